From an optimization exercise on the open Yosys and OpenROAD flow, aimed at small area; shortcuts taken in it are not production practice.
Where RTL was checked, it was by simulation tests only, not by an equivalence proof against the original.
Runs are listed by start time; runs that overlapped did not see each other's results, and the first one shown may already differ from the original design.
Not every run is shown, and edits may drop behaviour that the tests do not exercise.
For runs 3 to 6, only the layout was checked, not whether the RTL still works.
The clock cells of runs 6 and 7 come from the design's own scripts or RTL, not from TritonCTS.
The clock input has no modelled driver; a real chip could not lean on it and would need a root buffer or a full tree.
Power is estimated from default activity; no workload was simulated.

[flow/config.mk]
export PLATFORM = sky130hd
export DESIGN_NAME = top_level
export DESIGN_NICKNAME = top_level
export VERILOG_FILES = /design/flow/design.v
export SDC_FILE = /design/flow/constraint.sdc
export NUM_CORES = 4
export LEC_CHECK = 0
export CAP_MARGIN = 20
export CORE_MARGIN = 2
export CORE_UTILIZATION = 40
export SLEW_MARGIN = 20
[flow/constraint.sdc]
create_clock -name core_clock -period 20.0 [get_ports {clk}]
set_input_delay 4.0000 -clock core_clock [delete_from_list [all_inputs] [get_ports {clk}]]
set_output_delay 4.0000 -clock core_clock [all_outputs]
set_load 0.01 [all_outputs]
[flow/design.v]
module timer(clk, rst, timedClk);
  input clk, rst;
  output reg timedClk;
  reg [31:0] counter;
  always_ff @(posedge clk) begin
    if (rst) begin
      counter <= 32'd0;
      timedClk <= 1'd0;
    end else begin
      counter++;
      if (counter == 32'd24999999) begin
        timedClk <= 1'd1;
        counter <= 32'd0;
      end else begin
        timedClk <= 1'd0;
      end
    end
  end
endmodule
module traffic_light(clk, rst, attention, preset, preset_add, force_red, preferential, leds, lgreen);
  input clk, rst;
  input attention, preferential;
  input preset, preset_add, force_red;
  output reg lgreen;
  reg lgreen_ff;
  output reg [0:2] leds;
  reg [0:2] leds_ff;
  reg [7:0] timer;
  reg [7:0] timer_ff;
  reg [3:0] last_state;
  reg [3:0] last_state_ff;
  reg [7:0] extra_time;
  reg [7:0] extra_time_ff;
  enum {STATE_INITIAL, STATE_GREEN, STATE_YELLOW, STATE_RED, ADD_TIMER, ATTENTION, PRESET, ADD_PRESET} CurrentState, NextState;
  always_ff @(posedge clk, posedge rst) begin
    if (rst == 1'b1) begin
		CurrentState <= STATE_INITIAL;
		timer_ff <= 8'd0;
		last_state_ff <= 4'd0;
		extra_time_ff <= 8'd0;
		leds_ff <= 3'd0;
		lgreen_ff <= 1'd0;
	 end else begin
		CurrentState <= NextState;
		timer_ff <= timer;
		extra_time_ff <= extra_time;
		last_state_ff <= last_state;
		leds_ff <= leds;
		lgreen_ff <= lgreen;
	 end
  end
  always_comb begin
    timer = timer_ff;
    last_state = last_state_ff;
    extra_time = extra_time_ff;
    leds = leds_ff;
	 lgreen = lgreen_ff;
    case (CurrentState)
      STATE_INITIAL: begin
        leds = 3'b000;
        last_state = 4'd0;
        if (preferential) begin
          extra_time = 7'd10;
        end else begin
          extra_time = 7'd0;
        end
      end
      PRESET: begin
			lgreen = 1'd0;
      end
      ADD_PRESET: begin
        extra_time = extra_time + 7'd10;
		  lgreen = 1'd1;
      end
      STATE_GREEN: begin
        leds = 3'b100;
        if (last_state != 4'd1) timer = 7'd0;
        last_state = 4'd1;
      end
      STATE_YELLOW: begin
        leds = 3'b010;
        if (last_state != 4'd2) timer = 7'd0;
        last_state = 4'd2;
      end
      STATE_RED: begin
        leds = 3'b001;
        if (last_state != 4'd3) timer = 7'd0;
        last_state = 4'd3;
      end
      ADD_TIMER: begin
        timer = timer + 7'd1;
      end
      ATTENTION: begin
        leds = 3'b000;
        if (last_state != 4'd4) timer = 7'd0;
        last_state = 4'd4;
      end
    endcase
  end
  always_comb begin
    NextState = CurrentState;
    case (CurrentState)
      STATE_INITIAL: begin
        if (!preset) NextState = STATE_GREEN;
        else NextState = PRESET;
      end
      PRESET: begin
        if (!preset) NextState = STATE_GREEN;
        else if (preset_add) NextState = ADD_PRESET;
      end
      ADD_PRESET: begin
        if (!preset_add) NextState = PRESET;
      end
      STATE_GREEN: begin
        if (force_red) NextState = STATE_RED;
        else if (attention) NextState = ATTENTION;
        else if (timer == (7'd30 + extra_time) && last_state == 4'd1) NextState = STATE_YELLOW;
        else NextState = ADD_TIMER;
      end
      STATE_YELLOW: begin
        if (force_red) NextState = STATE_RED;
        else if (attention && timer == 1) NextState = ATTENTION;
        else if (timer == 7'd3 && last_state == 4'd2) NextState = STATE_RED;
        else NextState = ADD_TIMER;
      end
      STATE_RED: begin
        if (attention && !force_red) NextState = ATTENTION;
        else if (timer == 7'd2 && last_state == 4'd3 && !force_red) NextState = STATE_GREEN;
        else if (!force_red) NextState = ADD_TIMER;
      end
      ADD_TIMER: begin
        if (last_state == 4'd1) NextState = STATE_GREEN;
        else if (last_state == 4'd2) NextState = STATE_YELLOW;
        else if (last_state == 4'd3) NextState = STATE_RED;
        else if (last_state == 4'd4) NextState = ATTENTION;
      end
      ATTENTION: begin
        if (timer == 7'd1) NextState = STATE_YELLOW;
        else NextState = ADD_TIMER;
      end
    endcase
  end
endmodule
module top_level(clk, rst, attention, preset, preset_adds, force_reds, preferentials, ltfs, lgreen);
  input clk, rst;
  input attention;
  input preset;
  input [3:0] preset_adds, force_reds, preferentials;
  output [11:0] ltfs;
  output [3:0] lgreen;
  reg [7:0] timer;
  reg [7:0] timer_ff;
  reg [3:0] last_state;
  reg [3:0] last_state_ff;
  reg [0:3] resets;
  reg [0:3] resets_ff;
  reg timedClk;
  timer t(.*);
  traffic_light tl1(.clk(clk), .rst(resets[0]), .attention(attention), .preset(preset), .preset_add(preset_adds[0]), .force_red(force_reds[0]), .preferential(preferentials[0]), .leds(ltfs[2:0]), .lgreen(lgreen[0]));
  traffic_light tl2(.clk(clk), .rst(resets[1]), .attention(attention), .preset(preset), .preset_add(preset_adds[1]), .force_red(force_reds[1]), .preferential(preferentials[1]), .leds(ltfs[5:3]), .lgreen(lgreen[1]));
  traffic_light tl3(.clk(clk), .rst(resets[2]), .attention(attention), .preset(preset), .preset_add(preset_adds[2]), .force_red(force_reds[2]), .preferential(preferentials[2]), .leds(ltfs[8:6]), .lgreen(lgreen[2]));
  traffic_light tl4(.clk(clk), .rst(resets[3]), .attention(attention), .preset(preset), .preset_add(preset_adds[3]), .force_red(force_reds[3]), .preferential(preferentials[3]), .leds(ltfs[11:9]), .lgreen(lgreen[3]));
  enum {INITIAL, TRAFFIC_LIGHT_1, TRAFFIC_LIGHT_2, TRAFFIC_LIGHT_3, TRAFFIC_LIGHT_4, ADD_TIMER} CurrentState, NextState;
  always_ff @(posedge clk, posedge rst) begin
    if (rst == 1'b1) begin
		CurrentState <= INITIAL;
		timer_ff <= 8'd0;
		resets_ff <= 4'd0;
		last_state_ff <= 4'd0;
	 end else begin
		CurrentState <= NextState;
		timer_ff <= timer;
		resets_ff <= resets;
		last_state_ff <= last_state;
	end
  end
  always_comb begin
    timer = timer_ff;
    resets = resets_ff;
    last_state = last_state_ff;
    case (CurrentState)
      INITIAL: begin
        timer = 8'd0;
        resets[0] = 1'b1;
        resets[1] = 1'b1;
        resets[2] = 1'b1;
        resets[3] = 1'b1;
      end
      TRAFFIC_LIGHT_1: begin
        if (last_state !== 4'd1) timer = 8'd0;
        last_state = 4'd1;
        resets[0] = 1'b0;
        resets[1] = 1'b1;
        resets[2] = 1'b1;
        resets[3] = 1'b1;
      end
      TRAFFIC_LIGHT_2: begin
        if (last_state !== 4'd2) timer = 8'd0;
        resets[0] = 1'b0;
        resets[1] = 1'b0;
        resets[2] = 1'b1;
        resets[3] = 1'b1;
        last_state = 4'd2;
      end
      TRAFFIC_LIGHT_3: begin
        if (last_state !== 4'd3) timer = 8'd0;
        resets[0] = 1'b0;
        resets[1] = 1'b0;
        resets[2] = 1'b0;
        resets[3] = 1'b1;
        last_state = 4'd3;
      end
      TRAFFIC_LIGHT_4: begin
        if (last_state !== 4'd4) timer = 8'd0;
        resets[0] = 1'b0;
        resets[1] = 1'b0;
        resets[2] = 1'b0;
        resets[3] = 1'b0;
        last_state = 4'd4;
      end
      ADD_TIMER: begin
        timer = timer + 8'd1;
      end
    endcase
  end
  always_comb begin
    NextState = CurrentState;
    case (CurrentState)
      INITIAL: NextState = TRAFFIC_LIGHT_1;
      TRAFFIC_LIGHT_1: begin
        if (timer == 8'd3) NextState = TRAFFIC_LIGHT_2;
        else NextState = ADD_TIMER;
      end
      TRAFFIC_LIGHT_2: begin
        if (timer == 8'd3) NextState = TRAFFIC_LIGHT_3;
        else NextState = ADD_TIMER;
      end
      TRAFFIC_LIGHT_3: begin
        if (timer == 8'd3) NextState = TRAFFIC_LIGHT_4;
        else NextState = ADD_TIMER;
      end
      TRAFFIC_LIGHT_4: begin
      end
      ADD_TIMER: begin
        if (last_state == 4'd1) NextState = TRAFFIC_LIGHT_1;
        else if (last_state == 4'd2) NextState = TRAFFIC_LIGHT_2;
        else if (last_state == 4'd3) NextState = TRAFFIC_LIGHT_3;
        else if (last_state == 4'd4) NextState = TRAFFIC_LIGHT_4;
      end
    endcase
  end
endmodule
[flow/run.sh]
#!/bin/bash
# synth_recipe.tcl (not shown) runs the flow's synth.tcl, then flattens the netlist and writes it again
# the make line also repeats each setting of config.mk as NAME=value (left out here)
make -C /OpenROAD-flow-scripts/flow DESIGN_CONFIG=/design/flow/config.mk WORK_HOME=/design/flow/orfs CLKGATE_MAP_FILE= SYNTH_SCRIPT=/design/flow/synth_recipe.tcl finish
==> results_tabular.tex, run 1 <==
\begin{tabular}{lr}
\hline
Metric & Value \\
\hline
\multicolumn{2}{l}{\textbf{Logic synthesis}} \\
\quad Number of distinct library cell variants in the gate-level netlist after synthesis & 94 \\
\quad Post-synthesis instance area & 0.00900 mm\^{}2 \\
\quad Dominant register cell in the synthesized netlist & sky130\_fd\_sc\_hd\_\_dfrtp\_1 \\
\quad Register bit count reported by yosys & 127 \\
\quad Gate Count Post-Synth & 1081 \\
\quad Net count after synthesis & 1110 \\
\quad Number of synthesized flops with an enable pin & 0 \\
\quad Share of the yosys chip area belonging to registers & 0.353 \\
\quad Number of warnings printed during yosys synthesis & 3 \\
\quad FFs w/ async S/R, synth & 1.00 \\
\quad Synth Area per Inst & 8.32 um\^{}2 \\
\multicolumn{2}{l}{\textbf{CTS}} \\
\quad Num CTS Buffers & 17 \\
\quad Clock-pin slew on the worst setup and hold paths & 0.06 ns \\
\quad Number of H-tree branching levels & 4 \\
\quad Post-CTS Repair Setup Buffers & 0 \\
\quad Deepest clock path buffer count & 2 \\
\quad Root Buffer & sky130\_fd\_sc\_hd\_\_clkbuf\_16 \\
\quad Number of buffers added to fix hold violations after cts & 0 \\
\quad TritonCTS clock tree & yes \\
\quad Resized Gates After CTS & 0 \\
\quad Clock tree sinks & 127 \\
\quad Skew-Pair Late Insertion Delay & 0.42 ns \\
\multicolumn{2}{l}{\textbf{Pwr}} \\
\quad Relative contribution of the clock network to total power & 0.200 \\
\quad Net switching power of the design & 709 uW \\
\quad Maximum vdd drop & 0.0865 mV \\
\quad Static power due to leakage & 4.42 nW \\
\quad Internal power & 887 uW \\
\quad Part of the total power dissipated in combinational logic & 0.530 \\
\quad Part of the power in registers & 0.270 \\
\quad Total power divided by cell area & 157 mW/mm\^{}2 \\
\quad Switch share & 0.444 \\
\multicolumn{2}{l}{\textbf{Global route}} \\
\quad Met1 Use GR & 0.270 \\
\quad Met2 GRT Util & 0.300 \\
\quad Tot GR Track Use & 0.189 \\
\quad Number of global-route vias before repair & 7396 \\
\quad Largest net degree at the start of global routing & 36 \\
\quad Antenna violations before repair & 0 \\
\quad GR Overflow Total & 0 \\
\quad Most Used Layer, Global Route & met2 \\
\quad Global-route wire length before repair & 37.1 mm \\
\quad Met3 Track Usage GR & 0.0287 \\
\multicolumn{2}{l}{\textbf{Drt}} \\
\quad Drt via density & 5.90 \\
\quad Total routed wirelength & 22.1 mm \\
\quad Number of nets with antenna violations after routing & 0 \\
\quad First-pass DRT Iterations & 6 \\
\quad Drt wl/cell & 16.1 um \\
\quad Vias after detailed routing & 8130 \\
\quad Number of DRC violations after detailed-routing iteration 0 & 547 \\
\quad Count of unresolved DRC violations after routing & 0 \\
\multicolumn{2}{l}{\textbf{STA}} \\
\quad Accumulated negative setup slack & 0 ns \\
\quad Worst max-slew margin expressed relative to the limit & 0.293 \\
\quad Finish-stage setup viols & 0 \\
\quad Count of final hold-check violations & 0 \\
\quad Max Fclk & 0.147 GHz \\
\quad Max-slew violations & 0 \\
\quad Worst-case clock skew & 0.0108 ns \\
\quad Fin crit period & 6.79 ns \\
\quad Slew @ Worst Pin & 1.05 ns \\
\quad Post-route clock period utilization & 0.339 \\
\quad Setup repair after global routing missed its margin & no \\
\multicolumn{2}{l}{\textbf{Floorplan}} \\
\quad Total die area & 0.0237 mm\^{}2 \\
\quad Horiz. Die Dim & 154 um \\
\quad Core ar. & 0.0220 mm\^{}2 \\
\quad Effective utilization at floorplan & 0.410 \\
\quad FP Rows & 54 \\
\quad Top-level I/O count & 32 \\
\quad Vertical extent of the die & 154 um \\
\multicolumn{2}{l}{\textbf{Worst setup path}} \\
\quad CP Data Required Time & 20.31 ns \\
\quad Data arrival at the endpoint of the critical path & 7.09 ns \\
\quad Reg2reg start & tl3.CurrentState[2] \\
\quad Worst reg2reg path depth & 9 \\
\quad Endpoint of the worst register-to-register path & tl3.CurrentState[2] \\
\quad Largest fanout on the critical path & 3 \\
\quad Type of origin of the critical path & input port \\
\quad Worst reg2reg setup slack & 15.96 ns \\
\quad Worst setup path category & input port to flip-flop \\
\quad Endpoint type of the worst setup path & flip-flop \\
\multicolumn{2}{l}{\textbf{Placement}} \\
\quad Cell Area, Placed & 0.00949 mm\^{}2 \\
\quad Input/output buffers & 31 \\
\quad Final HPWL DP & 15.6 mm \\
\quad RePlAce Congestion & 0.867 \\
\multicolumn{2}{l}{\textbf{Worst hold path}} \\
\quad Worst min path class & flip-flop to async pin \\
\multicolumn{2}{l}{\textbf{Cells and area}} \\
\quad Ratio of cells with drive above 1 in the final layout & 0.0738 \\
\quad Final Instance Area & 0.0102 mm\^{}2 \\
\quad Final-layout fill cell count & 2084 \\
\quad Post-layout nets & 1113 \\
\quad Diodes inserted & 0 \\
\quad Area growth from synthesis to layout & 13.2\% \\
\multicolumn{2}{l}{\textbf{Flow run}} \\
\quad Number of maximum-capacitance constraint violations & 0 \\
\multicolumn{2}{l}{\textbf{Run status}} \\
\quad Result of the run & complete, no violations \\
\hline
\end{tabular}
[flip-flops by register name (all words and copies together), names as in the netlist, 8 cells and up]
register and cells:
tl4.extra_time_ff 8, tl1.timer_ff 8, tl1.extra_time_ff 8, tl4.timer_ff 8
tl3.timer_ff 8, tl3.extra_time_ff 8, tl2.timer_ff 8, tl2.extra_time_ff 8
timer_ff 8
[power groups by stage]
stage          Sequential (mW)  Clock, mW  Combinational [mW]
2_1_floorplan            0.381          0               0.694
3_3_place_gp             0.433          0               0.836
3_5_place_dp             0.433          0               0.839
4_1_cts                  0.429      0.327               0.845
5_1_grt                  0.447      0.338               0.947
6_report                 0.432      0.318               0.846
[synthesized netlist by cell type (9+ instances only)]
master | n | area [um^2]
sky130_fd_sc_hd__nor2b_1 | 20 | 125
sky130_fd_sc_hd__clkbuf_1 | 37 | 139
sky130_fd_sc_hd__nand2_1 | 98 | 368
sky130_fd_sc_hd__xor2_1 | 17 | 149
sky130_fd_sc_hd__o21a_1 | 10 | 75.1
sky130_fd_sc_hd__nand3_1 | 56 | 280
sky130_fd_sc_hd__or4_1 | 11 | 82.6
sky130_fd_sc_hd__dfrtp_1 | 127 | 3180
sky130_fd_sc_hd__and2_1 | 18 | 113
sky130_fd_sc_hd__nor2_1 | 90 | 338
sky130_fd_sc_hd__a21oi_1 | 65 | 325
sky130_fd_sc_hd__nor3_1 | 32 | 160
sky130_fd_sc_hd__inv_1 | 53 | 199
sky130_fd_sc_hd__a31oi_1 | 19 | 119
sky130_fd_sc_hd__mux2i_1 | 14 | 140
sky130_fd_sc_hd__o31ai_1 | 11 | 82.6
sky130_fd_sc_hd__ha_1 | 13 | 163
sky130_fd_sc_hd__o22ai_1 | 10 | 62.6
sky130_fd_sc_hd__nand4_1 | 17 | 106
sky130_fd_sc_hd__o21ai_0 | 62 | 310
sky130_fd_sc_hd__or3_1 | 15 | 93.8
sky130_fd_sc_hd__a21o_1 | 15 | 113
sky130_fd_sc_hd__and3_1 | 14 | 87.6
sky130_fd_sc_hd__xnor2_1 | 30 | 263
sky130_fd_sc_hd__nor4_1 | 10 | 62.6
sky130_fd_sc_hd__nor4b_1 | 10 | 87.6
sky130_fd_sc_hd__o211ai_1 | 20 | 150
sky130_fd_sc_hd__nand2b_1 | 9 | 56.3
[worst max-delay path: stages]
cell and delay [ns]:
sky130_fd_sc_hd__clkdlybuf4s50_1 0.40, sky130_fd_sc_hd__or4_1 0.39, sky130_fd_sc_hd__o211ai_1 0.13, sky130_fd_sc_hd__ha_1 0.24
sky130_fd_sc_hd__nand3_1 0.13, sky130_fd_sc_hd__or2_1 0.25, sky130_fd_sc_hd__or4_1 0.49, sky130_fd_sc_hd__a31o_1 0.23
sky130_fd_sc_hd__a2111o_1 0.38, sky130_fd_sc_hd__a31oi_1 0.22, sky130_fd_sc_hd__a2bb2o_4 0.23
[logic make-up (layout without fill, tap and decap cells)]
group,Yosys count,count (layout),synth area share
adder cells (fa/ha/maj),14,14,0.0192
AND/OR/NAND/NOR,451,451,0.266
XOR/XNOR,48,48,0.0483
buffers and inverters,112,128,0.0524
flip-flops,127,127,0.353
multiplexers,20,20,0.0231
AO/OA/AOI/OAI,309,309,0.238
[layout make-up]
| type | instances | area [um^2] | area share |
|---|---|---|---|
| multi-input combinational | 842 | 5400 | 0.530 |
| timing repair buffer | 42 | 453 | 0.0445 |
| tap | 280 | 350 | 0.0344 |
| clock buffer | 19 | 443 | 0.0435 |
| inverter | 54 | 203 | 0.0199 |
| sequential | 127 | 3180 | 0.312 |
| clock inverter | 13 | 164 | 0.0161 |
[cell usage in the layout, fill, tap and decap left out, drive strengths merged, types with 7 or more instances in the layout]
| cell | count |
|---|---|
| o31ai | 11 |
| o21a | 10 |
| xnor2 | 30 |
| o22ai | 10 |
| a31oi | 19 |
| or3b | 8 |
| nand2b | 9 |
| nand3b | 7 |
| or2 | 8 |
| and2 | 19 |
| nand4 | 17 |
| nor2 | 92 |
| nand2 | 98 |
| nor3 | 33 |
| xor2 | 17 |
| buf | 11 |
| inv | 54 |
| clkbuf | 19 |
| nand3 | 56 |
| a221oi | 7 |
| nor4b | 10 |
| a21o | 15 |
| mux2i | 14 |
| clkdlybuf4s50 | 31 |
| or4 | 11 |
| o41ai | 8 |
| dfrtp | 127 |
| nor3b | 7 |
| a22oi | 7 |
| nor4bb | 7 |
| a211oi | 7 |
| a21oi | 66 |
| and3 | 14 |
| nor2b | 20 |
| ha | 13 |
| or3 | 15 |
| o21ai | 64 |
| o211ai | 21 |
| nor4 | 10 |
[worst max path at each step]
stage | from | end | slack (ns) | depth (start not counted)
floorplan | preferentials[2] | tl3.CurrentState[2] | 13.39 | 10
global placement | preferentials[2] | tl3.CurrentState[2] | 12.86 | 11
detailed placement | preferentials[2] | tl3.CurrentState[2] | 12.78 | 11
CTS | preferentials[2] | tl3.CurrentState[2] | 13.23 | 11
global route | preferentials[2] | tl3.CurrentState[2] | 13.08 | 11
finish | preferentials[2] | tl3.CurrentState[2] | 13.21 | 11
[metrics by stage]
| stage | util | cells | power, mW | setup WS, ns | hold WS, ns |
|---|---|---|---|---|---|
| 6_report | 0.464 | 1377 | 1.60 | 13.21 | 0.342 |
| 5_1_grt | 0.464 | 1377 | 1.73 | 13.08 | 0.385 |
| 4_1_cts | 0.460 | 1374 | 1.60 | 13.23 | 0.437 |
| 3_5_place_dp | 0.432 | 1342 | 1.27 | 12.78 | 0.436 |
| 3_3_place_gp | 0.432 | 1342 | 1.27 | 12.86 | 0.436 |
| 2_1_floorplan | - | 1081 | 1.07 | 13.39 | 0.443 |
[layer usage]
layer	routed length [um]	up-vias	part of all wire
met5	0	-	0
met4	218	0	0.0099
met3	796	23	0.036
met2	10300	189	0.47
met1	10800	3889	0.49
li1	-	4029	-
==> run 2: changes to the inputs <==
==> flow/design.v (replaced) <==
module timer(clk, rst, timedClk);
  input clk, rst;
  output reg timedClk;
  reg [31:0] counter;
  always_ff @(posedge clk) begin
    if (rst) begin
      counter <= 32'd0;
      timedClk <= 1'd0;
    end else begin
      counter++;
      if (counter == 32'd24999999) begin
        timedClk <= 1'd1;
        counter <= 32'd0;
      end else begin
        timedClk <= 1'd0;
      end
    end
  end
endmodule
module traffic_light #(parameter ID = 0) (clk, rst, attention, preset, preset_add, force_red, preferential, leds, lgreen);
  input clk, rst;
  input attention, preferential;
  input preset, preset_add, force_red;
  output lgreen;
  output [0:2] leds;
  localparam [2:0] S_INIT   = 3'd0,
                   S_PRESET = 3'd1,
                   S_ADD    = 3'd2,
                   S_ATT    = 3'd3,
                   S_GREEN  = 3'd4,
                   S_YELLOW = 3'd5,
                   S_RED    = 3'd6;
  reg [2:0] st, st_n;
  reg [8:0] c;
  reg [6:0] tgt;
  reg clr, hold;
  wire go = (ID == 0) ? c[0] :
            (ID == 1) ? c[3] :
            (ID == 2) ? (c[3] & c[2] & c[1] & c[0]) :
                        (c[4] & c[2] & c[1]);
  wire dec = ~c[0];
  always @* begin
    st_n = st;
    clr = 1'b0;
    hold = 1'b0;
    case (st)
      S_INIT:
        if (go) begin
          st_n = preset ? S_PRESET : S_GREEN;
          clr = 1'b1;
        end
      S_PRESET:
        if (!preset) begin
          st_n = S_GREEN;
          clr = 1'b1;
        end else if (preset_add) begin
          st_n = S_ADD;
        end
      S_ADD:
        if (!preset_add) st_n = S_PRESET;
      S_GREEN:
        if (dec) begin
          if (force_red) begin
            st_n = S_RED; clr = 1'b1;
          end else if (attention) begin
            st_n = S_ATT; clr = 1'b1;
          end else if (c[8:1] == {tgt, 1'b0}) begin
            st_n = S_YELLOW; clr = 1'b1;
          end
        end
      S_YELLOW:
        if (dec) begin
          if (force_red) begin
            st_n = S_RED; clr = 1'b1;
          end else if (attention && c[1] && !c[2]) begin
            st_n = S_ATT; clr = 1'b1;
          end else if (c[1] && c[2]) begin
            st_n = S_RED; clr = 1'b1;
          end
        end
      S_RED:
        if (dec) begin
          if (force_red) begin
            hold = 1'b1;
          end else if (attention) begin
            st_n = S_ATT; clr = 1'b1;
          end else if (c[2]) begin
            st_n = S_GREEN; clr = 1'b1;
          end
        end
      default:
        if (dec && c[1]) begin
          st_n = S_YELLOW; clr = 1'b1;
        end
    endcase
  end
  always @(posedge clk, posedge rst) begin
    if (rst) begin
      st <= S_INIT;
      c <= 9'd0;
    end else begin
      st <= st_n;
      if (clr) c <= 9'd0;
      else if (!hold) c <= c + 9'd1;
    end
  end
  always @(posedge clk) begin
    if (st == S_INIT) tgt <= preferential ? 7'd20 : 7'd15;
    else if (st == S_ADD) tgt <= tgt + 7'd5;
  end
  assign leds = {st == S_GREEN, st == S_YELLOW, st == S_RED};
  assign lgreen = (st == S_ADD);
endmodule
module top_level(clk, rst, attention, preset, preset_adds, force_reds, preferentials, ltfs, lgreen);
  input clk, rst;
  input attention;
  input preset;
  input [3:0] preset_adds, force_reds, preferentials;
  output [11:0] ltfs;
  output [3:0] lgreen;
  traffic_light #(.ID(0)) tl1(.clk(clk), .rst(rst), .attention(attention), .preset(preset), .preset_add(preset_adds[0]), .force_red(force_reds[0]), .preferential(preferentials[0]), .leds(ltfs[2:0]), .lgreen(lgreen[0]));
  traffic_light #(.ID(1)) tl2(.clk(clk), .rst(rst), .attention(attention), .preset(preset), .preset_add(preset_adds[1]), .force_red(force_reds[1]), .preferential(preferentials[1]), .leds(ltfs[5:3]), .lgreen(lgreen[1]));
  traffic_light #(.ID(2)) tl3(.clk(clk), .rst(rst), .attention(attention), .preset(preset), .preset_add(preset_adds[2]), .force_red(force_reds[2]), .preferential(preferentials[2]), .leds(ltfs[8:6]), .lgreen(lgreen[2]));
  traffic_light #(.ID(3)) tl4(.clk(clk), .rst(rst), .attention(attention), .preset(preset), .preset_add(preset_adds[3]), .force_red(force_reds[3]), .preferential(preferentials[3]), .leds(ltfs[11:9]), .lgreen(lgreen[3]));
endmodule
==> run 2 against run 1 <==
First-iteration DRC count shrank 14%. Clock power shrank 46%. Via count shrank 47%. Die area shrank 40%. Critical path depth shrank 8. Worst setup slack gained 0.68 ns. Routed wire length shrank 48%. Critical path type is now flip-flop to output pin.
==> results_tabular.tex, run 2 <==
\begin{tabular}{lr}
\hline
Metric & Value \\
\hline
\multicolumn{2}{l}{\textbf{Pwr}} \\
\quad Net switching power of the design & 402 uW (-43\%) \\
\quad Relative contribution of the clock network to total power & 0.181 (-0.019) \\
\quad Part of the total power dissipated in combinational logic & 0.443 (-0.087) \\
\quad Total Power Consumption & 953 uW (-40\%) \\
\quad Part of the power in registers & 0.376 (+0.106) \\
\quad Internal power & 552 uW (-38\%) \\
\quad Static power due to leakage & 2.48 nW (-44\%) \\
\quad Maximum vdd drop & 0.0882 mV (+2.0\%) \\
\quad Total power divided by cell area & 160 mW/mm\^{}2 (+2.2\%) \\
\quad Switch share & 0.421 (-0.0228) \\
\multicolumn{2}{l}{\textbf{CTS}} \\
\quad Number of H-tree branching levels & 3 (-1) \\
\quad Root Buffer & sky130\_fd\_sc\_hd\_\_clkbuf\_16 \\
\quad Deepest clock path buffer count & 2 (unchanged) \\
\quad Number of buffers added to fix hold violations after cts & 0 (unchanged) \\
\quad Clock tree sinks & 76 (-40\%) \\
\quad Post-CTS Repair Setup Buffers & 0 (unchanged) \\
\quad TritonCTS clock tree & yes \\
\quad Skew-Pair Late Insertion Delay & 0.34 ns (-0.08 ns) \\
\quad Num CTS Buffers & 9 (-8) \\
\quad Resized Gates After CTS & 0 (unchanged) \\
\quad Clock-pin slew on the worst setup and hold paths & 0.06 ns (about the same) \\
\multicolumn{2}{l}{\textbf{Logic synthesis}} \\
\quad Main area contributors after synthesis & sky130\_fd\_sc\_hd\_\_dfrtp\_1 23\%, sky130\_fd\_sc\_hd\_\_edfxtp\_1 16\%, sky130\_fd\_sc\_hd\_\_xor2\_1 10\% \\
\quad FFs w/ async S/R, synth & 0.632 (-0.368) \\
\quad Number of synthesized flops with an enable pin & 28 (+28) \\
\quad Register bit count reported by yosys & 76 (-40\%) \\
\quad Portion of synthesized cell area occupied by the leading cell type & 0.227 (-0.126) \\
\quad Net count after synthesis & 616 (-45\%) \\
\quad Share of the yosys chip area belonging to registers & 0.387 (+0.0335) \\
\quad Largest family of logic cells by synthesized area & simple AND/OR/NAND/NOR gates \\
\quad Parity-gate share of the synthesized area counting xor and xnor cells & 0.119 (+0.0712) \\
\quad Top cell type by total area after synthesis & sky130\_fd\_sc\_hd\_\_dfrtp\_1 \\
\quad Simple-gate share of the synthesized area & 0.209 (-0.0567) \\
\quad Post-synthesis instance area & 0.00528 mm\^{}2 (-41\%) \\
\quad Synth Area per Inst & 8.98 um\^{}2 (+7.9\%) \\
\quad Gate Count Post-Synth & 588 (-46\%) \\
\quad Number of distinct library cell variants in the gate-level netlist after synthesis & 70 (-26\%) \\
\quad Mux cell area share after synthesis & 0.0232 (+0.000135) \\
\quad Synth Area in Compound Gates & 0.184 (-0.0539) \\
\quad Number of warnings printed during yosys synthesis & 4 (+1) \\
\quad Library cell with the highest instance count after synthesis & sky130\_fd\_sc\_hd\_\_xor2\_1 \\
\quad Dominant register cell in the synthesized netlist & sky130\_fd\_sc\_hd\_\_dfrtp\_1 \\
\quad Post-Synth Adder-Cell Area & 0.0284 (+0.00924) \\
\quad Post-synth top cells & 62 x sky130\_fd\_sc\_hd\_\_xor2\_1, 59 x sky130\_fd\_sc\_hd\_\_nor2\_1, 48 x sky130\_fd\_sc\_hd\_\_dfrtp\_1 \\
\multicolumn{2}{l}{\textbf{Cells and area}} \\
\quad Diodes inserted & 0 (unchanged) \\
\quad Ratio of cells with drive above 1 in the final layout & 0.0433 (-0.0305) \\
\quad Post-layout nets & 623 (-44\%) \\
\quad Area used by sequential logic in the layout & 0.00204 mm\^{}2 (-36\%) \\
\quad Area growth from synthesis to layout & 12.7\% \\
\quad Most frequent cells in the layout & 62 x sky130\_fd\_sc\_hd\_\_xor2\_1, 59 x sky130\_fd\_sc\_hd\_\_nor2\_1, 48 x sky130\_fd\_sc\_hd\_\_dfrtp\_1 \\
\quad Final-layout fill cell count & 1227 (-41\%) \\
\quad Most common library cell in the layout ignoring fill and taps & sky130\_fd\_sc\_hd\_\_xor2\_1 \\
\quad Multi-input gate area in the final layout & 0.00298 mm\^{}2 (-45\%) \\
\multicolumn{2}{l}{\textbf{Global route}} \\
\quad Tot GR Track Use & 0.171 (-0.0178) \\
\quad Global-route wire length before repair & 19.8 mm (-47\%) \\
\quad GR Overflow Total & 0 (unchanged) \\
\quad Antenna violations before repair & 0 (unchanged) \\
\quad Number of global-route vias before repair & 4059 (-45\%) \\
\quad Largest net degree at the start of global routing & 49 (+36\%) \\
\multicolumn{2}{l}{\textbf{STA}} \\
\quad Finish-stage setup viols & 0 (unchanged) \\
\quad Accumulated negative setup slack & 0 ns (unchanged) \\
\quad Fin crit period & 6.11 ns (-0.681 ns) \\
\quad Max Fclk & 0.164 GHz (+11\%) \\
\quad Worst-case clock skew & 0.00572 ns (-0.00510 ns) \\
\quad Slew @ Worst Pin & 0.849 ns (-0.197 ns) \\
\quad Max-slew violations & 0 (unchanged) \\
\quad Worst max-slew margin expressed relative to the limit & 0.434 (+0.141) \\
\quad Post-route clock period utilization & 0.305 (-0.0341) \\
\quad Count of final hold-check violations & 0 (unchanged) \\
\quad Setup repair after global routing missed its margin & no \\
\multicolumn{2}{l}{\textbf{Worst hold path}} \\
\quad Worst min path class & flip-flop to flip-flop \\
\multicolumn{2}{l}{\textbf{Floorplan}} \\
\quad Vertical extent of the die & 119 um (-23\%) \\
\quad Horiz. Die Dim & 119 um (-23\%) \\
\quad Effective utilization at floorplan & 0.413 (+0.00367) \\
\quad FP Rows & 41 (-24\%) \\
\quad Total die area & 0.0141 mm\^{}2 (-40\%) \\
\quad Top-level I/O count & 32 (unchanged) \\
\quad Core ar. & 0.0128 mm\^{}2 (-42\%) \\
\multicolumn{2}{l}{\textbf{Drt}} \\
\quad First-pass DRT Iterations & 5 (-1) \\
\quad Total routed wirelength & 11.5 mm (-48\%) \\
\quad Vias after detailed routing & 4299 (-47\%) \\
\quad Drt wl/cell & 14.9 um (-7.4\%) \\
\quad Drt via density & 5.57 (-5.7\%) \\
\quad Count of unresolved DRC violations after routing & 0 (unchanged) \\
\quad Number of nets with antenna violations after routing & 0 (unchanged) \\
\quad Number of DRC violations after detailed-routing iteration 0 & 471 (-14\%) \\
\multicolumn{2}{l}{\textbf{Worst setup path}} \\
\quad Endpoint type of the worst setup path & output pin \\
\quad Worst path cell trace & inv\_1 -> nor3\_1 -> clkdlybuf4s50\_1 \\
\quad Type of origin of the critical path & flip-flop \\
\quad CP Data Required Time & 16.00 ns (-4.31 ns) \\
\quad Dominant delay contributor by cell family on the critical path & buffers and inverters \\
\quad Biggest cell delay along the critical path & 0.63 ns (+0.14 ns) \\
\quad Worst setup path category & flip-flop to output pin \\
\quad Data arrival at the endpoint of the critical path & 2.11 ns (-4.98 ns) \\
\quad Largest fanout on the critical path & 14 (+11) \\
\quad Critical-path top delay cell & sky130\_fd\_sc\_hd\_\_clkdlybuf4s50\_1 \\
\quad Number of buffer and inverter stages on the critical path & 2 (+1) \\
\multicolumn{2}{l}{\textbf{Placement}} \\
\quad RePlAce Congestion & 0.860 (-0.85\%) \\
\quad Input/output buffers & 31 (unchanged) \\
\quad Final HPWL DP & 7.83 mm (-50\%) \\
\multicolumn{2}{l}{\textbf{Flow run}} \\
\quad Number of maximum-capacitance constraint violations & 0 (unchanged) \\
\multicolumn{2}{l}{\textbf{Run status}} \\
\quad Result of the run & complete, no violations \\
\hline
\end{tabular}
[run 2: cell count changes after synthesis, moves of 28 or more]
| cell | previous run | this run |
|---|---|---|
| sky130_fd_sc_hd__inv_1 | 53 | 19 |
| sky130_fd_sc_hd__nor2_1 | 90 | 59 |
| sky130_fd_sc_hd__a21oi_1 | 65 | 34 |
| sky130_fd_sc_hd__dfrtp_1 | 127 | 48 |
| sky130_fd_sc_hd__xor2_1 | 17 | 62 |
| sky130_fd_sc_hd__edfxtp_1 | 0 | 28 |
| sky130_fd_sc_hd__nand3_1 | 56 | 22 |
| sky130_fd_sc_hd__nand2_1 | 98 | 37 |
[run 2: through the flow]
stage | instance area [um^2] | hold slack [ns] | utilization | instances | setup slack [ns]
final | 5950 | 0.564 | 0.466 | 772 | 13.89
after global routing | 5950 | 0.586 | 0.466 | 772 | 13.80
after CTS | 5950 | 0.570 | 0.466 | 771 | 13.91
after detailed placement | 5640 | 0.557 | 0.441 | 755 | 13.54
after global placement | 5640 | 0.546 | 0.441 | 755 | 13.59
after floorplan | 5280 | 0.523 | - | 588 | 14.73
[run 2: power groups by stage]
stage / Clock [mW] / Combinational, mW / Sequential, mW
2_1_floorplan: 0 / 0.389 / 0.287
3_3_place_gp: 0 / 0.412 / 0.357
3_5_place_dp: 0 / 0.419 / 0.358
4_1_cts: 0.178 / 0.423 / 0.355
5_1_grt: 0.186 / 0.476 / 0.373
6_report: 0.173 / 0.423 / 0.358
[run 2: layer usage]
| layer | wire, um | share of wire | vias to the layer above | GRT usage |
|---|---|---|---|---|
| li1 | - | - | 2137 | - |
| met2 | 5150 | 0.45 | 99 | 0.261 |
| met4 | 120 | 0.010 | 0 | 0.0379 |
| met5 | 0 | 0 | - | 0 |
| met1 | 5700 | 0.50 | 2053 | 0.240 |
| met3 | 512 | 0.045 | 10 | 0.0498 |
[run 2: cells by family after synthesis]
family                   Yosys count
AND/OR/NAND/NOR                  213
multiplexers                      11
flip-flops                        76
buffers and inverters             58
AO/OA/AOI/OAI                    146
adder cells (fa/ha/maj)           12
XOR/XNOR                          72
[run 2: final cells by class]
type	instances	area share
multi-input cells	454	0.500
flip-flops and latches	76	0.343
repair buffers	34	0.0555
clock buffers	12	0.0397
well taps	172	0.0361
inverters	20	0.0128
clock inverters	4	0.0124
[run 2: path summary, 6_finish.rpt]
path | cells after the start | start | slack, ns | endpoint
max | 3 | tl2.st[2] | 13.89 | ltfs[5]
max in group asynchronous | 2 | rst | 15.36 | tl1.c[8]
min | 2 | tl1.c[8] | 0.56 | tl1.c[8]
min in group asynchronous | 2 | rst | 4.12 | tl2.st[1]
max reg2reg | 6 | tl3.st[1] | 17.66 | tl3.c[1]
min reg2reg | 2 | tl1.c[8] | 0.56 | tl1.c[8]
[run 2: worst min-delay path, cell delays in order, from the launching register on]
cell and delay (ns):
sky130_fd_sc_hd__dfrtp_1 0.37, sky130_fd_sc_hd__xor2_1 0.08, sky130_fd_sc_hd__nor2_1 0.08
==> run 3: changes to the inputs <==
--- a/flow/design.v
+++ b/flow/design.v
@@ -33,7 +33,7 @@
   reg [2:0] st, st_n;
   reg [8:0] c;
   reg [6:0] tgt;
-  reg clr, hold;
+  reg clr, inc;
   wire go = (ID == 0) ? c[0] :
             (ID == 1) ? c[3] :
             (ID == 2) ? (c[3] & c[2] & c[1] & c[0]) :
@@ -42,7 +42,7 @@
   always @* begin
     st_n = st;
     clr = 1'b0;
-    hold = 1'b0;
+    inc = 1'b1;
     case (st)
       S_INIT:
         if (go) begin
@@ -81,32 +81,36 @@
       S_RED:
         if (dec) begin
           if (force_red) begin
-            hold = 1'b1;
+            inc = 1'b0;
           end else if (attention) begin
             st_n = S_ATT; clr = 1'b1;
           end else if (c[2]) begin
             st_n = S_GREEN; clr = 1'b1;
           end
         end
-      default:
+      S_ATT:
         if (dec && c[1]) begin
           st_n = S_YELLOW; clr = 1'b1;
         end
+      default: ;
     endcase
   end
+  localparam NR = (ID == 0) ? 1 : (ID == 3) ? 5 : 4;
+  wire [8:0] c_n = clr ? 9'd0 : c + {8'd0, inc};
   always @(posedge clk, posedge rst) begin
     if (rst) begin
       st <= S_INIT;
-      c <= 9'd0;
+      c[NR-1:0] <= {NR{1'b0}};
     end else begin
       st <= st_n;
-      if (clr) c <= 9'd0;
-      else if (!hold) c <= c + 9'd1;
+      c[NR-1:0] <= c_n[NR-1:0];
     end
   end
-  always @(posedge clk) begin
-    if (st == S_INIT) tgt <= preferential ? 7'd20 : 7'd15;
-    else if (st == S_ADD) tgt <= tgt + 7'd5;
+  always @(posedge clk) c[8:NR] <= c_n[8:NR];
+  wire add5 = ((st == S_INIT) & go & preferential) | (st == S_ADD);
+  always @(posedge clk, posedge rst) begin
+    if (rst) tgt <= 7'd15;
+    else tgt <= tgt + (add5 ? 7'd5 : 7'd0);
   end
   assign leds = {st == S_GREEN, st == S_YELLOW, st == S_RED};
   assign lgreen = (st == S_ADD);
==> flow/flow/run.sh (new file) <==
#!/bin/bash
set -e
export BUFFER_PORTS_ARGS="-buffer_cell sky130_fd_sc_hd__buf_1"
export CTS_ARGS="-sink_clustering_enable -repair_clock_nets -sink_clustering_size 40 -sink_clustering_max_diameter 300 -buf_list sky130_fd_sc_hd__clkbuf_8 -root_buf sky130_fd_sc_hd__clkbuf_8 -dont_use_dummy_load"
bash standard.sh > standard.log 2>&1
==> flow/standard.sh (new file) <==
#!/bin/bash
# synth_recipe.tcl (not shown) runs the flow's synth.tcl, then flattens the netlist and writes it again
# the make line also repeats each setting of config.mk as NAME=value (left out here)
make -C /OpenROAD-flow-scripts/flow DESIGN_CONFIG=/design/flow/config.mk WORK_HOME=/design/flow/orfs CLKGATE_MAP_FILE= SYNTH_SCRIPT=/design/flow/synth_recipe.tcl "${@:-finish}"
removed: flow/run.sh
==> run 3 against run 2 <==
Still clean on timing, DRC and antenna. Sequential power is 8.9% lower. Critical path depth stayed put. Power is 20% lower. First-iteration DRC count is 14% lower. Routed wire length is 10% lower. Register-to-register slack worse by 0.17 ns.
==> results_tabular.tex, run 3 <==
\begin{tabular}{lr}
\hline
Metric & Value \\
\hline
\multicolumn{2}{l}{\textbf{CTS}} \\
\quad Num CTS Buffers & 9 (unchanged) \\
\quad Number of H-tree branching levels & 3 (unchanged) \\
\quad Resized Gates After CTS & 0 (unchanged) \\
\quad Number of buffers added to fix hold violations after cts & 0 (unchanged) \\
\quad Clock tree sinks & 76 (unchanged) \\
\quad Clock-pin slew on the worst setup and hold paths & 0.07 ns (about the same) \\
\quad Root Buffer & sky130\_fd\_sc\_hd\_\_clkbuf\_8 \\
\quad Deepest clock path buffer count & 2 (unchanged) \\
\quad Skew-Pair Late Insertion Delay & 0.37 ns (+0.03 ns) \\
\quad TritonCTS clock tree & yes \\
\quad Post-CTS Repair Setup Buffers & 0 (unchanged) \\
\multicolumn{2}{l}{\textbf{Drt}} \\
\quad Number of nets with antenna violations after routing & 0 (unchanged) \\
\quad First-pass DRT Iterations & 4 (-1) \\
\quad Count of unresolved DRC violations after routing & 0 (unchanged) \\
\quad Number of DRC violations after detailed-routing iteration 0 & 404 (-14\%) \\
\quad Drt via density & 5.53 (-0.76\%) \\
\quad Total routed wirelength & 10.3 mm (-10\%) \\
\quad Vias after detailed routing & 3896 (-9.4\%) \\
\quad Drt wl/cell & 14.6 um (-1.8\%) \\
\multicolumn{2}{l}{\textbf{Cells and area}} \\
\quad Most common library cell in the layout ignoring fill and taps & sky130\_fd\_sc\_hd\_\_nor2\_1 \\
\quad Area growth from synthesis to layout & 5.66\% \\
\quad Post-layout nets & 598 (-4.0\%) \\
\quad Final-layout fill cell count & 1174 (-4.3\%) \\
\quad Ratio of cells with drive above 1 in the final layout & 0.0663 (+0.0230) \\
\quad Util after Layout & 0.430 (-0.0362) \\
\quad Diodes inserted & 0 (unchanged) \\
\quad Final Instance Area & 0.00514 mm\^{}2 (-14\%) \\
\quad Most frequent cells in the layout & 53 x sky130\_fd\_sc\_hd\_\_nor2\_1, 52 x sky130\_fd\_sc\_hd\_\_xor2\_1, 39 x sky130\_fd\_sc\_hd\_\_a21oi\_1 \\
\multicolumn{2}{l}{\textbf{Worst hold path}} \\
\quad Worst min path class & flip-flop to flip-flop \\
\multicolumn{2}{l}{\textbf{Worst setup path}} \\
\quad CP Data Required Time & 16.00 ns (about the same) \\
\quad Type of origin of the critical path & flip-flop \\
\quad Worst setup path category & flip-flop to output pin \\
\quad Endpoint type of the worst setup path & output pin \\
\quad Largest fanout on the critical path & 21 (+7) \\
\quad Data arrival at the endpoint of the critical path & 1.76 ns (-0.35 ns) \\
\multicolumn{2}{l}{\textbf{Logic synthesis}} \\
\quad Gate Count Post-Synth & 551 (-6.3\%) \\
\quad Main area contributors after synthesis & sky130\_fd\_sc\_hd\_\_dfrtp\_1 20\%, sky130\_fd\_sc\_hd\_\_xor2\_1 9.4\%, sky130\_fd\_sc\_hd\_\_dfxtp\_1 9.1\% \\
\quad Number of synthesized flops with an enable pin & 0 (-100\%) \\
\quad Library cell with the highest instance count after synthesis & sky130\_fd\_sc\_hd\_\_nor2\_1 \\
\quad Number of distinct library cell variants in the gate-level netlist after synthesis & 63 (-10\%) \\
\quad FFs w/ async S/R, synth & 0.711 (+0.0789) \\
\quad Dominant register cell in the synthesized netlist & sky130\_fd\_sc\_hd\_\_dfrtp\_1 \\
\quad Share of the yosys chip area belonging to registers & 0.372 (-0.0144) \\
\quad Number of warnings printed during yosys synthesis & 4 (unchanged) \\
\quad Net count after synthesis & 589 (-4.4\%) \\
\quad Register bit count reported by yosys & 76 (unchanged) \\
\quad Top cell type by total area after synthesis & sky130\_fd\_sc\_hd\_\_dfrtp\_1 \\
\quad Post-synth top cells & 53 x sky130\_fd\_sc\_hd\_\_nor2\_1, 52 x sky130\_fd\_sc\_hd\_\_xor2\_1, 39 x sky130\_fd\_sc\_hd\_\_a21oi\_1 \\
\quad Synth Area per Inst & 8.83 um\^{}2 (-1.7\%) \\
\quad Post-synthesis instance area & 0.00487 mm\^{}2 (-7.8\%) \\
\quad Portion of synthesized cell area occupied by the leading cell type & 0.195 (-0.0321) \\
\multicolumn{2}{l}{\textbf{Floorplan}} \\
\quad Core ar. & 0.0120 mm\^{}2 (-6.4\%) \\
\quad Horiz. Die Dim & 114 um (-3.9\%) \\
\quad Total die area & 0.0131 mm\^{}2 (-7.6\%) \\
\quad FP Rows & 40 (-2.4\%) \\
\quad Effective utilization at floorplan & 0.407 (-0.00656) \\
\quad Vertical extent of the die & 114 um (-3.9\%) \\
\quad Top-level I/O count & 32 (unchanged) \\
\multicolumn{2}{l}{\textbf{STA}} \\
\quad Slew @ Worst Pin & 0.908 ns (+0.0593 ns) \\
\quad Accumulated negative setup slack & 0 ns (unchanged) \\
\quad Post-route clock period utilization & 0.288 (-0.0173) \\
\quad Worst-case clock skew & 0.0126 ns (+0.00693 ns) \\
\quad Worst max-slew margin expressed relative to the limit & 0.395 (-0.0389) \\
\quad Max-slew violations & 0 (unchanged) \\
\quad Fin crit period & 5.76 ns (-0.346 ns) \\
\quad Max Fclk & 0.174 GHz (+6.0\%) \\
\quad Count of final hold-check violations & 0 (unchanged) \\
\quad Setup repair after global routing missed its margin & no \\
\quad Finish-stage setup viols & 0 (unchanged) \\
\multicolumn{2}{l}{\textbf{Placement}} \\
\quad Input/output buffers & 31 (unchanged) \\
\quad Final HPWL DP & 7.19 mm (-8.2\%) \\
\quad RePlAce Congestion & 0.800 (-7.0\%) \\
\quad Cell Area, Placed & 0.00502 mm\^{}2 (-11\%) \\
\multicolumn{2}{l}{\textbf{Pwr}} \\
\quad Total power divided by cell area & 149 mW/mm\^{}2 (-7.3\%) \\
\quad Maximum vdd drop & 0.0465 mV (-47\%) \\
\quad Static power due to leakage & 2.20 nW (-11\%) \\
\multicolumn{2}{l}{\textbf{Run status}} \\
\quad Result of the run & complete, no violations \\
\multicolumn{2}{l}{\textbf{Global route}} \\
\quad Global-route wire length before repair & 17.8 mm (-10\%) \\
\quad GR Overflow Total & 0 (unchanged) \\
\quad Largest net degree at the start of global routing & 55 (+12\%) \\
\quad Tot GR Track Use & 0.168 (-0.00315) \\
\quad Number of global-route vias before repair & 3734 (-8.0\%) \\
\quad Antenna violations before repair & 0 (unchanged) \\
\multicolumn{2}{l}{\textbf{Flow run}} \\
\quad Number of maximum-capacitance constraint violations & 0 (unchanged) \\
\hline
\end{tabular}
run 3: cell types whose count changed in the layout (fill, tap and decap cells not counted), moves of 14 or more:
cell,before,now
sky130_fd_sc_hd__buf_1,0,31
sky130_fd_sc_hd__clkdlybuf4s50_1,31,0
sky130_fd_sc_hd__dfstp_2,0,16
sky130_fd_sc_hd__dfxtp_1,0,22
sky130_fd_sc_hd__edfxtp_1,28,0
sky130_fd_sc_hd__xnor2_1,10,24
run 3: worst max-delay path: stages (launching register included):
cell	delay, ns
sky130_fd_sc_hd__dfrtp_1	0.70
sky130_fd_sc_hd__nor2b_1	0.33
sky130_fd_sc_hd__and2_1	0.21
sky130_fd_sc_hd__buf_1	0.16
run 3: path summary, 6_finish.rpt:
path                             from          to  slack, ns  cells after the start
max                         tl3.st[2]     ltfs[6]      14.24                      3
min                        tl4.tgt[6]  tl4.tgt[6]       0.49                      1
max reg2reg                 tl4.st[1]    tl4.c[8]      17.49                     10
min in group asynchronous         rst    tl3.c[3]       3.79                      3
min reg2reg                tl4.tgt[6]  tl4.tgt[6]       0.49                      1
max in group asynchronous         rst  tl2.tgt[4]      15.73                      3
run 3: through the flow:
stage,worst slack [ns],cells,total power [mW],hold WS (ns)
after global routing,14.07,705,0.840,0.515
after floorplan,14.48,551,0.602,0.461
after detailed placement,13.98,696,0.675,0.476
after CTS,14.20,705,0.771,0.490
final,14.24,705,0.764,0.488
after global placement,14.03,696,0.666,0.477
run 3: cell families after synthesis:
family                   count (synthesis)  synth area share
adder cells (fa/ha/maj)                 22            0.0566
AO/OA/AOI/OAI                          130             0.179
flip-flops                              76             0.372
AND/OR/NAND/NOR                        185             0.195
XOR/XNOR                                76             0.137
buffers and inverters                   58            0.0514
multiplexers                             4           0.00849
run 3: cell type report:
class                   instances  area [um^2]  share of cell area
inverters                      23         86.3              0.0168
flip-flops and latches         76         1810               0.352
clock buffers                   9          124              0.0241
repair buffers                 33          131              0.0256
multi-input cells             417         2800               0.545
well taps                     147          184              0.0358
run 3: routing by layer:
layer  vias to the layer above  global-route usage  part of all wire
li1                       1960                   -                 -
met1                      1860               0.224              0.48
met2                        68               0.269              0.47
met3                         8              0.0296             0.037
met4                         0              0.0707            0.0098
met5                         -                   0                 0
run 3: report_power, final:
part / switching, mW / internal [mW] / total [mW]
clock: 0.0521 / 0.0402 / 0.0923
sequential: 0.106 / 0.220 / 0.326
combinational: 0.187 / 0.159 / 0.346
total: 0.345 / 0.419 / 0.764
==> run 4: changes to the inputs <==
==> flow/flow/run.sh (replaced) <==
#!/bin/bash
set -e
export BUFFER_PORTS_ARGS="-buffer_cell sky130_fd_sc_hd__buf_1"
export CTS_ARGS="-repair_clock_nets -buf_list sky130_fd_sc_hd__clkbuf_16 -root_buf sky130_fd_sc_hd__clkbuf_16 -dont_use_dummy_load"
bash standard.sh > standard.log 2>&1
==> run 4 against run 3 <==
Still clean. Non-clock buffer count stayed put. Register-to-register slack about the same. Hold slack got worse by 0.0020 ns. Routed wire length about the same. Global-route usage up 0.20 points. Sequential power about the same. Worst setup slack better by 0.019 ns. Design area up 2.0%. Cell count unchanged. First-iteration DRC count is 9.9% lower. Sequential share of layout area down 0.68 points. Critical path type unchanged. Largest cell class unchanged.
==> results_tabular.tex, run 4 <==
\begin{tabular}{lr}
\hline
Metric & Value \\
\hline
\multicolumn{2}{l}{\textbf{Run status}} \\
\quad Result of the run & complete, no violations \\
\multicolumn{2}{l}{\textbf{STA}} \\
\quad Max-slew violations & 0 (unchanged) \\
\quad Accumulated negative setup slack & 0 ns (unchanged) \\
\quad Slack of the critical path & 14.26 ns (+0.0186 ns) \\
\quad Worst-case clock skew & 0.0109 ns (-0.00170 ns) \\
\quad Max Fclk & 0.174 GHz (+0.32\%) \\
\quad Finish-stage setup viols & 0 (unchanged) \\
\quad Setup repair after global routing missed its margin & no \\
\quad Count of final hold-check violations & 0 (unchanged) \\
\quad Post-route clock period utilization & 0.287 (-0.000930) \\
\quad Slew @ Worst Pin & 0.917 ns (+0.00943 ns) \\
\quad Fin crit period & 5.74 ns (-0.0186 ns) \\
\quad Final hold slack & 0.486 ns (-0.00201 ns) \\
\quad Worst max-slew margin expressed relative to the limit & 0.389 (-0.00629) \\
\multicolumn{2}{l}{\textbf{Drt}} \\
\quad Total routed wirelength & 10.3 mm (about the same) \\
\quad First-pass DRT Iterations & 4 (unchanged) \\
\quad Drt wl/cell & 14.6 um (about the same) \\
\quad Count of unresolved DRC violations after routing & 0 (unchanged) \\
\quad Number of nets with antenna violations after routing & 0 (unchanged) \\
\quad Vias after detailed routing & 3913 (+0.44\%) \\
\quad Drt via density & 5.55 (+0.44\%) \\
\quad Number of DRC violations after detailed-routing iteration 0 & 364 (-9.9\%) \\
\multicolumn{2}{l}{\textbf{Cells and area}} \\
\quad Area growth from synthesis to layout & 7.74\% \\
\quad Most frequent cells in the layout & 53 x sky130\_fd\_sc\_hd\_\_nor2\_1, 52 x sky130\_fd\_sc\_hd\_\_xor2\_1, 39 x sky130\_fd\_sc\_hd\_\_a21oi\_1 \\
\quad Number of standard cells in the final layout excluding fillers & 705 (unchanged) \\
\quad Diodes inserted & 0 (unchanged) \\
\quad Ratio of cells with drive above 1 in the final layout & 0.0663 (unchanged) \\
\quad Post-layout nets & 598 (unchanged) \\
\quad Final Instance Area & 0.00524 mm\^{}2 (+2.0\%) \\
\quad Most common library cell in the layout ignoring fill and taps & sky130\_fd\_sc\_hd\_\_nor2\_1 \\
\quad Util after Layout & 0.438 (+0.00847) \\
\multicolumn{2}{l}{\textbf{Floorplan}} \\
\quad Effective utilization at floorplan & 0.407 (unchanged) \\
\quad Top-level I/O count & 32 (unchanged) \\
\quad Total die area & 0.0131 mm\^{}2 (unchanged) \\
\quad Horiz. Die Dim & 114 um (unchanged) \\
\quad Core ar. & 0.0120 mm\^{}2 (unchanged) \\
\quad Vertical extent of the die & 114 um (unchanged) \\
\quad FP Rows & 40 (unchanged) \\
\multicolumn{2}{l}{\textbf{CTS}} \\
\quad Skew-Pair Late Insertion Delay & 0.34 ns (-0.03 ns) \\
\quad Num CTS Buffers & 9 (unchanged) \\
\quad Number of H-tree branching levels & 3 (unchanged) \\
\quad Post-CTS Repair Setup Buffers & 0 (unchanged) \\
\quad Clock-pin slew on the worst setup and hold paths & 0.05 ns (-0.02 ns) \\
\quad Deepest clock path buffer count & 2 (unchanged) \\
\quad TritonCTS clock tree & yes \\
\quad Resized Gates After CTS & 0 (unchanged) \\
\quad Root Buffer & sky130\_fd\_sc\_hd\_\_clkbuf\_16 \\
\quad Clock tree sinks & 76 (unchanged) \\
\quad Number of buffers added to fix hold violations after cts & 0 (unchanged) \\
\multicolumn{2}{l}{\textbf{Worst setup path}} \\
\quad Endpoint of the most critical setup path & ltfs[6] \\
\quad Endpoint of the worst register-to-register path & tl4.c[8] \\
\quad Worst reg2reg path depth & 10 (unchanged) \\
\quad Type of origin of the critical path & flip-flop \\
\quad Worst reg2reg setup slack & 17.49 ns (about the same) \\
\quad First element of the critical path & tl3.st[2] \\
\quad Endpoint type of the worst setup path & output pin \\
\quad Largest fanout on the critical path & 21 (unchanged) \\
\quad Worst setup path category & flip-flop to output pin \\
\quad Reg2reg start & tl4.st[1] \\
\quad CP Data Required Time & 16.00 ns (about the same) \\
\quad Data arrival at the endpoint of the critical path & 1.74 ns (-0.02 ns) \\
\multicolumn{2}{l}{\textbf{Pwr}} \\
\quad Total power divided by cell area & 154 mW/mm\^{}2 (+3.7\%) \\
\quad Static power due to leakage & 2.25 nW (+2.1\%) \\
\quad Part of the power in registers & 0.404 (-0.022) \\
\quad Net switching power of the design & 350 uW (+1.4\%) \\
\quad Relative contribution of the clock network to total power & 0.167 (+0.046) \\
\quad Maximum vdd drop & 0.0505 mV (+8.6\%) \\
\quad Total Power Consumption & 807 uW (+5.7\%) \\
\quad Internal power & 458 uW (+9.3\%) \\
\quad Switch share & 0.433 (-0.0186) \\
\quad Part of the total power dissipated in combinational logic & 0.429 (-0.024) \\
\multicolumn{2}{l}{\textbf{Logic synthesis}} \\
\quad Post-synthesis instance area & 0.00487 mm\^{}2 (unchanged) \\
\quad Register bit count reported by yosys & 76 (unchanged) \\
\quad Dominant register cell in the synthesized netlist & sky130\_fd\_sc\_hd\_\_dfrtp\_1 \\
\quad Top cell type by total area after synthesis & sky130\_fd\_sc\_hd\_\_dfrtp\_1 \\
\quad Synth Area per Inst & 8.83 um\^{}2 (unchanged) \\
\quad Share of the yosys chip area belonging to registers & 0.372 (unchanged) \\
\quad Portion of synthesized cell area occupied by the leading cell type & 0.195 (unchanged) \\
\quad Net count after synthesis & 589 (unchanged) \\
\quad Number of distinct library cell variants in the gate-level netlist after synthesis & 63 (unchanged) \\
\quad Library cell with the highest instance count after synthesis & sky130\_fd\_sc\_hd\_\_nor2\_1 \\
\quad Main area contributors after synthesis & sky130\_fd\_sc\_hd\_\_dfrtp\_1 20\%, sky130\_fd\_sc\_hd\_\_xor2\_1 9.4\%, sky130\_fd\_sc\_hd\_\_dfxtp\_1 9.1\% \\
\quad Number of warnings printed during yosys synthesis & 4 (unchanged) \\
\quad FFs w/ async S/R, synth & 0.711 (unchanged) \\
\quad Number of synthesized flops with an enable pin & 0 (unchanged) \\
\quad Post-synth top cells & 53 x sky130\_fd\_sc\_hd\_\_nor2\_1, 52 x sky130\_fd\_sc\_hd\_\_xor2\_1, 39 x sky130\_fd\_sc\_hd\_\_a21oi\_1 \\
\quad Gate Count Post-Synth & 551 (unchanged) \\
\multicolumn{2}{l}{\textbf{Placement}} \\
\quad RePlAce Congestion & 0.800 (unchanged) \\
\quad Setup slack at placement & 13.98 ns (unchanged) \\
\quad Input/output buffers & 31 (unchanged) \\
\quad Cell Area, Placed & 0.00502 mm\^{}2 (unchanged) \\
\quad Placed cell count & 696 (unchanged) \\
\quad Final HPWL DP & 7.19 mm (unchanged) \\
\multicolumn{2}{l}{\textbf{Global route}} \\
\quad Global-route wire length before repair & 17.8 mm (+0.24\%) \\
\quad GR Overflow Total & 0 (unchanged) \\
\quad Tot GR Track Use & 0.170 (+0.00204) \\
\quad Number of global-route vias before repair & 3728 (-0.16\%) \\
\quad Largest net degree at the start of global routing & 55 (unchanged) \\
\quad Antenna violations before repair & 0 (unchanged) \\
\multicolumn{2}{l}{\textbf{Worst hold path}} \\
\quad Worst min path class & flip-flop to flip-flop \\
\multicolumn{2}{l}{\textbf{Flow run}} \\
\quad Number of maximum-capacitance constraint violations & 0 (unchanged) \\
\hline
\end{tabular}
run 4: changes by cell type in the layout (fill, tap and decap cells not counted):
cell                        before  now
sky130_fd_sc_hd__clkbuf_16       0    9
sky130_fd_sc_hd__clkbuf_8        9    0
run 4: power by group through the flow:
stage                     Sequential (mW)  Clock, mW  Combinational [mW]
after floorplan                     0.262          0               0.340
after global placement              0.326          0               0.340
after detailed placement            0.328          0               0.347
after CTS                           0.325      0.141               0.349
after global routing                0.341      0.149               0.396
final                               0.326      0.135               0.346
run 4: area by class of cell:
| type | count | area (um^2) |
|---|---|---|
| sequential | 76 | 1810 |
| clock buffer | 9 | 225 |
| inverter | 23 | 86.3 |
| timing repair buffer | 33 | 131 |
| multi-input combinational | 417 | 2800 |
| tap | 147 | 184 |
| fill | 1161 | 6720 |
run 4: worst max-delay path, cell delays in order, from the launching register on:
cell	delay [ns]
sky130_fd_sc_hd__dfrtp_1	0.69
sky130_fd_sc_hd__nor2b_1	0.34
sky130_fd_sc_hd__and2_1	0.21
sky130_fd_sc_hd__buf_1	0.16
run 4: layer usage:
layer  wire length [um]  GRT usage  up-vias
met5                  0          0        -
met4                102     0.0512        0
met3                387     0.0503        9
met2               4820      0.270       61
met1               4980      0.224     1880
li1                   -          -     1963
run 4: cells by family (layout without fill, tap and decap cells):
kind of cell | Yosys count | count (layout) | share of synthesized area
and+or+nand+nor | 185 | 185 | 0.195
AOI/OAI and AO/OA | 130 | 130 | 0.179
xor gates and xnor gates | 76 | 76 | 0.137
DFF | 76 | 76 | 0.372
buffers and inverters | 58 | 65 | 0.0514
adders and majority gates | 22 | 22 | 0.0566
muxes | 4 | 4 | 0.00849
run 4: worst min path at each step:
stage / cells after the start / slack (ns) / startpoint / endpoint
after floorplan: 1 / 0.46 / tl2.tgt[6] / tl2.tgt[6]
after global placement: 1 / 0.48 / tl2.tgt[6] / tl2.tgt[6]
after detailed placement: 1 / 0.48 / tl2.tgt[6] / tl2.tgt[6]
after CTS: 1 / 0.49 / tl2.tgt[6] / tl2.tgt[6]
after global routing: 1 / 0.51 / tl3.tgt[6] / tl3.tgt[6]
final: 1 / 0.49 / tl4.tgt[6] / tl4.tgt[6]
==> run 5: changes to the inputs <==
==> flow/flow/run.sh (replaced) <==
#!/bin/bash
set -e
export BUFFER_PORTS_ARGS="-buffer_cell sky130_fd_sc_hd__buf_1"
export CTS_ARGS="-sink_clustering_enable -repair_clock_nets -sink_clustering_size 100 -sink_clustering_max_diameter 500 -sink_clustering_levels 1 -buf_list sky130_fd_sc_hd__clkbuf_8 -root_buf sky130_fd_sc_hd__clkbuf_8 -dont_use_dummy_load"
bash standard.sh > standard.log 2>&1
==> run 5 against run 4 <==
Critical path depth is the same. Non-clock buffer count unchanged. Clock skew rose by 0.0017 ns. Register-to-register slack is essentially flat. Combinational power barely moved. Worst setup slack worse by 0.019 ns. Synthesized area unchanged. Core utilization down 0.85 points. Die area is the same. Flip-flop and latch count is the same. Cell count unchanged. Via count down 0.43%. Critical endpoint unchanged.
==> results_tabular.tex, run 5 <==
\begin{tabular}{lr}
\hline
Metric & Value \\
\hline
\multicolumn{2}{l}{\textbf{Floorplan}} \\
\quad Vertical extent of the die & 114 um (unchanged) \\
\quad Core ar. & 0.0120 mm\^{}2 (unchanged) \\
\quad Top-level I/O count & 32 (unchanged) \\
\quad Horiz. Die Dim & 114 um (unchanged) \\
\quad Total die area & 0.0131 mm\^{}2 (unchanged) \\
\quad Effective utilization at floorplan & 0.407 (unchanged) \\
\quad FP Rows & 40 (unchanged) \\
\multicolumn{2}{l}{\textbf{Cells and area}} \\
\quad Multi-input gate area in the final layout & 0.00280 mm\^{}2 (unchanged) \\
\quad Util after Layout & 0.430 (-0.00847) \\
\quad Final Instance Area & 0.00514 mm\^{}2 (-1.9\%) \\
\quad Area growth from synthesis to layout & 5.66\% \\
\quad Number of standard cells in the final layout excluding fillers & 705 (unchanged) \\
\quad Ratio of cells with drive above 1 in the final layout & 0.0663 (unchanged) \\
\quad Post-layout nets & 598 (unchanged) \\
\quad Area used by sequential logic in the layout & 0.00181 mm\^{}2 (unchanged) \\
\quad Diodes inserted & 0 (unchanged) \\
\quad Most frequent cells in the layout & 53 x sky130\_fd\_sc\_hd\_\_nor2\_1, 52 x sky130\_fd\_sc\_hd\_\_xor2\_1, 39 x sky130\_fd\_sc\_hd\_\_a21oi\_1 \\
\quad Final-layout fill cell count & 1174 (+1.1\%) \\
\quad Most common library cell in the layout ignoring fill and taps & sky130\_fd\_sc\_hd\_\_nor2\_1 \\
\multicolumn{2}{l}{\textbf{Placement}} \\
\quad RePlAce Congestion & 0.800 (unchanged) \\
\quad Input/output buffers & 31 (unchanged) \\
\quad Final HPWL DP & 7.19 mm (unchanged) \\
\quad Setup slack at placement & 13.98 ns (unchanged) \\
\quad Placed cell count & 696 (unchanged) \\
\quad Cell Area, Placed & 0.00502 mm\^{}2 (unchanged) \\
\multicolumn{2}{l}{\textbf{STA}} \\
\quad Max-slew violations & 0 (unchanged) \\
\quad Max Fclk & 0.174 GHz (-0.32\%) \\
\quad Count of final hold-check violations & 0 (unchanged) \\
\quad Worst max-slew margin expressed relative to the limit & 0.395 (+0.00629) \\
\quad Final hold slack & 0.488 ns (+0.00201 ns) \\
\quad Worst-case clock skew & 0.0126 ns (+0.00170 ns) \\
\quad Fin crit period & 5.76 ns (+0.0186 ns) \\
\quad Setup repair after global routing missed its margin & no \\
\quad Finish-stage setup viols & 0 (unchanged) \\
\quad Slew @ Worst Pin & 0.908 ns (-0.00943 ns) \\
\quad Post-route clock period utilization & 0.288 (+0.000930) \\
\quad Accumulated negative setup slack & 0 ns (unchanged) \\
\quad Slack of the critical path & 14.24 ns (-0.0186 ns) \\
\multicolumn{2}{l}{\textbf{Pwr}} \\
\quad Maximum vdd drop & 0.0465 mV (-7.9\%) \\
\quad Total power divided by cell area & 149 mW/mm\^{}2 (-3.6\%) \\
\quad Static power due to leakage & 2.20 nW (-2.1\%) \\
\quad Total Power Consumption & 764 uW (-5.4\%) \\
\multicolumn{2}{l}{\textbf{Logic synthesis}} \\
\quad Post-synthesis instance area & 0.00487 mm\^{}2 (unchanged) \\
\quad Gate Count Post-Synth & 551 (unchanged) \\
\quad Register bit count reported by yosys & 76 (unchanged) \\
\quad Top cell type by total area after synthesis & sky130\_fd\_sc\_hd\_\_dfrtp\_1 \\
\quad Portion of synthesized cell area occupied by the leading cell type & 0.195 (unchanged) \\
\quad Dominant register cell in the synthesized netlist & sky130\_fd\_sc\_hd\_\_dfrtp\_1 \\
\quad Net count after synthesis & 589 (unchanged) \\
\quad Number of warnings printed during yosys synthesis & 4 (unchanged) \\
\quad Synth Area per Inst & 8.83 um\^{}2 (unchanged) \\
\quad Main area contributors after synthesis & sky130\_fd\_sc\_hd\_\_dfrtp\_1 20\%, sky130\_fd\_sc\_hd\_\_xor2\_1 9.4\%, sky130\_fd\_sc\_hd\_\_dfxtp\_1 9.1\% \\
\quad FFs w/ async S/R, synth & 0.711 (unchanged) \\
\quad Post-synth top cells & 53 x sky130\_fd\_sc\_hd\_\_nor2\_1, 52 x sky130\_fd\_sc\_hd\_\_xor2\_1, 39 x sky130\_fd\_sc\_hd\_\_a21oi\_1 \\
\quad Number of synthesized flops with an enable pin & 0 (unchanged) \\
\quad Library cell with the highest instance count after synthesis & sky130\_fd\_sc\_hd\_\_nor2\_1 \\
\quad Share of the yosys chip area belonging to registers & 0.372 (unchanged) \\
\quad Number of distinct library cell variants in the gate-level netlist after synthesis & 63 (unchanged) \\
\multicolumn{2}{l}{\textbf{Worst setup path}} \\
\quad Worst path cell trace & nor2b\_1 -> and2\_1 -> buf\_1 \\
\quad Endpoint type of the worst setup path & output pin \\
\quad Largest fanout on the critical path & 21 (unchanged) \\
\quad Worst reg2reg setup slack & 17.49 ns (about the same) \\
\quad Data arrival at the endpoint of the critical path & 1.76 ns (+0.02 ns) \\
\quad Number of buffer and inverter stages on the critical path & 1 (unchanged) \\
\quad Dominant delay contributor by cell family on the critical path & flip-flops \\
\quad Worst setup path category & flip-flop to output pin \\
\quad Critical-path top delay cell & sky130\_fd\_sc\_hd\_\_dfrtp\_1 \\
\quad CP Data Required Time & 16.00 ns (about the same) \\
\quad Type of origin of the critical path & flip-flop \\
\quad Biggest cell delay along the critical path & 0.70 ns (about the same) \\
\multicolumn{2}{l}{\textbf{CTS}} \\
\quad Number of H-tree branching levels & 3 (unchanged) \\
\quad Skew-Pair Late Insertion Delay & 0.37 ns (+0.03 ns) \\
\quad Num CTS Buffers & 9 (unchanged) \\
\quad Number of buffers added to fix hold violations after cts & 0 (unchanged) \\
\quad Root Buffer & sky130\_fd\_sc\_hd\_\_clkbuf\_8 \\
\quad Clock tree sinks & 76 (unchanged) \\
\quad Deepest clock path buffer count & 2 (unchanged) \\
\quad TritonCTS clock tree & yes \\
\quad Post-CTS Repair Setup Buffers & 0 (unchanged) \\
\quad Clock-pin slew on the worst setup and hold paths & 0.07 ns (+0.02 ns) \\
\quad Resized Gates After CTS & 0 (unchanged) \\
\multicolumn{2}{l}{\textbf{Drt}} \\
\quad Vias after detailed routing & 3896 (-0.43\%) \\
\quad Drt via density & 5.53 (-0.43\%) \\
\quad Total routed wirelength & 10.3 mm (about the same) \\
\quad Drt wl/cell & 14.6 um (about the same) \\
\quad Count of unresolved DRC violations after routing & 0 (unchanged) \\
\quad Number of nets with antenna violations after routing & 0 (unchanged) \\
\quad First-pass DRT Iterations & 4 (unchanged) \\
\quad Number of DRC violations after detailed-routing iteration 0 & 404 (+11\%) \\
\multicolumn{2}{l}{\textbf{Run status}} \\
\quad Result of the run & complete, no violations \\
\multicolumn{2}{l}{\textbf{Global route}} \\
\quad Largest net degree at the start of global routing & 55 (unchanged) \\
\quad Global-route wire length before repair & 17.8 mm (-0.24\%) \\
\quad Tot GR Track Use & 0.168 (-0.00204) \\
\quad Number of global-route vias before repair & 3734 (+0.16\%) \\
\quad GR Overflow Total & 0 (unchanged) \\
\quad Antenna violations before repair & 0 (unchanged) \\
\multicolumn{2}{l}{\textbf{Worst hold path}} \\
\quad Worst min path class & flip-flop to flip-flop \\
\multicolumn{2}{l}{\textbf{Flow run}} \\
\quad Number of maximum-capacitance constraint violations & 0 (unchanged) \\
\hline
\end{tabular}
## run 5: path summary, 6_finish.rpt
path | startpoint | to | depth (start not counted)
max reg2reg | tl4.st[1] | tl4.c[8] | 10
min reg2reg | tl4.tgt[6] | tl4.tgt[6] | 1
min | tl4.tgt[6] | tl4.tgt[6] | 1
min in group asynchronous | rst | tl3.c[3] | 3
max in group asynchronous | rst | tl2.tgt[4] | 3
max | tl3.st[2] | ltfs[6] | 3
## run 5: cells by family after synthesis
kind of cell / Yosys count / synth area share
multiplexers: 4 / 0.00849
flip-flops: 76 / 0.372
buffers and inverters: 58 / 0.0514
AO/OA/AOI/OAI: 130 / 0.179
XOR/XNOR: 76 / 0.137
adder cells (fa/ha/maj): 22 / 0.0566
AND/OR/NAND/NOR: 185 / 0.195
## run 5: layout make-up
cell class                 count  share of cell area
inverter                      23              0.0168
sequential                    76               0.352
clock buffer                   9              0.0241
timing repair buffer          33              0.0256
tap                          147              0.0358
multi-input combinational    417               0.545
## run 5: layer usage
layer	track usage	up-vias	wire, um
met2	0.269	68	4870
met1	0.224	1860	4950
met3	0.0296	8	383
met4	0.0707	0	101
li1	-	1960	-
met5	0	-	0
## run 5: power breakdown
group	total [mW]	switching, mW	internal [mW]
registers	0.326	0.106	0.220
logic	0.346	0.187	0.159
clock network	0.0923	0.0521	0.0402
total	0.764	0.345	0.419
==> run 6: changes to the inputs <==
--- a/flow/design.v
+++ b/flow/design.v
@@ -96,7 +96,9 @@
     endcase
   end
   localparam NR = (ID == 0) ? 1 : (ID == 3) ? 5 : 4;
-  wire [8:0] c_n = clr ? 9'd0 : c + {8'd0, inc};
+  wire [NR:0] lo_inc = {1'b0, c[NR-1:0]} + {{NR{1'b0}}, inc};
+  wire [8-NR:0] hi_inc = c[8:NR] + {{(8-NR){1'b0}}, lo_inc[NR]};
+  wire [8:0] c_n = clr ? 9'd0 : {hi_inc, lo_inc[NR-1:0]};
   always @(posedge clk, posedge rst) begin
     if (rst) begin
       st <= S_INIT;
==> flow/flow/run.sh (replaced) <==
#!/bin/bash
set -e
HERE=$(cd "$(dirname "$0")" && pwd)
export BUFFER_PORTS_ARGS="-buffer_cell sky130_fd_sc_hd__buf_1"
export FLOW_CLK_BUF=sky130_fd_sc_hd__clkbuf_8
export FLOW_CLK_LEAVES=4
export PRE_CTS_TCL="$HERE/clock_root.tcl"
bash standard.sh > standard.log 2>&1
==> flow/flow/clock_root.tcl (new file) <==
# Run before ORFS's CTS step (as its PRE_CTS_TCL hook), in place of ORFS's
# clock_tree_synthesis, which builds a 9-buffer H-tree with dummy loads for
# these few registers. The registers are split into FLOW_CLK_LEAVES groups by
# position (halves by x, then halves by y); each group gets one clock buffer
# at its centre, and the clock port drives those buffers. Every register gets
# the clock through one buffer of the same kind, so no register's clock is
# delayed on purpose relative to another's.
set block [ord::get_db_block]
set db [ord::get_db]
set clk_net [[$block findBTerm clk] getNet]
set master [$db findMaster $::env(FLOW_CLK_BUF)]
set nleaves $::env(FLOW_CLK_LEAVES)

set sinks {}
foreach it [$clk_net getITerms] {
  set loc [[$it getInst] getLocation]
  lappend sinks [list [lindex $loc 0] [lindex $loc 1] $it]
}

# split a list of sinks into n groups: halve along x, then y, alternately
proc split_sinks {sinks n axis} {
  if {$n <= 1} { return [list $sinks] }
  set sorted [lsort -integer -index $axis $sinks]
  set n1 [expr {$n / 2}]
  set cut [expr {([llength $sorted] * $n1) / $n}]
  set a [lrange $sorted 0 [expr {$cut - 1}]]
  set b [lrange $sorted $cut end]
  set next [expr {1 - $axis}]
  return [concat [split_sinks $a $n1 $next] [split_sinks $b [expr {$n - $n1}] $next]]
}

set i 0
foreach group [split_sinks $sinks $nleaves 0] {
  set buf [odb::dbInst_create $block $master clkbuf_leaf_$i]
  set net [odb::dbNet_create $block clknet_leaf_$i]
  $net setSigType CLOCK
  set sx 0
  set sy 0
  foreach s $group {
    set sx [expr {$sx + [lindex $s 0]}]
    set sy [expr {$sy + [lindex $s 1]}]
    set it [lindex $s 2]
    $it disconnect
    $it connect $net
  }
  set n [llength $group]
  [$buf findITerm A] connect $clk_net
  [$buf findITerm X] connect $net
  $buf setLocation [expr {$sx / $n}] [expr {$sy / $n}]
  $buf setPlacementStatus PLACED
  puts "clock_root: clkbuf_leaf_$i drives $n clock pins"
  incr i
}
detailed_placement
set_propagated_clock [all_clocks]
proc clock_tree_synthesis {args} { puts "clock_tree_synthesis skipped: clock buffers inserted by clock_root.tcl" }
==> run 6 against run 5 <==
Power about the same. Combinational power grew 7.5%. Via count is 1.8% lower. Synthesized cell count shrank 3.3%. Synthesized area is 0.87% higher. Register-to-register slack worse by 0.36 ns. Core utilization decreased by 0.18 points. Global-route usage fell by 1.5 points. Largest power group unchanged. Sequential share of layout area unchanged. Die area is 0.84% higher. Worst setup slack gained 0.055 ns. Critical path depth increased by 7. Still clean.
==> results_tabular.tex, run 6 <==
\begin{tabular}{lr}
\hline
Metric & Value \\
\hline
\multicolumn{2}{l}{\textbf{Worst setup path}} \\
\quad Largest fanout on the critical path & 7 (-67\%) \\
\quad Endpoint of the worst register-to-register path & tl3.c[8] \\
\quad Worst reg2reg path depth & 11 (+1) \\
\quad Worst reg2reg setup slack & 17.13 ns (-0.36 ns) \\
\quad Endpoint type of the worst setup path & flip-flop \\
\quad CP Data Required Time & 20.04 ns (+4.04 ns) \\
\quad Type of origin of the critical path & input port \\
\quad Data arrival at the endpoint of the critical path & 5.75 ns (+3.99 ns) \\
\quad Reg2reg start & tl3.st[1] \\
\quad Worst setup path category & input port to flip-flop \\
\quad Critical-path top delay cell & sky130\_fd\_sc\_hd\_\_buf\_1 \\
\quad Top cell by count, worst path & sky130\_fd\_sc\_hd\_\_ha\_1 \\
\quad Biggest cell delay along the critical path & 0.25 ns (-0.45 ns) \\
\quad Worst path cell trace & buf\_1 -> nand3b\_1 -> ha\_1 -> ha\_1 -> and3\_1 -> ha\_1 -> ha\_1 -> nand3\_1 -> xor2\_1 -> nor3\_1 \\
\multicolumn{2}{l}{\textbf{Floorplan}} \\
\quad Horiz. Die Dim & 115 um (+0.42\%) \\
\quad Top-level I/O count & 32 (unchanged) \\
\quad Effective utilization at floorplan & 0.409 (+0.00185) \\
\quad Core ar. & 0.0120 mm\^{}2 (+0.42\%) \\
\quad FP Rows & 40 (unchanged) \\
\quad Total die area & 0.0132 mm\^{}2 (+0.84\%) \\
\quad Vertical extent of the die & 115 um (+0.42\%) \\
\multicolumn{2}{l}{\textbf{STA}} \\
\quad Slack of the critical path & 14.29 ns (+0.0546 ns) \\
\quad Fin crit period & 5.71 ns (-0.0546 ns) \\
\quad Count of final hold-check violations & 0 (unchanged) \\
\quad Max-slew violations & 0 (unchanged) \\
\quad Finish-stage setup viols & 0 (unchanged) \\
\quad Worst-case clock skew & 0.00656 ns (-0.00609 ns) \\
\quad Accumulated negative setup slack & 0 ns (unchanged) \\
\quad Worst max-slew margin expressed relative to the limit & 0.450 (+0.0553) \\
\quad Setup repair after global routing missed its margin & no \\
\quad Max Fclk & 0.175 GHz (+0.96\%) \\
\quad Slew @ Worst Pin & 0.816 ns (-0.0918 ns) \\
\quad Post-route clock period utilization & 0.285 (-0.00273) \\
\multicolumn{2}{l}{\textbf{Cells and area}} \\
\quad Ratio of cells with drive above 1 in the final layout & 0.0758 (+0.00948) \\
\quad Final Instance Area & 0.00514 mm\^{}2 (unchanged) \\
\quad Most common library cell in the layout ignoring fill and taps & sky130\_fd\_sc\_hd\_\_xor2\_1 \\
\quad Post-layout nets & 587 (-1.8\%) \\
\quad Most frequent cells in the layout & 55 x sky130\_fd\_sc\_hd\_\_xor2\_1, 42 x sky130\_fd\_sc\_hd\_\_nor2\_1, 38 x sky130\_fd\_sc\_hd\_\_dfrtp\_1 \\
\quad Diodes inserted & 0 (unchanged) \\
\quad Area used by sequential logic in the layout & 0.00181 mm\^{}2 (unchanged) \\
\quad Multi-input gate area in the final layout & 0.00286 mm\^{}2 (+2.1\%) \\
\quad Final-layout fill cell count & 1185 (+0.94\%) \\
\quad Area growth from synthesis to layout & 4.74\% \\
\multicolumn{2}{l}{\textbf{Pwr}} \\
\quad Maximum vdd drop & 0.0588 mV (+26\%) \\
\quad Part of the total power dissipated in combinational logic & 0.487 (+0.034) \\
\quad Static power due to leakage & 2.26 nW (+2.8\%) \\
\quad Switch share & 0.443 (-0.00807) \\
\quad Net switching power of the design & 339 uW (-1.7\%) \\
\quad Part of the power in registers & 0.436 (+0.010) \\
\quad Total power divided by cell area & 149 mW/mm\^{}2 (about the same) \\
\quad Relative contribution of the clock network to total power & 0.076 (-0.045) \\
\quad Internal power & 425 uW (+1.5\%) \\
\multicolumn{2}{l}{\textbf{CTS}} \\
\quad Resized Gates After CTS & 0 (unchanged) \\
\quad Skew-Pair Late Insertion Delay & 0.17 ns (-0.20 ns) \\
\quad Number of buffers added to fix hold violations after cts & 0 (unchanged) \\
\quad Clock-pin slew on the worst setup and hold paths & 0.12 ns (+0.05 ns) \\
\quad Post-CTS Repair Setup Buffers & 0 (unchanged) \\
\multicolumn{2}{l}{\textbf{Logic synthesis}} \\
\quad Number of warnings printed during yosys synthesis & 4 (unchanged) \\
\quad Register bit count reported by yosys & 76 (unchanged) \\
\quad Post-synthesis instance area & 0.00491 mm\^{}2 (+0.87\%) \\
\quad Number of synthesized flops with an enable pin & 0 (unchanged) \\
\quad Portion of synthesized cell area occupied by the leading cell type & 0.194 (-0.00169) \\
\quad Top cell type by total area after synthesis & sky130\_fd\_sc\_hd\_\_dfrtp\_1 \\
\quad Main area contributors after synthesis & sky130\_fd\_sc\_hd\_\_dfrtp\_1 19\%, sky130\_fd\_sc\_hd\_\_xor2\_1 9.8\%, sky130\_fd\_sc\_hd\_\_dfxtp\_1 9.0\% \\
\quad FFs w/ async S/R, synth & 0.711 (unchanged) \\
\quad Dominant register cell in the synthesized netlist & sky130\_fd\_sc\_hd\_\_dfrtp\_1 \\
\quad Gate Count Post-Synth & 533 (-3.3\%) \\
\quad Number of distinct library cell variants in the gate-level netlist after synthesis & 62 (-1.6\%) \\
\quad Post-synth top cells & 55 x sky130\_fd\_sc\_hd\_\_xor2\_1, 42 x sky130\_fd\_sc\_hd\_\_nor2\_1, 38 x sky130\_fd\_sc\_hd\_\_dfrtp\_1 \\
\quad Synth Area per Inst & 9.21 um\^{}2 (+4.3\%) \\
\quad Library cell with the highest instance count after synthesis & sky130\_fd\_sc\_hd\_\_xor2\_1 \\
\quad Net count after synthesis & 577 (-2.0\%) \\
\quad Share of the yosys chip area belonging to registers & 0.369 (-0.00323) \\
\multicolumn{2}{l}{\textbf{Worst hold path}} \\
\quad Worst min path class & flip-flop to flip-flop \\
\quad Hold Path Stages & 1 (unchanged) \\
\quad Hold path startpoint & tl4.tgt[6] \\
\quad Hold Crit Endpoint & tl4.tgt[6] \\
\multicolumn{2}{l}{\textbf{Placement}} \\
\quad RePlAce Congestion & 0.805 (+0.68\%) \\
\quad Setup slack at placement & 14.13 ns (+0.144 ns) \\
\quad Final HPWL DP & 7.11 mm (-1.1\%) \\
\quad Input/output buffers & 31 (unchanged) \\
\quad Cell Area, Placed & 0.00509 mm\^{}2 (+1.4\%) \\
\multicolumn{2}{l}{\textbf{Global route}} \\
\quad Antenna violations before repair & 0 (unchanged) \\
\quad Tot GR Track Use & 0.153 (-0.0151) \\
\quad Largest net degree at the start of global routing & 55 (unchanged) \\
\quad Number of global-route vias before repair & 3637 (-2.6\%) \\
\quad Global-route wire length before repair & 17.3 mm (-2.8\%) \\
\quad GR Overflow Total & 0 (unchanged) \\
\multicolumn{2}{l}{\textbf{Drt}} \\
\quad Number of DRC violations after detailed-routing iteration 0 & 305 (-25\%) \\
\quad Total routed wirelength & 9.87 mm (-4.2\%) \\
\quad Count of unresolved DRC violations after routing & 0 (unchanged) \\
\quad Vias after detailed routing & 3824 (-1.8\%) \\
\quad First-pass DRT Iterations & 4 (unchanged) \\
\quad Number of nets with antenna violations after routing & 0 (unchanged) \\
\quad Drt via density & 5.56 (+0.58\%) \\
\quad Drt wl/cell & 14.3 um (-1.8\%) \\
\multicolumn{2}{l}{\textbf{Run status}} \\
\quad Result of the run & complete, no violations \\
\multicolumn{2}{l}{\textbf{Flow run}} \\
\quad Number of maximum-capacitance constraint violations & 0 (unchanged) \\
\hline
\end{tabular}
-- run 6: per-stage QoR --
step                      hold slack [ns]   util  total power [mW]  cells
after floorplan                     0.461      -             0.631    533
after global placement              0.476  0.423             0.700    684
after detailed placement            0.479  0.423             0.710    684
after CTS                           0.499  0.428             0.770    688
after global routing                0.505  0.428             0.839    688
final                               0.497  0.428             0.764    688
-- run 6: worst max-delay path, delay by kind of cell --
kind,cells,cell delay (ns)
adders and majority gates,4,0.88
buffers and inverters,1,0.25
xor gates and xnor gates,1,0.15
and+or+nand+nor,4,0.47
-- run 6: logic make-up (layout without fill, tap and decap cells) --
group | count (synthesis) | in the layout | synth area share
DFF | 76 | 76 | 0.369
and+or+nand+nor | 185 | 185 | 0.206
buffers and inverters | 54 | 62 | 0.0479
xor gates and xnor gates | 69 | 69 | 0.123
muxes | 13 | 13 | 0.0303
AOI/OAI and AO/OA | 108 | 108 | 0.152
adders and majority gates | 28 | 28 | 0.0714
-- run 6: cell type report --
| type | count | area share |
|---|---|---|
| flip-flops and latches | 76 | 0.352 |
| inverters | 24 | 0.0175 |
| plain buffers | 4 | 0.0107 |
| multi-input cells | 403 | 0.557 |
| repair buffers | 34 | 0.0270 |
| well taps | 147 | 0.0358 |
-- run 6: worst max path at each step --
stage,endpoint,cells past startpoint,startpoint,slack (ns)
after global placement,tl3.c[8],10,force_reds[2],14.15
after CTS,tl3.c[8],10,force_reds[2],14.31
after detailed placement,tl3.c[8],10,force_reds[2],14.13
final,tl3.c[8],10,force_reds[2],14.29
after global routing,tl3.c[8],10,force_reds[2],14.11
after floorplan,tl1.st[0],6,preset,14.48
-- run 6: routing by layer --
layer / track usage / share of wire / up-vias
met2: 0.263 / 0.48 / 54
met4: 0.0145 / 0.0092 / 0
li1: - / - / 1917
met5: 0 / 0 / -
met3: 0.0169 / 0.040 / 9
met1: 0.217 / 0.48 / 1844
-- run 6: power groups by stage --
stage	logic (mW)	clock network (mW)	registers (mW)
after floorplan	0.358	0	0.273
after global placement	0.366	0	0.333
after detailed placement	0.374	0	0.336
after CTS	0.376	0.0616	0.333
after global routing	0.423	0.0659	0.349
final	0.372	0.0584	0.333
==> run 7: changes to the inputs <==
--- a/flow/design.v
+++ b/flow/design.v
@@ -33,38 +33,39 @@
   reg [2:0] st, st_n;
   reg [8:0] c;
   reg [6:0] tgt;
-  reg clr, inc;
+  reg clr, hold;
   wire go = (ID == 0) ? c[0] :
             (ID == 1) ? c[3] :
             (ID == 2) ? (c[3] & c[2] & c[1] & c[0]) :
                         (c[4] & c[2] & c[1]);
   wire dec = ~c[0];
+  wire green_done = (&c[8:2]) & ~c[1];
   always @* begin
     st_n = st;
     clr = 1'b0;
-    inc = 1'b1;
+    hold = 1'b0;
     case (st)
       S_INIT:
         if (go) begin
           st_n = preset ? S_PRESET : S_GREEN;
           clr = 1'b1;
         end
-      S_PRESET:
-        if (!preset) begin
-          st_n = S_GREEN;
-          clr = 1'b1;
-        end else if (preset_add) begin
-          st_n = S_ADD;
-        end
-      S_ADD:
+      S_PRESET: begin
+        clr = 1'b1;
+        if (!preset) st_n = S_GREEN;
+        else if (preset_add) st_n = S_ADD;
+      end
+      S_ADD: begin
+        clr = 1'b1;
         if (!preset_add) st_n = S_PRESET;
+      end
       S_GREEN:
         if (dec) begin
           if (force_red) begin
             st_n = S_RED; clr = 1'b1;
           end else if (attention) begin
             st_n = S_ATT; clr = 1'b1;
-          end else if (c[8:1] == {tgt, 1'b0}) begin
+          end else if (green_done) begin
             st_n = S_YELLOW; clr = 1'b1;
           end
         end
@@ -81,7 +82,7 @@
       S_RED:
         if (dec) begin
           if (force_red) begin
-            inc = 1'b0;
+            hold = 1'b1;
           end else if (attention) begin
             st_n = S_ATT; clr = 1'b1;
           end else if (c[2]) begin
@@ -95,10 +96,18 @@
       default: ;
     endcase
   end
+  wire add5 = ((st == S_INIT) & go & preferential) | (st == S_ADD);
+  wire [6:0] tgt_n = tgt + (add5 ? 7'd5 : 7'd0);
+  always @(posedge clk, posedge rst) begin
+    if (rst) tgt <= 7'd15;
+    else tgt <= tgt_n;
+  end
   localparam NR = (ID == 0) ? 1 : (ID == 3) ? 5 : 4;
-  wire [NR:0] lo_inc = {1'b0, c[NR-1:0]} + {{NR{1'b0}}, inc};
+  wire [NR:0] lo_inc = {1'b0, c[NR-1:0]} + {{NR{1'b0}}, ~hold};
   wire [8-NR:0] hi_inc = c[8:NR] + {{(8-NR){1'b0}}, lo_inc[NR]};
-  wire [8:0] c_n = clr ? 9'd0 : {hi_inc, lo_inc[NR-1:0]};
+  wire to_green = (st_n == S_GREEN) & (st != S_GREEN);
+  wire [8:0] c_ld = {~tgt_n[6:1], to_green & ~tgt_n[0], 2'b00};
+  wire [8:0] c_n = clr ? c_ld : {hi_inc, lo_inc[NR-1:0]};
   always @(posedge clk, posedge rst) begin
     if (rst) begin
       st <= S_INIT;
@@ -109,11 +118,6 @@
     end
   end
   always @(posedge clk) c[8:NR] <= c_n[8:NR];
-  wire add5 = ((st == S_INIT) & go & preferential) | (st == S_ADD);
-  always @(posedge clk, posedge rst) begin
-    if (rst) tgt <= 7'd15;
-    else tgt <= tgt + (add5 ? 7'd5 : 7'd0);
-  end
   assign leds = {st == S_GREEN, st == S_YELLOW, st == S_RED};
   assign lgreen = (st == S_ADD);
 endmodule
==> flow/flow/run.sh (replaced) <==
#!/bin/bash
set -e
HERE=$(cd "$(dirname "$0")" && pwd)
export BUFFER_PORTS_ARGS="-buffer_cell sky130_fd_sc_hd__buf_1"
export FLOW_CLK_BUF=sky130_fd_sc_hd__clkbuf_16
export FLOW_CLK_LEAVES=4
export PRE_CTS_TCL="$HERE/clock_root.tcl"
bash standard.sh > standard.log 2>&1
==> run 7 against run 6 <==
Critical path type unchanged. Synthesized area shrank 5.5%. Cell count shrank 7.0%. Global-route usage grew 0.23 points. Worst setup slack lost 0.14 ns. First-iteration DRC count shrank 0.33%. Critical path depth shrank 4.
==> results_tabular.tex, run 7 <==
\begin{tabular}{lr}
\hline
Metric & Value \\
\hline
\multicolumn{2}{l}{\textbf{Logic synthesis}} \\
\quad Portion of synthesized cell area occupied by the leading cell type & 0.205 (+0.0113) \\
\quad Post-synth top cells & 38 x sky130\_fd\_sc\_hd\_\_dfrtp\_1, 38 x sky130\_fd\_sc\_hd\_\_nor2\_1, 29 x sky130\_fd\_sc\_hd\_\_ha\_1, 29 x sky130\_fd\_sc\_hd\_\_inv\_1, 28 x sky130\_fd\_sc\_hd\_\_nand2\_1 \\
\quad Post-synthesis instance area & 0.00464 mm\^{}2 (-5.5\%) \\
\quad Dominant register cell in the synthesized netlist & sky130\_fd\_sc\_hd\_\_dfrtp\_1 \\
\quad Synth Area per Inst & 9.43 um\^{}2 (+2.4\%) \\
\quad Number of warnings printed during yosys synthesis & 4 (unchanged) \\
\quad Share of the yosys chip area belonging to registers & 0.391 (+0.0215) \\
\quad Number of distinct library cell variants in the gate-level netlist after synthesis & 66 (+6.5\%) \\
\quad Gate Count Post-Synth & 492 (-7.7\%) \\
\quad Top cell type by total area after synthesis & sky130\_fd\_sc\_hd\_\_dfrtp\_1 \\
\quad Main area contributors after synthesis & sky130\_fd\_sc\_hd\_\_dfrtp\_1 21\%, sky130\_fd\_sc\_hd\_\_dfxtp\_1 9.5\%, sky130\_fd\_sc\_hd\_\_dfstp\_2 9.1\% \\
\quad Net count after synthesis & 537 (-6.9\%) \\
\quad FFs w/ async S/R, synth & 0.711 (unchanged) \\
\quad Register bit count reported by yosys & 76 (unchanged) \\
\quad Number of synthesized flops with an enable pin & 0 (unchanged) \\
\multicolumn{2}{l}{\textbf{Drt}} \\
\quad Number of DRC violations after detailed-routing iteration 0 & 304 (-0.33\%) \\
\quad Total routed wirelength & 9.67 mm (-2.0\%) \\
\quad Drt via density & 5.58 (+0.30\%) \\
\quad Count of unresolved DRC violations after routing & 0 (unchanged) \\
\quad Number of nets with antenna violations after routing & 0 (unchanged) \\
\quad Drt wl/cell & 15.1 um (+5.4\%) \\
\quad Vias after detailed routing & 3568 (-6.7\%) \\
\quad First-pass DRT Iterations & 5 (+1) \\
\multicolumn{2}{l}{\textbf{Placement}} \\
\quad Setup slack at placement & 14.00 ns (-0.131 ns) \\
\quad RePlAce Congestion & 0.894 (+11\%) \\
\quad Input/output buffers & 31 (unchanged) \\
\quad Final HPWL DP & 6.98 mm (-1.8\%) \\
\multicolumn{2}{l}{\textbf{CTS}} \\
\quad Resized Gates After CTS & 0 (unchanged) \\
\quad Clock-pin slew on the worst setup and hold paths & 0.08 ns (-0.04 ns) \\
\quad Skew-Pair Late Insertion Delay & 0.14 ns (-0.03 ns) \\
\quad Number of buffers added to fix hold violations after cts & 0 (unchanged) \\
\quad Post-CTS Repair Setup Buffers & 0 (unchanged) \\
\multicolumn{2}{l}{\textbf{STA}} \\
\quad Worst-case clock skew & 0.00294 ns (-0.00361 ns) \\
\quad Slack of the critical path & 14.16 ns (-0.136 ns) \\
\quad Slew @ Worst Pin & 0.774 ns (-0.0417 ns) \\
\quad Max-slew violations & 0 (unchanged) \\
\quad Fin crit period & 5.84 ns (+0.136 ns) \\
\quad Finish-stage setup viols & 0 (unchanged) \\
\quad Setup repair after global routing missed its margin & no \\
\quad Accumulated negative setup slack & 0 ns (unchanged) \\
\quad Count of final hold-check violations & 0 (unchanged) \\
\quad Worst max-slew margin expressed relative to the limit & 0.484 (+0.0338) \\
\quad Post-route clock period utilization & 0.292 (+0.00681) \\
\quad Max Fclk & 0.171 GHz (-2.3\%) \\
\multicolumn{2}{l}{\textbf{Worst setup path}} \\
\quad Dominant delay contributor by cell family on the critical path & buffers and inverters \\
\quad Logic depth of the worst path, buffers included & 6 (-4) \\
\quad Endpoint of the most critical setup path & tl4.c[4] \\
\quad Worst reg2reg setup slack & 17.59 ns (+0.46 ns) \\
\quad Biggest cell delay along the critical path & 0.56 ns (+0.31 ns) \\
\quad Endpoint of the worst register-to-register path & tl4.c[8] \\
\quad Endpoint type of the worst setup path & flip-flop \\
\quad Type of origin of the critical path & input port \\
\quad First element of the critical path & attention \\
\quad CP Data Required Time & 20.06 ns (+0.02 ns) \\
\quad Critical-path top delay cell & sky130\_fd\_sc\_hd\_\_buf\_1 \\
\quad Worst path cell trace & buf\_1 -> inv\_1 -> o21ai\_0 -> nor2\_1 -> o2111ai\_2 -> mux2i\_1 \\
\quad Number of buffer and inverter stages on the critical path & 2 (+1) \\
\quad Largest fanout on the critical path & 19 (+12) \\
\quad Reg2reg start & tl4.c[2] \\
\quad Data arrival at the endpoint of the critical path & 5.90 ns (+0.15 ns) \\
\quad Worst reg2reg path depth & 10 (-1) \\
\quad Worst setup path category & input port to flip-flop \\
\multicolumn{2}{l}{\textbf{Cells and area}} \\
\quad Area growth from synthesis to layout & 4.56\% \\
\quad Ratio of cells with drive above 1 in the final layout & 0.0785 (+0.00269) \\
\quad Post-layout nets & 544 (-7.3\%) \\
\quad Most frequent cells in the layout & 38 x sky130\_fd\_sc\_hd\_\_nor2\_1, 38 x sky130\_fd\_sc\_hd\_\_dfrtp\_1, 31 x sky130\_fd\_sc\_hd\_\_buf\_1 \\
\quad Final-layout fill cell count & 1131 (-4.6\%) \\
\quad Diodes inserted & 0 (unchanged) \\
\multicolumn{2}{l}{\textbf{Run status}} \\
\quad Result of the run & complete, no violations \\
\multicolumn{2}{l}{\textbf{Global route}} \\
\quad Tot GR Track Use & 0.155 (+0.00233) \\
\quad GR Overflow Total & 0 (unchanged) \\
\quad Antenna violations before repair & 0 (unchanged) \\
\quad Global-route wire length before repair & 17.0 mm (-1.5\%) \\
\quad Number of global-route vias before repair & 3553 (-2.3\%) \\
\quad Largest net degree at the start of global routing & 55 (unchanged) \\
\multicolumn{2}{l}{\textbf{Floorplan}} \\
\quad Vertical extent of the die & 112 um (-2.7\%) \\
\quad Total die area & 0.0125 mm\^{}2 (-5.3\%) \\
\quad FP Rows & 39 (-2.5\%) \\
\quad Top-level I/O count & 32 (unchanged) \\
\quad Horiz. Die Dim & 112 um (-2.7\%) \\
\quad Core ar. & 0.0114 mm\^{}2 (-5.3\%) \\
\quad Effective utilization at floorplan & 0.408 (-0.000700) \\
\multicolumn{2}{l}{\textbf{Pwr}} \\
\quad Total power divided by cell area & 144 mW/mm\^{}2 (-3.4\%) \\
\quad Maximum vdd drop & 0.0598 mV (+1.7\%) \\
\quad Static power due to leakage & 2.09 nW (-7.6\%) \\
\multicolumn{2}{l}{\textbf{Worst hold path}} \\
\quad Worst min path class & flip-flop to flip-flop \\
\multicolumn{2}{l}{\textbf{Flow run}} \\
\quad Number of maximum-capacitance constraint violations & 0 (unchanged) \\
\hline
\end{tabular}
run 7: layout make-up:
| cell class | count | area [um^2] | area share |
|---|---|---|---|
| Sequential cell | 76 | 1810 | 0.374 |
| Inverter | 29 | 109 | 0.0224 |
| Timing Repair Buffer | 32 | 124 | 0.0255 |
| Buffer | 4 | 100 | 0.0206 |
| Tap cell | 143 | 179 | 0.0369 |
| Multi-Input combinational cell | 356 | 2530 | 0.521 |
run 7: per-stage QoR:
step	utilization	instance area [um^2]	power [mW]	std cells	hold WS, ns
6_report	0.427	4850	0.696	640	0.471
5_1_grt	0.427	4850	0.761	640	0.489
4_1_cts	0.427	4850	0.701	640	0.476
3_5_place_dp	0.418	4750	0.624	636	0.467
3_3_place_gp	0.418	4750	0.613	636	0.459
2_1_floorplan	-	4640	0.559	492	0.436
run 7: cell families after synthesis:
family / after synthesis / share of synthesized area
simple gates: 169 / 0.198
compound gates: 93 / 0.139
flops: 76 / 0.391
buf+inv: 60 / 0.0647
xor+xnor: 41 / 0.0774
fa+ha+maj: 29 / 0.0782
mux: 24 / 0.0518
run 7: power breakdown:
group / switching (mW) / internal, mW
sequential: 0.0943 / 0.224
combinational: 0.157 / 0.147
clock: 0.0377 / 0.0362
run 7: how the worst min path moves through the flow:
| stage | from | to | slack (ns) | cells past startpoint |
|---|---|---|---|---|
| 3_3_place_gp | tl1.tgt[6] | tl1.tgt[6] | 0.46 | 1 |
| 5_1_grt | tl4.tgt[6] | tl4.tgt[6] | 0.49 | 1 |
| 3_5_place_dp | tl4.tgt[6] | tl4.tgt[6] | 0.47 | 1 |
| 2_1_floorplan | tl1.tgt[6] | tl1.tgt[6] | 0.44 | 1 |
| 6_report | tl4.tgt[6] | tl4.tgt[6] | 0.47 | 1 |
| 4_1_cts | tl4.tgt[6] | tl4.tgt[6] | 0.48 | 1 |
run 7: metal layers:
layer	routed length (um)	global-route usage
met1	4390	0.213
met2	4710	0.274
met3	486	0.0191
met4	83	0.0132
met5	0	0

## re-timing with driven ports
No port has a modelled driver above. Below, the same layouts with a new extraction and two added sets of constraints. Step 1 assumes that a clkbuf_16 drives the clock port and a buf_2 every other input. Step 2 times the ports against the registers' clock, not the clock port: input delays grow and output delays shrink by t, the midpoint of the rising clock arrivals with the driver on. Slacks: ideal / step 1 / step 2; pairs: ideal / step 1.
run | t, ns | setup WS [ns] | hold slack, ns | worst setup path after step 2 | worst slew at a driven data input, ns
run 1 | 0.455 | 13.213 / 13.235 / 12.780 | 0.342 / 0.342 / 0.342 | input to register | 0.05
run 2 | 0.381 | 13.894 / 13.854 / 13.815 | 0.564 / 0.564 / 0.564 | input to register | 0.03
run 3 | 0.396 | 14.240 / 14.208 / 13.962 | 0.488 / 0.488 / 0.488 | input to register | 0.04
run 4 | 0.371 | 14.258 / 14.222 / 13.954 | 0.486 / 0.486 / 0.486 | input to register | 0.04
run 5 | 0.396 | 14.240 / 14.208 / 13.962 | 0.488 / 0.488 / 0.488 | input to register | 0.04
run 6 | 0.237 | 14.295 / 14.306 / 14.096 | 0.497 / 0.497 / 0.497 | input to register | 0.04
run 7 | 0.227 | 14.158 / 14.210 / 13.983 | 0.471 / 0.471 / 0.471 | input to register | 0.05
After both steps setup and hold are still met in every run listed. For run 1, which loses most, drivers alone change the setup slack by +0.022 ns; drivers and shift together by -0.433 ns.
